What follows belongs to an exercise in optimizing a design on an open flow for small area and few clock cycles; a production flow would make more cautious choices.
At most, simulation tests tie the RTL to the original design; equivalence was not proved.
Order is by start time. A run may have started before the one above it ended, and the first run may already hold edits.
Some runs may be left out. An edit can pass the tests and still lose a function that they never use.
Only the layout flow was run in run 2; the RTL was not checked for function there.

[flow/config.mk]
export PLATFORM = sky130hd
export DESIGN_NAME = cpu
export DESIGN_NICKNAME = cpu
export VERILOG_FILES = /design/flow/design.v
export SDC_FILE = /design/flow/constraint.sdc
export NUM_CORES = 4
export LEC_CHECK = 0
export CAP_MARGIN = 20
export CORE_MARGIN = 2
export CORE_UTILIZATION = 30
export SETUP_SLACK_MARGIN = 1.0
export SLEW_MARGIN = 20
[flow/constraint.sdc]
create_clock -name core_clock -period 14.0 [get_ports {clk}]
set_input_delay 2.8000 -clock core_clock [delete_from_list [all_inputs] [get_ports {clk}]]
set_output_delay 2.8000 -clock core_clock [all_outputs]
set_load 0.01 [all_outputs]
[flow/design.v]
module alu32 ( input [5:0] op,       
               input [31:0] rv1,     
               input [31:0] rv2,     
               output [31:0] rvout   
             );
    localparam ADD   = 6'd0;
    localparam SLL   = 6'd1;
    localparam SLT   = 6'd2;
    localparam SLTU  = 6'd3;
    localparam XOR   = 6'd4;
    localparam SRL   = 6'd5;
    localparam OR    = 6'd6;
    localparam AND   = 6'd7;
    localparam SRA   = 6'd8;
    localparam SUB   = 6'd9;
    reg [31:0] rvout_r;
    always @(op, rv1, rv2) begin
        case(op)
            ADD:
                rvout_r = rv1 + rv2;
            SUB:
                rvout_r = rv1 - rv2;
            SLL:
                rvout_r = rv1 << rv2[4:0];
            SLT:
                rvout_r = $signed(rv1) < $signed(rv2);
            SLTU:
                rvout_r = rv1 < rv2;
            XOR:
                rvout_r = rv1 ^ rv2;
            SRL:
                rvout_r = rv1 >> rv2[4:0];
            SRA:
                rvout_r = $signed(rv1) >>> rv2[4:0];
            OR:
                rvout_r = rv1 | rv2;
            AND:
                rvout_r = rv1 & rv2;
            default:
                rvout_r = 32'b0;
        endcase
    end
    assign rvout = rvout_r;
endmodule
module regfile ( input reset,
                 input [4:0] rs1,      
                 input [4:0] rs2,      
                 input [4:0] rd,       
                 input we,             
                 input [31:0] wdata,   
                 output [31:0] rv1,    
                 output [31:0] rv2,    
                 input clk             
               );
    reg [31:0] internalRegisters [0:31];
    reg [31:0] rv1_r, rv2_r;
    always @(posedge clk) begin
            if (we == 1'b1) begin
                if(rd == 5'd0)
                    internalRegisters[rd] <= 32'd0;
                else
                    internalRegisters[rd] <= wdata;
            end
    end
    assign rv1 = (rs1 == 5'd0) ? 32'd0 : internalRegisters[rs1];
    assign rv2 = (rs2 == 5'd0) ? 32'd0 : internalRegisters[rs2];
endmodule
module control ( input [31:0] idata,     
                 input reset,            
                 output branch,          
                 output jump,            
                 output dMEMToReg,       
                 output [5:0] aluOp,     
                 output [4:0] rs1,       
                 output [4:0] rs2,       
                 output [4:0] rd,        
                 output regOrImm,        
                 output regWrite         
               );
    reg dMEMToReg_r, regOrImm_r, regWrite_r, branch_r, jump_r;
    reg [5:0] aluOp_r;
    reg [4:0] rs1_r, rs2_r, rd_r;
    localparam LUI = 7'b0110111;
    localparam AUIPC = 7'b0010111;
    localparam JAL = 7'b1101111;
    localparam JALR = 7'b1100111;
    localparam BXX = 7'b1100011;
    localparam LXX = 7'b0000011;
    localparam SXX = 7'b0100011;
    localparam IXX = 7'b0010011;
    localparam RXX = 7'b0110011;
    always @(idata) begin
        case(idata[6:0])
            LUI,
            AUIPC: begin
                branch_r = 1'b0;
                jump_r = 1'b0;
                dMEMToReg_r = 1'b0;
                aluOp_r = 6'd0;
                rs1_r = 5'd0;
                rs2_r = 5'd0;
                rd_r = idata[11:7];
                regOrImm_r = 1'b1;
                regWrite_r = 1'b1;
            end
            JAL: begin
                branch_r = 1'b0;
                jump_r = 1'b1;
                dMEMToReg_r = 1'b0;
                aluOp_r = 6'd0;
                rs1_r = 5'd0;
                rs2_r = 5'd0;
                rd_r = idata[11:7];
                regOrImm_r = 1'b0;
                regWrite_r = 1'b1;
            end
            JALR: begin
                branch_r = 1'b0;
                jump_r = 1'b1;
                dMEMToReg_r = 1'b0;
                aluOp_r = 6'd0;
                rs1_r = idata[19:15];
                rs2_r = 5'd0;
                rd_r = idata[11:7];
                regOrImm_r = 1'b0;
                regWrite_r = 1'b1;
            end
            BXX: begin
                branch_r = 1'b1;
                jump_r = 1'b0;
                dMEMToReg_r = 1'b0;
                case(idata[14:12])
                    3'd0:    
                        aluOp_r = 6'd9;
                    3'd1:    
                        aluOp_r = 6'd9;
                    3'd4:    
                        aluOp_r = 6'd2;
                    3'd5:    
                        aluOp_r = 6'd2;
                    3'd6:    
                        aluOp_r = 6'd3;
                    3'd7:    
                        aluOp_r = 6'd3;
                    default:
                        aluOp_r = 6'd15;
                endcase
                rs1_r = idata[19:15];
                rs2_r = idata[24:20];
                rd_r = 5'd0;
                regOrImm_r = 1'b0;
                regWrite_r = 1'b0;
            end
            LXX: begin
                branch_r = 1'b0;
                jump_r = 1'b0;
                dMEMToReg_r = 1'b1;
                aluOp_r = 6'd0;
                rs1_r = idata[19:15];
                rs2_r = 5'd0;
                rd_r = idata[11:7];
                regOrImm_r = 1'b1;
                regWrite_r = 1'b1;
            end
            SXX: begin
                branch_r = 1'b0;
                jump_r = 1'b0;
                dMEMToReg_r = 1'b0;
                aluOp_r = 6'd0;
                rs1_r = idata[19:15];
                rs2_r = idata[24:20];
                rd_r = 5'd0;
                regOrImm_r = 1'b1;
                regWrite_r = 1'b0;
            end
            IXX: begin
                branch_r = 1'b0;
                jump_r = 1'b0;
                dMEMToReg_r = 1'b0;
                case (idata[14:12])
                    3'd0,    
                    3'd2,    
                    3'd3,    
                    3'd4,    
                    3'd6,    
                    3'd7:    
                        aluOp_r = {3'd0, idata[14:12]};
                    3'd1:    
                        aluOp_r = {3'd0, idata[14:12]};
                    3'd5:    
                        aluOp_r = (idata[30]) ? 6'd8:6'd5;
                    default:
                        aluOp_r = {3'd0, idata[14:12]};
                endcase
                rs1_r = idata[19:15];
                rs2_r = 5'd0;
                rd_r = idata[11:7];
                regOrImm_r = 1'b1;
                regWrite_r = 1'b1;
            end
            RXX: begin
                branch_r = 1'b0;
                jump_r = 1'b0;
                dMEMToReg_r = 1'b0;
                case(idata[14:12])
                    3'd1,    
                    3'd2,    
                    3'd3,    
                    3'd4,    
                    3'd6,    
                    3'd7:    
                        aluOp_r = {3'd0, idata[14:12]};
                    3'd0:    
                        aluOp_r = (idata[30]) ? 6'd9:6'd0;
                    3'd5:    
                        aluOp_r = (idata[30]) ? 6'd8:6'd5;
                    default:
                        aluOp_r = {3'd0, idata[14:12]};
                endcase
                rs1_r = idata[19:15];
                rs2_r = idata[24:20];
                rd_r = idata[11:7];
                regOrImm_r = 1'b0;
                regWrite_r = 1'b1;
            end
            default: begin  
                branch_r = 1'b0;
                jump_r = 1'b0;
                dMEMToReg_r = 1'b0;
                aluOp_r = 6'd0;
                rs1_r = 5'd0;
                rs2_r = 5'd0;
                rd_r = 5'd0;
                regOrImm_r = 1'b0;
                regWrite_r = 1'b0;
            end
        endcase
    end
    assign branch = ~reset & branch_r;
    assign jump = ~reset & jump_r;
    assign dMEMToReg = ~reset & dMEMToReg_r;
    assign aluOp = ~reset & aluOp_r;
    assign rs1 = ~reset & rs1_r;
    assign rs2 = ~reset & rs2_r;
    assign rd = ~reset & rd_r;
    assign regOrImm = ~reset & regOrImm_r;
    assign regWrite = ~reset & regWrite_r;
endmodule
module immGen ( input [31:0] idata,      
                output [31:0] imm        
              );
    localparam LUI = 7'b0110111;
    localparam AUIPC = 7'b0010111;
    localparam JAL = 7'b1101111;
    localparam JALR = 7'b1100111;
    localparam BXX = 7'b1100011;
    localparam LXX = 7'b0000011;
    localparam SXX = 7'b0100011;
    localparam IXX = 7'b0010011;
    localparam RXX = 7'b0110011;
    reg [31:0] imm_r;
    always @(idata) begin
        case(idata[6:0])
            LUI,
            AUIPC:
                imm_r = idata[31:12] << 12;
            JAL:
                imm_r = $signed({idata[31], idata[19:12], idata[20], idata[30:21], 1'b0});
            BXX:
                imm_r = $signed({idata[31], idata[7], idata[30:25], idata[11:8], 1'b0});
            SXX:
                imm_r = $signed({idata[31:25], idata[11:7]});
            LXX,
            JALR:
                imm_r = $signed(idata[31:20]);
            IXX:
                case(idata[14:12])
                    3'd0,        
                    3'd2,        
                    3'd3,        
                    3'd4,        
                    3'd6,        
                    3'd7:        
                        imm_r = $signed(idata[31:20]);
                    3'd1,        
                    3'd5:        
                        imm_r = {27'b0, idata[24:20]};
                endcase
            RXX:
                imm_r = 32'b0;
            default:
                imm_r = 32'b0;
        endcase
    end
    assign imm = imm_r;
endmodule
module cpu ( input clk,              
             input reset,            
             output reg [31:0] iaddr,  
             input [31:0] idata,     
             output [31:0] daddr,    
             input [31:0] drdata,    
             output [31:0] dwdata,   
             output [3:0] dwe        
           );
    wire branch, jump;
    reg start;
    wire dMEMMuxSel, immMuxSel;
    wire we_RF;
    wire [4:0] rs1_RF, rs2_RF, rd_RF;
    wire [31:0] wdata_RF, rv1_RF, rv2_RF;
    reg [31:0] drdata_RF;
    wire [5:0] op_ALU;
    wire [31:0] rv1_ALU, rv2_ALU, out_ALU;
    wire [31:0] immediate;
    reg [3:0] dwe_r;
    reg [31:0] maskedDWData_r;
    localparam LUI = 7'b0110111;
    localparam AUIPC = 7'b0010111;
    localparam JAL = 7'b1101111;
    localparam JALR = 7'b1100111;
    localparam BXX = 7'b1100011;
    localparam LXX = 7'b0000011;
    localparam SXX = 7'b0100011;
    localparam IXX = 7'b0010011;
    localparam RXX = 7'b0110011;
    always @(posedge clk) begin
        if (reset) begin
            iaddr <= 0;
            start <= 0;
        end
        else begin
            if (start == 0) begin
                start <= 1'b1;
                iaddr <= 0;
            end
            else begin
                start <= 1'b1;
                if (jump) begin
                    if (idata[6:0]==JALR)
                        iaddr <= ((immediate+rv1_RF) >> 1) << 1;
                    else if (idata[6:0]==JAL)
                        iaddr <= immediate + iaddr;
                end
                else if (branch) begin
                    iaddr <= iaddr + 32'd4;
                    case(idata[14:12])
                        3'd0: begin    
                            if (out_ALU == 32'b0)
                                iaddr <= immediate + iaddr;
                        end
                        3'd1: begin    
                            if (out_ALU != 32'b0)
                                iaddr <= immediate + iaddr;
                        end
                        3'd4: begin    
                            if (out_ALU == 32'b1)
                                iaddr <= immediate + iaddr;
                        end
                        3'd5: begin    
                            if (out_ALU == 32'b0)
                                iaddr <= immediate + iaddr;
                        end
                        3'd6: begin    
                            if (out_ALU == 32'b1)
                                iaddr <= immediate + iaddr;
                        end
                        3'd7: begin    
                            if (out_ALU == 32'b0)
                                iaddr <= immediate + iaddr;
                        end
                        default:
                            iaddr <= iaddr + 32'd4;
                    endcase
                end
                else
                    iaddr <= iaddr + 32'd4;
            end
        end
    end
    control cntrl(
        .idata(idata),
        .reset(reset),
        .branch(branch),
        .jump(jump),
        .dMEMToReg(dMEMMuxSel),
        .aluOp(op_ALU),
        .rs1(rs1_RF),
        .rs2(rs2_RF),
        .rd(rd_RF),
        .regOrImm(immMuxSel),
        .regWrite(we_RF)
    );
    immGen ig(
        .idata(idata),
        .imm(immediate)
    );
    regfile rf(
        .clk(clk),
        .rs1(rs1_RF),
        .rs2(rs2_RF),
        .rd(rd_RF),
        .we(we_RF),
        .wdata(wdata_RF),
        .rv1(rv1_RF),
        .rv2(rv2_RF),
        .reset(reset)
    );
    alu32 alu(
        .op(op_ALU),
        .rv1(rv1_ALU),
        .rv2(rv2_ALU),
        .rvout(out_ALU)
    );
    assign rv1_ALU = (idata[6:0] == JAL | idata[6:0] == JALR) ? iaddr+32'd4 : (idata[6:0] == AUIPC) ? iaddr : rv1_RF;
    assign rv2_ALU = (immMuxSel) ? immediate : rv2_RF;
    assign wdata_RF = (dMEMMuxSel) ? drdata_RF : out_ALU;
    assign dwe = {4{~reset}} & dwe_r;
    assign daddr = out_ALU;
    assign dwdata = {32{~reset}} & maskedDWData_r;
    always @(*) begin
        if (idata[6:0] == SXX) begin
            case(idata[14:12])
                3'b000: begin
                    maskedDWData_r = {4{rv2_RF[7:0]}};      
                    case(daddr[1:0])
                        2'b00:
                            dwe_r = 4'b0001;
                        2'b01:
                            dwe_r = 4'b0010;
                        2'b10:
                            dwe_r = 4'b0100;
                        2'b11:
                            dwe_r = 4'b1000;
                    endcase
                end
                3'b001: begin
                    maskedDWData_r = {2{rv2_RF[15:0]}};      
                    case(daddr[1:0])
                        2'b00:
                            dwe_r = 4'b0011;
                        2'b10:
                            dwe_r = 4'b1100;
                        default:
                            dwe_r = 4'b0000;
                    endcase
                end
                3'b010: begin
                    maskedDWData_r = rv2_RF;
                    case(daddr[1:0])
                        2'b00:
                            dwe_r = 4'b1111;
                        default:
                            dwe_r = 4'b0000;
                    endcase
                end
                default: begin
                    maskedDWData_r = 32'b0;
                    dwe_r = 4'b0000;
                end
            endcase
        end
        else begin
            dwe_r = 4'b0000;
            maskedDWData_r = 32'b0;
        end
    end
    always @(*) begin
        if (idata[6:0] == LXX) begin
            case(idata[14:12])
                3'b000: begin
                    case(daddr[1:0])
                        2'b00:
                            drdata_RF = $signed(drdata[7:0]);
                        2'b01:
                            drdata_RF = $signed(drdata[15:8]);
                        2'b10:
                            drdata_RF = $signed(drdata[23:16]);
                        2'b11:
                            drdata_RF = $signed(drdata[31:24]);
                    endcase
                end
                3'b001: begin
                    case(daddr[1:0])
                        2'b00:
                            drdata_RF = $signed(drdata[15:0]);
                        2'b10:
                            drdata_RF = $signed(drdata[31:16]);
                        default:
                            drdata_RF = 32'b0;
                    endcase
                end
                3'b010: begin
                    drdata_RF = drdata;
                end
                3'b100: begin
                    case(daddr[1:0])
                        2'b00:
                            drdata_RF = drdata[7:0];
                        2'b01:
                            drdata_RF = drdata[15:8];
                        2'b10:
                            drdata_RF = drdata[23:16];
                        2'b11:
                            drdata_RF = drdata[31:24];
                    endcase
                end
                3'b101: begin
                    case(daddr[1:0])
                        2'b00:
                            drdata_RF = drdata[15:0];
                        2'b10:
                            drdata_RF = drdata[31:16];
                        default:
                            drdata_RF = 32'b0;
                    endcase
                end
                default: begin
                    drdata_RF = 32'b0;
                end
            endcase
        end
        else
            drdata_RF = 32'b0;
    end
endmodule
[flow/run.sh]
#!/bin/bash
# synth_recipe.tcl (not shown) runs the flow's synth.tcl, then flattens the netlist and writes it again
# the make line also repeats each setting of config.mk as NAME=value (left out here)
make -C /OpenROAD-flow-scripts/flow DESIGN_CONFIG=/design/flow/config.mk WORK_HOME=/design/flow/orfs CLKGATE_MAP_FILE= SYNTH_SCRIPT=/design/flow/synth_recipe.tcl finish
==> reports/metrics.yaml, run 1 <==
finish:
  postLayoutCoreUtil_pct: 36.2
  regArea_mm2: 0.0314
  instances_no_fill: 10791
  syn2layout_area_growth_pct: 19.8
  layout.nets: 7925
  drive_gt1_share_pct: 14.3
  multi_input_area_mm2: 0.0348
  fillers: 22369
clocking:
  clk_pin_slew_ps: 60
  cts_tree: "built"
  ctsRootBufferMaster: "clkbuf_16"
  ctsHoldBuffers: 0
  htree_levels: 3
  insertion_delay_ps: 820
  max-clock-path-buffers: 3
  clock-sinks: 1057
  cts_made_buffers: 112
worst_setup_path:
  crit_path_end_kind: "output port"
  critPathLaunchType: "input port"
  crit_fanout: 14
  r2r_slack_ps: 5150
  worstPathArrival_ps: 10340
  crit_path_frequent_cell: "buf_4"
  crit_type: "in2out"
  critPathMaxStageDelay_ps: 660
  slowest_stage: "or4b_4"
  r2r_start: "iaddr[2]"
  crit_required_ps: 11200
  reg2reg_to: "iaddr[2]"
  rr_worst_depth: 27
global_routing:
  grt_use_met2_pct: 44.4
  overflow: 0
  grt_pass1_wl_um: 502000
  track_usage_pct: 30.3
  antenna_found_initial: 17
  grt_busiest_layer: "met2"
  grt_max_degree: 90
  first_global_vias: 64144
  gr-usage-met1_pct: 37.7
  gr-usage-met3_pct: 10.1
timing:
  hold_violations: 0
  slew_headroom_pct: 20.7
  worst_pin_slew_ps: 1190
  rsz0062_at_grt: "true"
  finalCriticalPeriod_ps: 13140
  slew_viol_final: 0
  worst_slack_ps: 858
  fin_crit_sh_pct: 93.9
  clock_skew_ps: 73.4
  fmax_mhz: 76.1
  finalSetupViolCount: 0
yosys:
  yosysTopAreaCell: "edfxtp_1"
  synth-xor-area-share_pct: 1.06
  avgSynthCellArea_um2: 9.10
  synthSimpleGateAreaFrac_pct: 19.7
  ys_warn_count: 5
  synth_compound_area_share_pct: 21.6
  async_flop_share_pct: 0
  synth_fa_ha_area_share_pct: 3.05
  syn_area_mm2: 0.0679
  ys_types: 120
  synth_top_family_by_area: "compound AO/OA/AOI/OAI gates"
  synth.area.top_cells: "edfxtp_1 (45%), nand2_1 (8.9%), a21oi_1 (3.2%)"
  ys.flop_type: "edfxtp_1"
  syn-instance-count: 7465
  synth_edf_count: 1024
  synthMuxAreaShare_pct: 3.60
  seq_area_frac_synth_pct: 46.2
  yosys.area.top_type_share_pct: 45.3
  ys_ff_latch: 1057
worst_hold_path:
  min_from: "iaddr[0]"
  hold_path.class: "reg2reg"
  whs_endpoint: "iaddr[0]"
  hold_depth: 2
floorplanning:
  die_w_um: 480
  io-pin-count: 166
  dieArea_mm2: 0.230
  row_count: 174
  die_h_um: 480
  core-area_mm2: 0.225
  start_util_pct: 30.2
drt:
  drt-initial-drc-count: 11702
  vias: 69825
  routed_wl_um: 367000
  final_antenna_net_count: 0
  avgRoutedWirePerCell_um: 34.0
  first_pass_iters: 7
  vias_per_cell: 6.47
  drc: 0
placement:
  hpwl_um: 239000
  dp_slack_ps: -386
  dp.cells: 10505
  gp_congestion: 1.06
  port_buffers: 165
status:
  status: "timing/DRC/antenna clean"
flow_run:
  cap_violations: 0
cell usage in the layout, fill, tap and decap left out, types with 36 or more instances in the layout:
| master | synthesis | layout |
|---|---|---|
| xnor2_1 | 52 | 52 |
| nor3_1 | 134 | 129 |
| o211ai_1 | 76 | 76 |
| nand3_1 | 404 | 403 |
| inv_1 | 167 | 167 |
| o22ai_1 | 83 | 80 |
| mux2i_1 | 202 | 191 |
| a221oi_1 | 147 | 143 |
| o221ai_1 | 49 | 49 |
| nor2_1 | 516 | 450 |
| nor2_4 | 2 | 42 |
| a311oi_1 | 81 | 80 |
| nand2_1 | 1603 | 1599 |
| buf_12 | 0 | 36 |
| nor4_1 | 58 | 44 |
| clkbuf_16 | 0 | 117 |
| buf_4 | 32 | 469 |
| ha_1 | 159 | 155 |
| a21oi_1 | 439 | 406 |
| o31ai_1 | 43 | 40 |
| a211oi_1 | 128 | 122 |
| edfxtp_1 | 1024 | 1024 |
| a21o_1 | 43 | 42 |
| a31oi_1 | 177 | 172 |
| and2_1 | 54 | 53 |
| o21ai_0 | 322 | 311 |
| and3_1 | 111 | 110 |
| clkdlybuf4s50_1 | 0 | 151 |
cells in the mapped netlist (20+ instances only):
library cell and instances:
inv_1 167, a311oi_1 81, o211ai_1 76, nand2b_1 31
a221oi_1 147, a221o_1 26, or3_1 32, buf_1 79
a22oi_1 28, a21oi_1 439, xnor2_1 52, edfxtp_1 1024
a2bb2oi_1 20, a21o_1 43, a31o_2 22, nand2_1 1603
nor3_1 134, a2111oi_0 43, buf_2 145, dfxtp_1 33
o221a_2 34, nand4_1 23, a211oi_1 128, o21bai_1 21
o21a_1 31, o22ai_1 83, o21ai_0 322, ha_1 159
mux2i_1 202, and3_1 111, nand3_1 404, a31oi_1 177
o31ai_1 43, and2_1 54, nor4_1 58, clkbuf_1 330
a311o_1 23, o21ai_1 25, buf_4 32, o32ai_1 20
xor2_1 30, nor2_1 516, mux2_2 20, o221ai_1 49
critical path, delay by kind of cell:
family | cells | cell delay (ps)
compound gates | 13 | 3270
simple gates | 4 | 1240
buf+inv | 7 | 2450
fa+ha+maj | 1 | 540
per-stage QoR:
stage          hold slack, ps  instance area (µm²)  TNS (ps)
6_report                  664                81400         0
5_1_grt                   691                81300         0
4_1_cts                   624                80500         0
3_5_place_dp              618                75400     -1510
3_3_place_gp              614                75400     -1480
2_1_floorplan             520                67900         0
worst max path at each step:
stage | startpoint | end | depth (start not counted)
floorplan | idata[3] | dwe[1] | 34
global placement | idata[6] | dwe[1] | 29
detailed placement | idata[6] | dwe[1] | 29
CTS | idata[3] | daddr[31] | 30
global route | idata[3] | daddr[31] | 33
finish | idata[15] | daddr[31] | 25
timing repair:
| item | CTS | global route |
|---|---|---|
| cloned | 11 | 7 |
| resized for setup | 145 | 111 |
| pin swaps | 23 | 35 |
| endpoints found under the setup margin | 29 | 15 |
| setup buffers | 27 | 24 |
metal layers:
| metal | up-vias | wire, µm |
|---|---|---|
| li1 | 28534 | - |
| met1 | 33956 | 133000 |
| met2 | 5919 | 152000 |
| met3 | 1404 | 51700 |
| met4 | 12 | 30200 |
| met5 | - | 81 |
cells by family after synthesis:
family                   after synthesis
flip-flops                          1057
AO/OA/AOI/OAI                       2095
multiplexers                         232
adder cells (fa/ha/maj)              163
XOR/XNOR                              82
AND/OR/NAND/NOR                     3064
buffers and inverters                772
final cells by class:
class                      count  share of cell area [%]
multi-input combinational   5637                    42.7
sequential                  1057                    38.6
timing repair buffer         715                    8.40
tap                         2992                    4.60
clock buffer                 121                    3.49
clock inverter                85                    1.35
inverter                     173                   0.798
antenna                       11                  0.0338
state kept, by name (all words and copies together), names as in the netlist:
name / count
rf.internalRegisters: 1024
iaddr: 32
start: 1
Testbench counts, summed over its fixed seeds: cycles 20,808.
Power of run 1 is not shown: the default activity estimate is doubtful for this run.
==> inputs of run 2 (changes only) <==
==> flow/design.v (replaced) <==
module alu32 ( input [31:0] idata,
               input [31:0] rv1,
               input [31:0] op2,
               input is_load,
               input is_link,
               input [31:0] drdata,
               input [31:2] pc4,
               output [31:0] out,
               output [31:0] sum,
               output lt,
               output ltu,
               output eq
             );
    wire [2:0] f3 = idata[14:12];
    wire b30 = idata[30];
    wire alu_class = ~idata[6] & idata[4] & ~idata[2];    
    wire is_op = alu_class & idata[5];
    wire is_branch = idata[6] & ~idata[2];
    wire sub = is_branch | (alu_class & ~f3[2] & f3[1]) | (is_op & b30 & (f3 == 3'd0));
    wire [31:0] b = op2 ^ {32{sub}};
    wire [31:0] p = rv1 ^ b;
    wire [31:0] g = rv1 & b;
    wire cout;
    bkadd #(32) add (.p(p), .g(g), .cin(sub), .s(sum), .cout(cout));
    assign ltu = ~cout;
    assign lt = ltu ^ rv1[31] ^ op2[31];
    assign eq = &p;                      
    wire shl = ~f3[2];
    wire [31:0] sr;
    shifter sh (.a(rv1), .left(shl), .arith(b30), .n(op2[4:0]), .y(sr));
    wire [31:0] lg = f3[0] ? g : (p | (g & {32{f3[1]}}));
    wire [1:0] a = sum[1:0];
    wire [7:0] ld_b = a[1] ? (a[0] ? drdata[31:24] : drdata[23:16])
                           : (a[0] ? drdata[15:8] : drdata[7:0]);
    wire [7:0] ld_h = a[1] ? drdata[31:24] : drdata[15:8];
    wire ld_sign = ~f3[2] & (f3[0] ? ld_h[7] : ld_b[7]);
    wire ld_zero = ~f3[1] & f3[0] & a[0];
    wire [31:0] ld;
    assign ld[7:0]   = f3[1] ? drdata[7:0] : ld_b;
    assign ld[15:8]  = f3[1] ? drdata[15:8] : f3[0] ? ld_h : {8{ld_sign}};
    assign ld[31:16] = f3[1] ? drdata[31:16] : {16{ld_sign}};
    wire other = is_load | is_link;
    wire r_sum = ~other & (~alu_class | (f3 == 3'd0));
    wire r_slt = ~other & alu_class & (f3[2:1] == 2'b01);
    wire r_lg  = ~other & alu_class & f3[2] & (f3[1] | ~f3[0]);
    wire r_sll = ~other & alu_class & (f3 == 3'd1);
    wire r_srx = ~other & alu_class & (f3 == 3'd5);
    wire r_ld  = is_load & ~ld_zero;
    wire [31:0] srev;
    genvar i;
    for (i = 0; i < 32; i = i + 1) begin : g_rev
        assign srev[i] = sr[31 - i];
    end
    assign out = ({32{r_sum}} & sum)
               | {31'd0, r_slt & (f3[0] ? ltu : lt)}
               | ({32{r_lg}}  & lg)
               | ({32{r_sll}} & srev)
               | ({32{r_srx}} & sr)
               | ({32{r_ld}}  & ld)
               | ({32{is_link}} & {pc4, 2'b00});
endmodule
module bkadd #(parameter W = 32) ( input [W-1:0] p, input [W-1:0] g, input cin,
                                   output [W-1:0] s, output cout );
    reg [W-1:0] G, P;
    integer d, i;
    always @(*) begin
        G = g; P = p;
        G[0] = g[0] | (p[0] & cin);
        for (d = 1; d < W; d = d * 2)
            for (i = 0; i < W; i = i + 1)
                if ((i + 1) % (2 * d) == 0 && i >= d) begin
                    G[i] = G[i] | (P[i] & G[i - d]);
                    P[i] = P[i] & P[i - d];
                end
        for (d = 1 << ($clog2(W) - 1); d >= 1; d = d / 2)
            for (i = 0; i < W; i = i + 1)
                if ((i + 1) % (2 * d) == d && i > d) begin
                    G[i] = G[i] | (P[i] & G[i - d]);
                    P[i] = P[i] & P[i - d];
                end
    end
    assign s = p ^ {G[W-2:0], cin};
    assign cout = G[W-1];
endmodule
module shifter ( input [31:0] a, input left, input arith, input [4:0] n,
                 output [31:0] y );
    wire [31:0] rrev;
    genvar i;
    for (i = 0; i < 32; i = i + 1) begin : g_rev
        assign rrev[i] = a[31 - i];
    end
    wire [31:0] sin = left ? rrev : a;
    wire fill = arith & a[31];
    assign y = $signed({fill, sin}) >>> n;
endmodule
module rdport ( input [31:0] sel, input [1023:0] d, output [31:0] y );
    genvar b, i;
    for (b = 0; b < 32; b = b + 1) begin : bit_
        wire [31:0] col;
        for (i = 0; i < 32; i = i + 1) begin : c
            assign col[i] = d[32*i + b];
        end
        rdbit u (.s(sel), .d(col), .y(y[b]));
    end
endmodule
module rdbit ( input [31:0] s, input [31:0] d, output y );
    wire [10:0] t;
    genvar k;
    for (k = 0; k < 10; k = k + 1) begin : g
        aoi222 u (.a1(s[3*k]), .b1(d[3*k]), .a2(s[3*k+1]), .b2(d[3*k+1]),
                  .a3(s[3*k+2]), .b3(d[3*k+2]), .y(t[k]));
    end
    aoi22 u10 (.a1(s[30]), .b1(d[30]), .a2(s[31]), .b2(d[31]), .y(t[10]));
    nand11 n (.a(t), .y(y));
endmodule
module aoi222 ( input a1, b1, a2, b2, a3, b3, output y );
    assign y = ~((a1 & b1) | (a2 & b2) | (a3 & b3));
endmodule
module aoi22 ( input a1, b1, a2, b2, output y );
    assign y = ~((a1 & b1) | (a2 & b2));
endmodule
module nand11 ( input [10:0] a, output y );
    assign y = ~&a;
endmodule
module control ( input [31:0] idata,
                 output is_load,
                 output is_store,
                 output is_branch,
                 output is_jal,
                 output is_jalr,
                 output is_link,
                 output is_auipc,
                 output u_type,
                 output use_imm,
                 output reg_we
               );
    wire b6 = idata[6], b5 = idata[5], b4 = idata[4], b3 = idata[3], b2 = idata[2];
    assign is_load   = ~b6 & ~b5 & ~b4;
    assign is_store  = ~b6 & b5 & ~b4;
    assign is_branch = b6 & ~b2;
    assign is_jal    = b3;
    assign is_jalr   = b6 & ~b3 & b2;
    assign is_link   = b6 & b2;
    assign u_type    = ~b6 & b4 & b2;
    assign is_auipc  = u_type & ~b5;
    assign use_imm   = ~(b5 & b4 & ~b2) & ~is_branch;    
    assign reg_we    = ~is_store & ~is_branch;
endmodule
module regdec ( input [4:0] a, input en, input x0, output [31:0] sel );
    genvar i;
    assign sel[0] = x0;
    for (i = 1; i < 32; i = i + 1) begin : d
        assign sel[i] = en & (a == i);
    end
endmodule
module immGen ( input [31:0] idata,
                output [31:0] imm,
                output [20:2] imm_pc
              );
    wire b6 = idata[6], b5 = idata[5], b4 = idata[4], b2 = idata[2];
    wire s_type = ~b4 & b5 & ~b6;
    wire u_type = b4 & b2;
    assign imm[31:12] = u_type ? idata[31:12] : {20{idata[31]}};
    assign imm[11:5]  = u_type ? 7'd0 : idata[31:25];
    assign imm[4:0]   = u_type ? 5'd0 : s_type ? idata[11:7] : idata[24:20];
    wire j = idata[3];
    assign imm_pc[20]    = idata[31];
    assign imm_pc[19:12] = j ? idata[19:12] : {8{idata[31]}};
    assign imm_pc[11]    = j ? idata[20] : idata[7];
    assign imm_pc[10:5]  = idata[30:25];
    assign imm_pc[4:2]   = j ? idata[24:22] : idata[11:9];
endmodule
module cpu ( input clk,
             input reset,
             output [31:0] iaddr,
             input [31:0] idata,
             output [31:0] daddr,
             input [31:0] drdata,
             output [31:0] dwdata,
             output [3:0] dwe
           );
    reg [31:2] pc;
    assign iaddr = {pc, 2'b00};
    wire is_load, is_store, is_branch, is_jal, is_jalr, is_link, is_auipc;
    wire u_type, use_imm, reg_we;
    wire [2:0] f3 = idata[14:12];
    wire [31:0] imm;
    wire [20:2] imm_pc;
    control ctl (
        .idata(idata), .is_load(is_load), .is_store(is_store),
        .is_branch(is_branch), .is_jal(is_jal), .is_jalr(is_jalr),
        .is_link(is_link), .is_auipc(is_auipc), .u_type(u_type),
        .use_imm(use_imm), .reg_we(reg_we)
    );
    immGen ig (.idata(idata), .imm(imm), .imm_pc(imm_pc));
    wire [31:0] wdata;
    wire [1023:0] xr;                  
    assign xr[31:0] = 32'd0;
    genvar k;
    for (k = 1; k < 32; k = k + 1) begin : x
        reg [31:0] q;
        always @(posedge clk)
            if (reg_we && idata[11:7] == k)
                q <= wdata;
        assign xr[32*k +: 32] = q;
    end
    wire [31:0] sel1, sel2;
    regdec d1 (.a(idata[19:15]), .en(~u_type), .x0(is_auipc), .sel(sel1));
    regdec d2 (.a(idata[24:20]), .en(1'b1), .x0(1'b0), .sel(sel2));
    wire [1023:0] xr1 = {xr[1023:32], pc, 2'b00};
    wire [31:0] rv1, rv2;
    rdport p1 (.sel(sel1), .d(xr1), .y(rv1));
    rdport p2 (.sel(sel2), .d(xr), .y(rv2));
    wire [31:0] op2 = use_imm ? imm : rv2;
    wire [31:0] alu_out, sum;
    wire lt, ltu, eq;
    wire [31:2] pc4 = pc + 30'd1;
    alu32 alu (
        .idata(idata), .rv1(rv1), .op2(op2),
        .is_load(is_load), .is_link(is_link), .drdata(drdata), .pc4(pc4),
        .out(wdata), .sum(sum), .lt(lt), .ltu(ltu), .eq(eq)
    );
    assign daddr = sum;
    wire cond = (f3[2] ? (f3[1] ? ltu : lt) : eq) ^ f3[0];
    wire taken = is_jal | (is_branch & cond);
    wire [31:2] pctgt;
    pcadd pa (.pc(pc), .imm(imm_pc), .s(pctgt));
    always @(posedge clk) begin
        if (reset)
            pc <= 30'd0;
        else if (is_jalr)
            pc <= sum[31:2];
        else if (taken)
            pc <= pctgt;
        else
            pc <= pc4;
    end
    assign dwdata[7:0]   = rv2[7:0];
    assign dwdata[15:8]  = (f3[1] | f3[0]) ? rv2[15:8] : rv2[7:0];
    assign dwdata[23:16] = f3[1] ? rv2[23:16] : rv2[7:0];
    assign dwdata[31:24] = f3[1] ? rv2[31:24] : f3[0] ? rv2[15:8] : rv2[7:0];
    wire [1:0] a = sum[1:0];
    wire st = is_store & ~reset;
    wire a00 = ~a[1] & ~a[0];
    wire sb = ~f3[1] & ~f3[0];
    wire sh = f3[0];
    wire sw = f3[1];
    assign dwe[0] = st & a00;
    assign dwe[1] = st & ((sb & ~a[1] & a[0]) | (~sb & a00));
    assign dwe[2] = st & ((sb & a[1] & ~a[0]) | (sh & a[1] & ~a[0]) | (sw & a00));
    assign dwe[3] = st & ((sb & a[1] & a[0]) | (sh & a[1] & ~a[0]) | (sw & a00));
endmodule
module pcadd ( input [31:2] pc, input [20:2] imm, output [31:2] s );
    wire [21:2] c;
    assign c[2] = 1'b0;
    genvar i;
    for (i = 2; i <= 20; i = i + 1) begin : lo
        assign s[i] = pc[i] ^ imm[i] ^ c[i];
        if (i < 20) begin : cy
            assign c[i+1] = (pc[i] & imm[i]) | (c[i] & (pc[i] ^ imm[i]));
        end
    end
    wire c21 = (pc[20] & imm[20]) | (c[20] & (pc[20] ^ imm[20]));
    wire sg = imm[20];
    wire [31:21] x;
    wire [32:21] cx, ci;
    assign cx[21] = 1'b0;
    assign ci[21] = c21;
    for (i = 21; i <= 31; i = i + 1) begin : hi
        assign x[i] = pc[i] ^ sg ^ cx[i];
        assign cx[i+1] = (pc[i] & sg) | (cx[i] & (pc[i] ^ sg));
        assign s[i] = x[i] ^ ci[i];
        assign ci[i+1] = x[i] & ci[i];
    end
endmodule
--- a/flow/config.mk
+++ b/flow/config.mk
@@ -10,3 +10,4 @@
 export CORE_UTILIZATION = 30
 export SETUP_SLACK_MARGIN = 1.0
 export SLEW_MARGIN = 20
+export SYNTH_HIERARCHICAL = 1
==> run 2 against run 1 <==
Die area fell by 26%. Maximum frequency increased by 1.7%. Non-clock buffer count shrank 348. Worst hold slack gained 230 ps. Register-to-register slack got worse by 1600 ps.
==> reports/metrics.yaml, run 2 <==
status:
  status: "timing/DRC/antenna clean"  # unchanged
global_routing:
  grt_max_degree: 69  # was 90
  first_global_vias: 38119  # was 64144
  track_usage_pct: 25.8  # was 30.3%
  gr-usage-met1_pct: 34.1  # was 37.7%
  gr-usage-met3_pct: 6.21  # was 10.1%
  grt_busiest_layer: "met2"  # unchanged
  grt_pass1_wl_um: 310000  # was 502000 µm
  antenna_found_initial: 19  # was 17
  grt_use_met2_pct: 38.6  # was 44.4%
  overflow: 0  # unchanged
clocking:
  clock-sinks: 1022  # was 1057
  htree_levels: 3  # unchanged
  clk_pin_slew_ps: 60  # about the same
  cts_made_buffers: 103  # was 112
  ctsRootBufferMaster: "clkbuf_16"  # unchanged
  insertion_delay_ps: 730  # was 820 ps
  cts_tree: "built"  # unchanged
  max-clock-path-buffers: 3  # unchanged
floorplanning:
  die_h_um: 412  # was 480 µm
  io-pin-count: 166  # unchanged
  start_util_pct: 30.3  # was 30.2%
  die_w_um: 412  # was 480 µm
  core-area_mm2: 0.165  # was 0.225 mm²
  row_count: 149  # was 174
  dieArea_mm2: 0.170  # was 0.230 mm²
yosys:
  yosysTopAreaCell: "edfxtp_1"  # unchanged
  syn_area_mm2: 0.0500  # was 0.0679 mm²
  ys.flop_type: "edfxtp_1"  # unchanged
  synth.area.top_cells: "edfxtp_1 (60%), a222oi_1 (13%), nand4_1 (1.9%)"  # was edfxtp_1 (45%), nand2_1 (8.9%), a21oi_1 (3.2%)
  synth.most_common_cell: "edfxtp_1"  # was nand2_1
  synth_edf_count: 992  # was 1024
  seq_area_frac_synth_pct: 60.7  # was 46.2%
  ys_warn_count: 8  # was 5
  syn-instance-count: 3405  # was 7465
  ys_types: 100  # was 120
  yosys.area.top_type_share_pct: 59.5  # was 45.3%
  ys_ff_latch: 1022  # was 1057
  async_flop_share_pct: 0  # unchanged
  ys_top_cells_by_count: "edfxtp_1 (992), a222oi_1 (640), nor2_1 (199)"  # was nand2_1 (1603), edfxtp_1 (1024), nor2_1 (516)
  avgSynthCellArea_um2: 14.7  # was 9.10 µm²
drt:
  vias: 41542  # was 69825
  avgRoutedWirePerCell_um: 37.7  # was 34.0 µm
  final_antenna_net_count: 0  # unchanged
  first_pass_iters: 13  # was 7
  drt-initial-drc-count: 10293  # was 11702
  routed_wl_um: 229000  # was 367000 µm
  vias_per_cell: 6.84  # was 6.47
  drc: 0  # unchanged
placement:
  port_buffers: 161  # was 165
  dp.cells: 5870  # was 10505
  hpwl_um: 152000  # was 239000 µm
  gp_congestion: 1.02  # was 1.06
finish:
  mostFrequentLayoutCells: "edfxtp_1 (992), a222oi_1 (640), buf_4 (203)"  # was nand2_1 (1599), edfxtp_1 (1024), buf_4 (469)
  layout.nets: 3950  # was 7925
  final_common_cell: "edfxtp_1"  # was nand2_1
  drive_gt1_share_pct: 17.7  # was 14.3%
  syn2layout_area_growth_pct: 19.1  # was 19.8%
  largest_reg_flops: 992  # was 1024
  regMostFlops: "x.q"  # was rf.internalRegisters
  instances_no_fill: 6071  # was 10791
  top_regs: "x.q: 992 flops, pc: 30 flops"  # was rf.internalRegisters: 1024 flops, iaddr: 32 flops, start: 1 flops
worst_hold_path:
  hold_path.class: "reg2reg"  # unchanged
worst_setup_path:
  crit_path_end_kind: "output port"  # unchanged
  crit_fanout: 14  # unchanged
  critPathLaunchType: "input port"  # unchanged
  crit_required_ps: 11200  # about the same
  critPathBufInv: 4  # was 7
  worstPathArrival_ps: 10120  # was 10340 ps
  crit_path_frequent_cell: "ha_1"  # was buf_4
  slowest_stage: "nor2_4"  # was or4b_4
  crit_chain: "clkdlybuf4s50_1 > buf_4 > and3b_1 > inv_1 > nand4bb_2 > nor2_4 > a222oi_1 > nand4_1 > or3_1 > ha_1 > ha_1 > or2_2 > ha_1 > o211ai_1 > a211oi_2 > nor3_2 > o31ai_4 > a31o_2 > a21o_1 > a21o_1 > ha_1 > nor2_1 > xnor2_1 > clkdlybuf4s50_1"
  crit_family: "simple AND/OR/NAND/NOR gates"  # was compound AO/OA/AOI/OAI gates
  critPathMaxStageDelay_ps: 690  # was 660 ps
  crit_type: "in2out"  # unchanged
timing:
  clock_skew_ps: 31.0  # was 73.4 ps
  worst_pin_slew_ps: 1030  # was 1190 ps
  finalSetupViolCount: 0  # unchanged
  rsz0062_at_grt: "false"  # was true
  fmax_mhz: 77.4  # was 76.1 MHz
  fin_crit_sh_pct: 92.3  # was 93.9%
  slew_headroom_pct: 30.6  # was 20.7%
  hold_slack_ps: 894  # was 664 ps
  finalCriticalPeriod_ps: 12920  # was 13140 ps
  slew_viol_final: 0  # unchanged
  hold_violations: 0  # unchanged
  fin_setup_tns_ps: 0  # unchanged
flow_run:
  cap_violations: 0  # unchanged
==> run 2: cell types whose count changed in the layout (fill, tap and decap cells not counted), sizes merged, moves of 124 or more <==
cell and change:
a211oi -128, a21oi -396, a222oi +636, a31oi -167, buf -330, inv -133, mux2i -144, nand2 -1502
nand3 -311, nand4 +129, nor2 -316, nor3 -124, o21ai -319
==> run 2: kinds of logic (layout without fill, tap and decap cells) <==
family / count (synthesis) / in the layout / synth area share (%)
flops: 1022 / 1022 / 60.7
simple gates: 767 / 770 / 8.22
compound gates: 1090 / 1090 / 20.4
buf+inv: 173 / 595 / 1.69
xor+xnor: 84 / 84 / 1.47
mux: 178 / 178 / 4.83
fa+ha+maj: 89 / 89 / 2.63
other cells: 2 / 54 / 0.0150
==> run 2: what timing repair did <==
item	CTS	global route
hold buffers	0	0
endpoints found under the setup margin	2	7
pin swaps	1	7
gates cloned	0	3
resized for setup	5	11
setup buffers	0	6
==> run 2: metal layers <==
layer | routed length [µm] | share of wire [%]
met5 | 38 | 0.017
met4 | 14900 | 6.5
met3 | 33000 | 14
met2 | 98900 | 43
met1 | 82300 | 36
==> run 2: area by class of cell <==
| type | instances | area, µm² |
|---|---|---|
| clock inverter | 56 | 622 |
| fill | 15667 | 106000 |
| multi-input combinational | 2256 | 19800 |
| clock buffer | 127 | 2710 |
| tap | 2189 | 2740 |
| sequential | 1022 | 30400 |
| inverter | 45 | 169 |
| timing repair buffer | 367 | 3180 |
| antenna | 9 | 22.5 |
==> run 2: path summary, 6_finish.rpt <==
check | start | endpoint | slack [ps] | cells after the start
max | idata[6] | daddr[21] | 1080 | 24
min | pc[15] | pc[15] | 890 | 3
max reg2reg | pc[2] | pc[31] | 3570 | 33
min reg2reg | pc[15] | pc[15] | 890 | 3
==> run 2: Yosys stat by module, one instance, submodules excluded, a selection <==
module / copies in the design / flip-flops and latches / area, µm²
cpu: 1 / 1022 / 32800
alu32: 1 / 0 / 3060
shifter: 1 / 0 / 2650
pcadd: 1 / 0 / 781
immGen: 1 / 0 / 601
regdec: 2 / 0 / 238
control: 1 / 0 / 82.6
nand11: 64 / 0 / 23.8
aoi22: 64 / 0 / 12.5
aoi222: 640 / 0 / 10.0
==> run 2: metrics by stage <==
step                worst slack [ps]  area (µm²)  util [%]
floorplan                       1300       50200         -
CTS                             1010       59400      36.0
detailed placement              56.0       56100      33.9
finish                          1080       59600      36.0
global placement                46.3       56100      33.9
global route                    1000       59600      36.0
==> run 2: tightest hold or removal path, delay by kind of cell, from the launching register on <==
| kind | cells | cell delay, ps |
|---|---|---|
| buffers and inverters | 1 | 200 |
| DFF | 1 | 300 |
| xor gates and xnor gates | 1 | 170 |
| AOI/OAI and AO/OA | 1 | 180 |
Power of run 2 is not shown: the default activity estimate is doubtful for this run.
==> inputs of run 3 (changes only) <==
==> flow/design.v (replaced) <==
module alu32 ( input [31:0] idata,
               input [31:0] rv1,
               input [31:0] op2,
               input is_load,
               input is_link,
               input [31:0] drdata,
               input [31:2] pc4,
               output [31:0] out,
               output [31:0] sum,
               output lt,
               output ltu,
               output eq
             );
    wire [2:0] f3 = idata[14:12];
    wire b30 = idata[30];
    wire alu_class = ~idata[6] & idata[4] & ~idata[2];    
    wire is_op = alu_class & idata[5];
    wire is_branch = idata[6] & ~idata[2];
    wire sub = is_branch | (alu_class & ~f3[2] & f3[1]) | (is_op & b30 & (f3 == 3'd0));
    wire [31:0] b = op2 ^ {32{sub}};
    wire [31:0] p = rv1 ^ b;
    wire [31:0] g = rv1 & b;
    wire cout;
    bkadd #(32) add (.p(p), .g(g), .cin(sub), .s(sum), .cout(cout));
    assign ltu = ~cout;
    assign lt = ltu ^ rv1[31] ^ op2[31];
    assign eq = &p;                      
    wire [31:0] sr;
    shifter sh (.a(rv1), .left(~f3[2]), .arith(b30), .n(op2[4:0]), .y(sr));
    wire other = is_load | is_link;
    wire r_sum = ~other & (~alu_class | (f3 == 3'd0));
    wire r_slt = ~other & alu_class & (f3[2:1] == 2'b01);
    wire s_p   = ~other & alu_class & f3[2] & ~f3[0];           
    wire s_g   = ~other & alu_class & f3[2] & f3[1];            
    wire r_sll = ~other & alu_class & (f3 == 3'd1);
    wire r_srx = ~other & alu_class & (f3 == 3'd5);
    wire [1:0] a = sum[1:0];
    wire lw  = is_load & f3[1];
    wire lbh = is_load & ~f3[1] & ~(f3[0] & a[0]);            
    wire lh  = lbh & f3[0];
    wire [3:0] lane;                                           
    assign lane[0] = lw | (lbh & ~a[1] & ~a[0]);
    assign lane[1] = lbh & ~a[1] & a[0];
    assign lane[2] = lbh & a[1] & ~a[0];
    assign lane[3] = lbh & a[1] & a[0];
    wire h0 = lw | (lh & ~a[1]);                               
    wire h1 = lh & a[1];                                       
    wire byte7 = a[1] ? (a[0] ? drdata[31] : drdata[23]) : (a[0] ? drdata[15] : drdata[7]);
    wire half15 = a[1] ? drdata[31] : drdata[15];
    wire sign = ~f3[2] & (f3[0] ? half15 : byte7);
    wire e8  = lbh & ~f3[0] & sign;                            
    wire e16 = lbh & sign;                                     
    wire slt = r_slt & (f3[0] ? ltu : lt);
    genvar i;
    for (i = 0; i < 32; i = i + 1) begin : o
        wire t0, t1, t2;
        aoi222 u0 (.a1(r_sum), .b1(sum[i]), .a2(s_p), .b2(p[i]), .a3(s_g), .b3(g[i]), .y(t0));
        aoi222 u1 (.a1(r_sll), .b1(sr[31 - i]), .a2(r_srx), .b2(sr[i]),
                   .a3(is_link), .b3(i >= 2 ? pc4[i < 2 ? 2 : i] : 1'b0), .y(t1));
        if (i < 8) begin : lo
            aoi222 u2 (.a1(lane[0]), .b1(drdata[i]), .a2(lane[1]), .b2(drdata[i + 8]),
                       .a3(lane[2]), .b3(drdata[i + 16]), .y(t2));
            if (i == 0) begin : b0
                or3n_a21 u3 (.t0(t0), .t1(t1), .t2(t2), .a1(lane[3]), .a2(drdata[i + 24]), .b(slt), .y(out[i]));
            end else begin : bn
                or3n_a2 u3 (.t0(t0), .t1(t1), .t2(t2), .a1(lane[3]), .a2(drdata[i + 24]), .y(out[i]));
            end
        end else if (i < 16) begin : mid
            or2n_a221 u3 (.t0(t0), .t1(t1), .a1(h0), .b1(drdata[i]), .a2(h1), .b2(drdata[i + 16]),
                          .c(e8), .y(out[i]));
        end else begin : hi
            or2n_a21 u3 (.t0(t0), .t1(t1), .a1(lw), .a2(drdata[i]), .b(e16), .y(out[i]));
        end
    end
endmodule
module or3n_a21 ( input t0, t1, t2, a1, a2, b, output y );
    assign y = ~(t0 & t1 & t2 & ~((a1 & a2) | b));
endmodule
module or3n_a2 ( input t0, t1, t2, a1, a2, output y );
    assign y = ~(t0 & t1 & t2 & ~(a1 & a2));
endmodule
module or2n_a221 ( input t0, t1, a1, b1, a2, b2, c, output y );
    assign y = ~(t0 & t1 & ~((a1 & b1) | (a2 & b2) | c));
endmodule
module or2n_a21 ( input t0, t1, a1, a2, b, output y );
    assign y = ~(t0 & t1 & ~((a1 & a2) | b));
endmodule
module bkadd #(parameter W = 32, parameter TOP = 16) (   
    input [W-1:0] p, input [W-1:0] g, input cin,
                                   output [W-1:0] s, output cout );
    reg [W-1:0] G, P;
    integer d, i;
    always @(*) begin
        G = g; P = p;
        G[0] = g[0] | (p[0] & cin);
        for (d = 1; d < W; d = d * 2)
            for (i = 0; i < W; i = i + 1)
                if ((i + 1) % (2 * d) == 0 && i >= d) begin
                    G[i] = G[i] | (P[i] & G[i - d]);
                    P[i] = P[i] & P[i - d];
                end
        for (d = TOP; d >= 1; d = d / 2)
            for (i = 0; i < W; i = i + 1)
                if ((i + 1) % (2 * d) == d && i > d) begin
                    G[i] = G[i] | (P[i] & G[i - d]);
                    P[i] = P[i] & P[i - d];
                end
    end
    assign s = p ^ {G[W-2:0], cin};
    assign cout = G[W-1];
endmodule
module mx2i ( input a0, input a1, input s, output y );
    assign y = ~(s ? a1 : a0);
endmodule
module shifter ( input [31:0] a, input left, input arith, input [4:0] n,
                 output [31:0] y );
    wire [31:0] t [0:5];
    wire fill = arith & a[31];
    wire [5:0] f;                        
    assign f[0] = fill;
    genvar i, k;
    for (i = 0; i < 32; i = i + 1) begin : rev
        mx2i m (.a0(a[i]), .a1(a[31 - i]), .s(left), .y(t[0][i]));
    end
    for (k = 1; k <= 5; k = k + 1) begin : lv
        assign f[k] = (k % 2) ? ~fill : fill;
        for (i = 0; i < 32; i = i + 1) begin : b
            if (i + (1 << (k - 1)) < 32) begin : m
                mx2i m (.a0(t[k-1][i]), .a1(t[k-1][i + (1 << (k - 1))]), .s(n[k-1]), .y(t[k][i]));
            end else begin : f_
                mx2i m (.a0(t[k-1][i]), .a1(f[k]), .s(n[k-1]), .y(t[k][i]));
            end
        end
    end
    assign y = t[5];
endmodule
module rdport32 ( input [31:0] sel, input [1023:0] d, output [31:0] y );
    genvar b, i;
    for (b = 0; b < 32; b = b + 1) begin : bit_
        wire [31:0] col;
        for (i = 0; i < 32; i = i + 1) begin : c
            assign col[i] = d[32*i + b];
        end
        rdbit32 u (.s(sel), .d(col), .y(y[b]));
    end
endmodule
module rdport31 ( input [30:0] sel, input [991:0] d, output [31:0] y );
    genvar b, i;
    for (b = 0; b < 32; b = b + 1) begin : bit_
        wire [30:0] col;
        for (i = 0; i < 31; i = i + 1) begin : c
            assign col[i] = d[32*i + b];
        end
        rdbit31 u (.s(sel), .d(col), .y(y[b]));
    end
endmodule
module rdbit32 ( input [31:0] s, input [31:0] d, output y );
    wire [9:0] t;
    genvar k;
    for (k = 0; k < 10; k = k + 1) begin : g
        aoi222 u (.a1(s[3*k]), .b1(d[3*k]), .a2(s[3*k+1]), .b2(d[3*k+1]),
                  .a3(s[3*k+2]), .b3(d[3*k+2]), .y(t[k]));
    end
    tail2 n (.t(t), .a1(s[30]), .b1(d[30]), .a2(s[31]), .b2(d[31]), .y(y));
endmodule
module rdbit31 ( input [30:0] s, input [30:0] d, output y );
    wire [9:0] t;
    genvar k;
    for (k = 0; k < 10; k = k + 1) begin : g
        aoi222 u (.a1(s[3*k]), .b1(d[3*k]), .a2(s[3*k+1]), .b2(d[3*k+1]),
                  .a3(s[3*k+2]), .b3(d[3*k+2]), .y(t[k]));
    end
    tail1 n (.t(t), .a(s[30]), .b(d[30]), .y(y));
endmodule
module aoi222 ( input a1, b1, a2, b2, a3, b3, output y );
    assign y = ~((a1 & b1) | (a2 & b2) | (a3 & b3));
endmodule
module tail2 ( input [9:0] t, input a1, b1, a2, b2, output y );
    assign y = ~(&t & ~((a1 & b1) | (a2 & b2)));
endmodule
module tail1 ( input [9:0] t, input a, b, output y );
    assign y = ~(&t & ~(a & b));
endmodule
module hold ( input we, input wn, input d, input q, output y );
    assign y = (we & d) | (wn & q);
endmodule
module wrdec ( input [4:0] a, input we, output [31:1] wen, output [31:1] wn );
    genvar i;
    for (i = 1; i < 32; i = i + 1) begin : d
        assign wen[i] = we & (a == i);
        assign wn[i] = ~wen[i];
    end
endmodule
module control ( input [31:0] idata,
                 output is_load,
                 output is_store,
                 output is_branch,
                 output is_jal,
                 output is_jalr,
                 output is_link,
                 output is_auipc,
                 output u_type,
                 output use_imm,
                 output reg_we
               );
    wire b6 = idata[6], b5 = idata[5], b4 = idata[4], b3 = idata[3], b2 = idata[2];
    assign is_load   = ~b6 & ~b5 & ~b4;
    assign is_store  = ~b6 & b5 & ~b4;
    assign is_branch = b6 & ~b2;
    assign is_jal    = b3;
    assign is_jalr   = b6 & ~b3 & b2;
    assign is_link   = b6 & b2;
    assign u_type    = ~b6 & b4 & b2;
    assign is_auipc  = u_type & ~b5;
    assign use_imm   = ~(b5 & b4 & ~b2) & ~is_branch;    
    assign reg_we    = ~is_store & ~is_branch;
endmodule
module regdec1 ( input [4:0] a, input en, input x0, output [31:0] sel );
    genvar i;
    assign sel[0] = x0;
    for (i = 1; i < 32; i = i + 1) begin : d
        assign sel[i] = en & (a == i);
    end
endmodule
module regdec2 ( input [4:0] a, output [31:1] sel );
    genvar i;
    for (i = 1; i < 32; i = i + 1) begin : d
        assign sel[i] = (a == i);
    end
endmodule
module immGen ( input [31:0] idata,
                input [31:0] rv2,
                output [31:0] op2,
                output [20:2] imm_pc
              );
    wire b6 = idata[6], b5 = idata[5], b4 = idata[4], b2 = idata[2];
    wire use_rv2 = (b5 & b4 & ~b2) | (b6 & ~b2);            
    wire u = ~use_rv2 & b4 & b2;                             
    wire s = ~b6 & ~b4 & b5;                                  
    wire i = ~use_rv2 & ~u & ~s;                             
    wire sgn = idata[31] & ~use_rv2 & ~u;                    
    assign op2[31]    = use_rv2 ? rv2[31] : idata[31];
    assign op2[30:12] = ({19{use_rv2}} & rv2[30:12]) | ({19{u}} & idata[30:12]) | {19{sgn}};
    assign op2[11:5]  = ({7{use_rv2}} & rv2[11:5]) | ({7{~use_rv2 & ~u}} & idata[31:25]);
    assign op2[4:0]   = ({5{use_rv2}} & rv2[4:0]) | ({5{i}} & idata[24:20]) | ({5{s}} & idata[11:7]);
    wire j = idata[3];
    assign imm_pc[20]    = idata[31];
    assign imm_pc[19:12] = j ? idata[19:12] : {8{idata[31]}};
    assign imm_pc[11]    = j ? idata[20] : idata[7];
    assign imm_pc[10:5]  = idata[30:25];
    assign imm_pc[4:2]   = j ? idata[24:22] : idata[11:9];
endmodule
module cpu ( input clk,
             input reset,
             output [31:0] iaddr,
             input [31:0] idata,
             output [31:0] daddr,
             input [31:0] drdata,
             output [31:0] dwdata,
             output [3:0] dwe
           );
    reg [31:2] pc;
    assign iaddr = {pc, 2'b00};
    wire is_load, is_store, is_branch, is_jal, is_jalr, is_link, is_auipc;
    wire u_type, use_imm, reg_we;
    wire [2:0] f3 = idata[14:12];
    wire [20:2] imm_pc;
    control ctl (
        .idata(idata), .is_load(is_load), .is_store(is_store),
        .is_branch(is_branch), .is_jal(is_jal), .is_jalr(is_jalr),
        .is_link(is_link), .is_auipc(is_auipc), .u_type(u_type),
        .use_imm(use_imm), .reg_we(reg_we)
    );
    wire [31:0] wdata;
    wire [1023:32] xr;                 
    wire [31:1] wen, wn;
    wrdec wd (.a(idata[11:7]), .we(reg_we), .wen(wen), .wn(wn));
    genvar k, j;
    for (k = 1; k < 32; k = k + 1) begin : x
        reg [31:0] q;
        wire [31:0] nq;
        for (j = 0; j < 32; j = j + 1) begin : b
            hold h (.we(wen[k]), .wn(wn[k]), .d(wdata[j]), .q(q[j]), .y(nq[j]));
        end
        always @(posedge clk)
            q <= nq;
        assign xr[32*k +: 32] = q;
    end
    wire [31:0] sel1;
    wire [31:1] sel2;
    regdec1 d1 (.a(idata[19:15]), .en(~u_type), .x0(is_auipc), .sel(sel1));
    regdec2 d2 (.a(idata[24:20]), .sel(sel2));
    wire [31:0] rv1, rv2;
    rdport32 p1 (.sel(sel1), .d({xr, pc, 2'b00}), .y(rv1));
    rdport31 p2 (.sel(sel2), .d(xr), .y(rv2));
    wire [31:0] op2;
    immGen ig (.idata(idata), .rv2(rv2), .op2(op2), .imm_pc(imm_pc));
    wire [31:0] alu_out, sum;
    wire lt, ltu, eq;
    wire [31:2] pc4, npc;
    alu32 alu (
        .idata(idata), .rv1(rv1), .op2(op2),
        .is_load(is_load), .is_link(is_link), .drdata(drdata), .pc4(pc4),
        .out(wdata), .sum(sum), .lt(lt), .ltu(ltu), .eq(eq)
    );
    assign daddr = sum;
    wire cond = (f3[2] ? (f3[1] ? ltu : lt) : eq) ^ f3[0];
    wire taken = is_jal | (is_branch & cond);
    pcnext pn (.pc(pc), .imm(imm_pc), .sum(sum[31:2]), .reset(reset),
               .is_jalr(is_jalr), .taken(taken), .pc4(pc4), .npc(npc));
    always @(posedge clk)
        pc <= npc;
    assign dwdata[7:0]   = rv2[7:0];
    assign dwdata[15:8]  = (f3[1] | f3[0]) ? rv2[15:8] : rv2[7:0];
    assign dwdata[23:16] = f3[1] ? rv2[23:16] : rv2[7:0];
    assign dwdata[31:24] = f3[1] ? rv2[31:24] : f3[0] ? rv2[15:8] : rv2[7:0];
    wire [1:0] a = sum[1:0];
    wire st = is_store & ~reset;
    wire a00 = ~a[1] & ~a[0];
    wire sb = ~f3[1] & ~f3[0];
    wire sh = f3[0];
    wire sw = f3[1];
    assign dwe[0] = st & a00;
    assign dwe[1] = st & ((sb & ~a[1] & a[0]) | (~sb & a00));
    assign dwe[2] = st & ((sb & a[1] & ~a[0]) | (sh & a[1] & ~a[0]) | (sw & a00));
    assign dwe[3] = st & ((sb & a[1] & a[0]) | (sh & a[1] & ~a[0]) | (sw & a00));
endmodule
module pcnext ( input [31:2] pc, input [20:2] imm, input [31:2] sum,
                input reset, input is_jalr, input taken,
                output [31:2] pc4, output [31:2] npc );
    wire [32:2] ci;
    assign ci[2] = 1'b1;
    genvar i;
    for (i = 2; i <= 31; i = i + 1) begin : inc
        assign pc4[i] = pc[i] ^ ci[i];
        assign ci[i+1] = pc[i] & ci[i];
    end
    wire [31:2] s;
    wire [21:2] c;
    assign c[2] = 1'b0;
    for (i = 2; i <= 20; i = i + 1) begin : lo
        assign s[i] = pc[i] ^ imm[i] ^ c[i];
        assign c[i+1] = (pc[i] & imm[i]) | (c[i] & (pc[i] ^ imm[i]));
    end
    wire sg = imm[20];
    wire [31:21] x;
    wire [32:21] cx, cc;
    assign cx[21] = 1'b0;
    assign cc[21] = c[21];
    for (i = 21; i <= 31; i = i + 1) begin : hi
        assign x[i] = pc[i] ^ sg ^ cx[i];
        assign cx[i+1] = (pc[i] & sg) | (cx[i] & (pc[i] ^ sg));
        assign s[i] = x[i] ^ cc[i];
        assign cc[i+1] = x[i] & cc[i];
    end
    wire s_j = ~reset & is_jalr;
    wire s_t = ~reset & ~is_jalr & taken;
    wire s_n = ~reset & ~is_jalr & ~taken;
    for (i = 2; i <= 31; i = i + 1) begin : sel
        ao222 m (.a1(s_j), .b1(sum[i]), .a2(s_t), .b2(s[i]), .a3(s_n), .b3(pc4[i]), .y(npc[i]));
    end
endmodule
module ao222 ( input a1, b1, a2, b2, a3, b3, output y );
    assign y = (a1 & b1) | (a2 & b2) | (a3 & b3);
endmodule
--- a/flow/config.mk
+++ b/flow/config.mk
@@ -7,7 +7,10 @@
 export LEC_CHECK = 0
 export CAP_MARGIN = 20
 export CORE_MARGIN = 2
-export CORE_UTILIZATION = 30
-export SETUP_SLACK_MARGIN = 1.0
+export CORE_UTILIZATION = 40
+export CTS_CLUSTER_DIAMETER = 100
+export CTS_CLUSTER_SIZE = 20
+export PLACE_DENSITY = 0.6
+export SETUP_SLACK_MARGIN = 0.3
 export SLEW_MARGIN = 20
 export SYNTH_HIERARCHICAL = 1
==> run 3 against run 2 <==
Still clean. Worst hold slack lost 390 ps. Synthesized cell count up 18%. First-iteration DRC count increased by 25%. Maximum frequency down 4.2%. Worst setup slack worse by 570 ps. Non-clock buffer count rose by 16. Via count rose by 14%. Critical path depth down 2. Core utilization increased by 10 points. Routed wire length is 4.8% higher. Cell count is 1.8% lower.
==> reports/metrics.yaml, run 3 <==
status:
  status: "timing/DRC/antenna clean"  # unchanged
timing:
  slew_viol_final: 0  # unchanged
  fin_crit_sh_pct: 96.4  # was 92.3%
  fin_setup_tns_ps: 0  # unchanged
  slew_headroom_pct: 6.85  # was 30.6%
  clock_skew_ps: 50.5  # was 31.0 ps
  hold_violations: 0  # unchanged
  finalSetupViolCount: 0  # unchanged
  rsz0062_at_grt: "false"  # unchanged
  worst_pin_slew_ps: 1400  # was 1030 ps
  finalCriticalPeriod_ps: 13490  # was 12920 ps
  fmax_mhz: 74.1  # was 77.4 MHz
worst_setup_path:
  critPathMaxStageDelay_ps: 890  # was 690 ps
  crit_path_end_kind: "output port"  # unchanged
  critPathBufInv: 3  # was 4
  crit_type: "in2out"  # unchanged
  critPathLaunchType: "input port"  # unchanged
  r2r_slack_ps: 3010  # was 3570 ps
  crit_fanout: 31  # was 14
  worstPathArrival_ps: 10690  # was 10120 ps
  crit_required_ps: 11200  # about the same
  reg2reg_to: "pc[31]"  # unchanged
  crit_path_frequent_cell: "ha_1"  # unchanged
  crit_family: "compound AO/OA/AOI/OAI gates"  # was simple AND/OR/NAND/NOR gates
  slowest_stage: "a222oi_1"  # was nor2_4
  crit_chain: "clkdlybuf4s50_1 > nand3b_1 > nor2_2 > buf_4 > a222oi_1 > nand4_1 > a2111o_1 > a221o_2 > xor2_1 > ha_1 > ha_1 > o211ai_1 > a211oi_2 > nor3_2 > o31ai_4 > a41oi_2 > o211a_1 > nor2_1 > ha_1 > nor2_1 > xnor2_1 > clkdlybuf4s50_1"  # was clkdlybuf4s50_1 > buf_4 > and3b_1 > inv_1 > nand4bb_2 > nor2_4 > a222oi_1 > nand4_1 > or3_1 > ha_1 > ha_1 > or2_2 > ha_1 > o211ai_1 > a211oi_2 > nor3_2 > o31ai_4 > a31o_2 > a21o_1 > a21o_1 > ha_1 > nor2_1 > xnor2_1 > clkdlybuf4s50_1
  r2r_start: "pc[2]"  # unchanged
  rr_worst_depth: 33  # unchanged
clocking:
  max-clock-path-buffers: 3  # unchanged
  cts_tree: "built"  # unchanged
  clock-sinks: 1022  # unchanged
  htree_levels: 2  # was 3
  post-cts-setup-buffers: 0  # unchanged
  cts_made_buffers: 59  # was 103
  insertion_delay_ps: 710  # was 730 ps
  ctsHoldBuffers: 0  # unchanged
  cts_resized: 0  # was 5
  ctsRootBufferMaster: "clkbuf_16"  # unchanged
  clk_pin_slew_ps: 90  # was 60 ps
floorplanning:
  core-area_mm2: 0.116  # was 0.165 mm²
  die_w_um: 345  # was 412 µm
  io-pin-count: 166  # unchanged
  start_util_pct: 40.2  # was 30.3%
  die_h_um: 345  # was 412 µm
  dieArea_mm2: 0.119  # was 0.170 mm²
  row_count: 125  # was 149
worst_hold_path:
  min_from: "x[1].q[24]"  # was pc[15]
  whs_endpoint: "x[1].q[24]"  # was pc[15]
  hold_depth: 1  # was 3
  hold_path.class: "reg2reg"  # unchanged
drt:
  drc: 0  # unchanged
  final_antenna_net_count: 0  # unchanged
  vias_per_cell: 7.94  # was 6.84
  avgRoutedWirePerCell_um: 40.3  # was 37.7 µm
  routed_wl_um: 240000  # was 229000 µm
  first_pass_iters: 13  # unchanged
  drt-initial-drc-count: 12832  # was 10293
  vias: 47321  # was 41542
yosys:
  avgSynthCellArea_um2: 11.6  # was 14.7 µm²
  syn-instance-count: 4020  # was 3405
  ys_warn_count: 9  # was 8
  syn_area_mm2: 0.0465  # was 0.0500 mm²
global_routing:
  antenna_found_initial: 16  # was 19
  first_global_vias: 41949  # was 38119
  grt_max_degree: 40  # was 69
  overflow: 0  # unchanged
  grt_pass1_wl_um: 332000  # was 310000 µm
  track_usage_pct: 38.4  # was 25.8%
placement:
  port_buffers: 161  # unchanged
  gp_congestion: 1.05  # was 1.02
  hpwl_um: 165000  # was 152000 µm
finish:
  mostFrequentLayoutCells: "a22o_1 (1024), dfxtp_1 (1022), a222oi_1 (742)"  # was edfxtp_1 (992), a222oi_1 (640), buf_4 (203)
  regMostFlops: "x.q"  # unchanged
  drive_gt1_share_pct: 11.3  # was 17.7%
  fillers: 10677  # was 15667
  syn2layout_area_growth_pct: 15.2  # was 19.1%
  layout.nets: 4605  # was 3950
  top_regs: "x.q: 992 flops, pc: 30 flops"  # unchanged
  largest_reg_flops: 992  # unchanged
  final_common_cell: "a22o_1"  # was edfxtp_1
flow_run:
  cap_violations: 0  # unchanged
==> run 3: worst max path at each step <==
stage / slack (ps) / to / cells past startpoint / from
floorplan: 1460 / pc[31] / 34 / idata[3]
global placement: 200 / pc[31] / 35 / idata[3]
detailed placement: 200 / pc[31] / 35 / idata[3]
CTS: 890 / daddr[27] / 22 / idata[20]
global route: 480 / pc[31] / 35 / idata[3]
finish: 510 / daddr[31] / 22 / idata[20]
==> run 3: layout make-up <==
cell class              instances  area (µm²)  share of cell area [%]
diodes                          5        12.5                  0.0234
clock buffers                  60        1490                    2.78
clock inverters                 8         150                   0.280
inverters                      66         248                   0.462
multi-input cells            2891       26000                    48.6
flip-flops and latches       1022       20500                    38.2
well taps                    1524        1910                    3.56
repair buffers                383        3270                    6.10
==> run 3: worst register-to-register path: cells and delay by family (launching register included) <==
family / cells / cell delay (ps)
buf+inv: 1 / 60
fa+ha+maj: 29 / 9710
xor+xnor: 2 / 290
compound gates: 1 / 230
flops: 1 / 580
==> run 3: metrics by stage <==
stage	setup WS (ps)	cells	util [%]	instance area (µm²)	hold slack [ps]
final	510	5959	46.3	53600	501
after floorplan	1460	4024	-	46500	461
after detailed placement	199	5874	44.8	51800	477
after global placement	201	5874	44.8	51800	475
after CTS	889	5942	46.2	53500	501
after global routing	482	5954	46.3	53600	512
==> run 3: routing by layer <==
layer | wire length [µm] | up-vias | GRT usage (%)
met3 | 35900 | 571 | 13.5
li1 | - | 19025 | -
met1 | 93300 | 23623 | 52.2
met4 | 11600 | 16 | 14.3
met5 | 109 | - | 0
met2 | 99100 | 4086 | 55.6
Testbench counts for the RTL of run 3, summed over its fixed seeds: cycles 20,776.
Power of run 3 is not shown: the default activity estimate is doubtful for this run.
==> inputs of run 4 (changes only) <==
--- a/flow/design.v
+++ b/flow/design.v
@@ -185,12 +185,23 @@
     assign y = (we & d) | (wn & q);
 endmodule
 module wrdec ( input [4:0] a, input we, output [31:1] wen, output [31:1] wn );
+    wire [3:0] hi;
+    wire [7:0] lo;
     genvar i;
+    for (i = 0; i < 4; i = i + 1) begin : h
+        assign hi[i] = we & (a[4:3] == i);
+    end
+    for (i = 0; i < 8; i = i + 1) begin : l
+        assign lo[i] = (a[2:0] == i);
+    end
     for (i = 1; i < 32; i = i + 1) begin : d
-        assign wen[i] = we & (a == i);
-        assign wn[i] = ~wen[i];
+        en2 e (.a(hi[i / 8]), .b(lo[i % 8]), .y(wen[i]), .yn(wn[i]));
     end
 endmodule
+module en2 ( input a, input b, output y, output yn );
+    assign yn = ~(a & b);
+    assign y = ~yn;
+endmodule
 module control ( input [31:0] idata,
                  output is_load,
                  output is_store,
==> flow/flow/run.sh (new file) <==
#!/bin/bash
# The standard layout (standard.sh, unchanged synthesis and steps),
# with the port buffers made from buf_1 cells instead of the default cell.
set -euo pipefail
export BUFFER_PORTS_ARGS="-buffer_cell sky130_fd_sc_hd__buf_1"
bash standard.sh > flow.log 2>&1
==> flow/standard.sh (new file) <==
#!/bin/bash
# synth_recipe.tcl (not shown) runs the flow's synth.tcl, then flattens the netlist and writes it again
# the make line also repeats each setting of config.mk as NAME=value (left out here)
make -C /OpenROAD-flow-scripts/flow DESIGN_CONFIG=/design/flow/config.mk WORK_HOME=/design/flow/orfs CLKGATE_MAP_FILE= SYNTH_SCRIPT=/design/flow/synth_recipe.tcl "${@:-finish}"
--- a/flow/config.mk
+++ b/flow/config.mk
@@ -7,10 +7,10 @@
 export LEC_CHECK = 0
 export CAP_MARGIN = 20
 export CORE_MARGIN = 2
-export CORE_UTILIZATION = 40
+export CORE_UTILIZATION = 30
 export CTS_CLUSTER_DIAMETER = 100
 export CTS_CLUSTER_SIZE = 20
 export PLACE_DENSITY = 0.6
 export SETUP_SLACK_MARGIN = 0.3
-export SLEW_MARGIN = 20
+export SLEW_MARGIN = 30
 export SYNTH_HIERARCHICAL = 1
removed: flow/run.sh
==> run 4 against run 3 <==
Still clean. Worst setup slack better by 70 ps. Design area is 1.3% lower. Register-to-register slack hardly changed. Critical endpoint unchanged.
==> reports/metrics.yaml, run 4 <==
status:
  status: "timing/DRC/antenna clean"  # unchanged
worst_setup_path:
  crit_required_ps: 11200  # about the same
  critPathMaxStageDelay_ps: 830  # was 890 ps
  slowest_stage: "nand2b_1"  # was a222oi_1
  critPathLaunchType: "input port"  # unchanged
  crit_path_end_kind: "output port"  # unchanged
  rr_worst_depth: 33  # unchanged
  crit_fanout: 33  # was 31
  crit_chain: "buf_1 > nand2b_1 > nor2_4 > a222oi_1 > nand4_1 > a2111o_1 > a221o_2 > buf_4 > xor2_1 > ha_1 > ha_1 > or2_2 > ha_1 > o211ai_1 > a211oi_2 > nor3_2 > o31ai_4 > a41oi_2 > o211a_1 > nor2_1 > ha_1 > nor2_1 > xnor2_1 > buf_1"  # was clkdlybuf4s50_1 > nand3b_1 > nor2_2 > buf_4 > a222oi_1 > nand4_1 > a2111o_1 > a221o_2 > xor2_1 > ha_1 > ha_1 > o211ai_1 > a211oi_2 > nor3_2 > o31ai_4 > a41oi_2 > o211a_1 > nor2_1 > ha_1 > nor2_1 > xnor2_1 > clkdlybuf4s50_1
  r2r_start: "pc[2]"  # unchanged
  crit_type: "in2out"  # unchanged
  r2r_slack_ps: 3000  # was 3010 ps
  reg2reg_to: "pc[31]"  # unchanged
  worstPathArrival_ps: 10620  # was 10690 ps
  crit_path_frequent_cell: "ha_1"  # unchanged
drt:
  routed_wl_um: 239000  # was 240000 µm
  final_antenna_net_count: 0  # unchanged
  vias: 46578  # was 47321
  avgRoutedWirePerCell_um: 37.1  # was 40.3 µm
  drt-initial-drc-count: 11875  # was 12832
  vias_per_cell: 7.22  # was 7.94
  first_pass_iters: 14  # was 13
  drc: 0  # unchanged
timing:
  clock_skew_ps: 35.4  # was 50.5 ps
  hold_violations: 0  # unchanged
  slew_headroom_pct: 25.3  # was 6.85%
  rsz0062_at_grt: "false"  # unchanged
  worst_pin_slew_ps: 1120  # was 1400 ps
  fin_crit_sh_pct: 95.9  # was 96.4%
  finalSetupViolCount: 0  # unchanged
  slew_viol_final: 0  # unchanged
  fin_setup_tns_ps: 0  # unchanged
  finalCriticalPeriod_ps: 13420  # was 13490 ps
  fmax_mhz: 74.5  # was 74.1 MHz
yosys:
  ys_warn_count: 9  # unchanged
  syn_area_mm2: 0.0464  # was 0.0465 mm²
  syn-instance-count: 3998  # was 4020
  avgSynthCellArea_um2: 11.6  # about the same
finish:
  top_regs: "x.q: 992 flops, pc: 30 flops"  # unchanged
  largest_reg_flops: 992  # unchanged
  final_common_cell: "a22o_1"  # unchanged
  layout.nets: 4582  # was 4605
  regMostFlops: "x.q"  # unchanged
  drive_gt1_share_pct: 10.4  # was 11.3%
  syn2layout_area_growth_pct: 13.9  # was 15.2%
  postLayoutCoreUtil_pct: 34.4  # was 46.3%
  fillers: 15511  # was 10677
  mostFrequentLayoutCells: "a22o_1 (1024), dfxtp_1 (1022), a222oi_1 (742)"  # unchanged
  design_area_mm2: 0.0529  # was 0.0536 mm²
placement:
  port_buffers: 161  # unchanged
  dpl_cell_area_mm2: 0.0512  # was 0.0518 mm²
  hpwl_um: 169000  # was 165000 µm
  gp_congestion: 1.00  # was 1.05
global_routing:
  grt_pass1_wl_um: 333000  # was 332000 µm
  overflow: 0  # unchanged
  first_global_vias: 41993  # was 41949
  track_usage_pct: 28.5  # was 38.4%
  grt_max_degree: 40  # unchanged
  antenna_found_initial: 11  # was 16
clocking:
  clock-sinks: 1022  # unchanged
  insertion_delay_ps: 720  # was 710 ps
  cts_tree: "built"  # unchanged
  ctsHoldBuffers: 0  # unchanged
  clk_pin_slew_ps: 80  # was 90 ps
  cts_resized: 0  # unchanged
  cts_made_buffers: 58  # was 59
  post-cts-setup-buffers: 0  # unchanged
  ctsRootBufferMaster: "clkbuf_16"  # unchanged
  htree_levels: 2  # unchanged
  max-clock-path-buffers: 3  # unchanged
worst_hold_path:
  min_from: "x[10].q[21]"  # was x[1].q[24]
  whs_endpoint: "x[10].q[21]"  # was x[1].q[24]
  hold_path.class: "reg2reg"  # unchanged
  hold_depth: 1  # unchanged
floorplanning:
  die_h_um: 397  # was 345 µm
  start_util_pct: 30.2  # was 40.2%
  dieArea_mm2: 0.158  # was 0.119 mm²
  core-area_mm2: 0.154  # was 0.116 mm²
  row_count: 144  # was 125
  die_w_um: 397  # was 345 µm
  io-pin-count: 166  # unchanged
flow_run:
  cap_violations: 0  # unchanged
[run 4: how the worst max path moves through the flow]
stage | start | end | slack [ps] | depth (start not counted)
finish | idata[24] | daddr[31] | 580 | 24
global route | idata[3] | pc[31] | 600 | 35
CTS | idata[24] | daddr[31] | 930 | 24
detailed placement | idata[3] | pc[31] | 230 | 35
global placement | idata[3] | pc[31] | 150 | 35
floorplan | idata[3] | pc[31] | 1210 | 34
[run 4: worst max-delay path: cells and delay by family]
family	cells	cell delay (ps)
XOR/XNOR	2	540
buffers and inverters	3	820
AO/OA/AOI/OAI	8	3270
AND/OR/NAND/NOR	7	2210
adder cells (fa/ha/maj)	4	940
[run 4: final cells by class]
cell class	count	area, µm²	area share [%]
clock inverters	6	106	0.201
inverters	66	248	0.469
multi-input cells	2879	25900	48.9
clock buffers	59	1460	2.75
repair buffers	373	2150	4.07
well taps	2044	2560	4.84
diodes	5	12.5	0.0237
flip-flops and latches	1022	20500	38.7
[run 4: per-stage QoR]
step	hold WS, ps	setup slack [ps]	cells
floorplan	461	1210	4002
global placement	474	153	6363
detailed placement	476	234	6376
CTS	504	931	6441
global route	513	604	6450
finish	500	580	6454
[run 4: layer usage]
layer | global-route usage (%) | wire (µm) | share of wire (%) | up-vias
met5 | 0 | 51 | 0.021 | -
met4 | 10.4 | 10800 | 4.5 | 10
met3 | 9.92 | 34400 | 14 | 520
met2 | 42.7 | 102000 | 42 | 3812
met1 | 37.6 | 92700 | 39 | 23285
li1 | - | - | - | 18951
Testbench counts for the RTL of run 4, summed over its fixed seeds: cycles 20,776.
Power of run 4 is not shown: the default activity estimate is doubtful for this run.
==> inputs of run 5 (changes only) <==
==> flow/run.sh (new file) <==
#!/bin/bash
# synth_recipe.tcl (not shown) runs the flow's synth.tcl, then flattens the netlist and writes it again
# the make line also repeats each setting of config.mk as NAME=value (left out here)
make -C /OpenROAD-flow-scripts/flow DESIGN_CONFIG=/design/flow/config.mk WORK_HOME=/design/flow/orfs CLKGATE_MAP_FILE= SYNTH_SCRIPT=/design/flow/synth_recipe.tcl finish
removed: flow/flow/run.sh
removed: flow/standard.sh
==> run 5 against run 4 <==
Via count barely moved. Still clean on timing, DRC and antenna. Clock-buffer cell count is 1 higher. Critical path depth down 2. Area after synthesis unchanged. Worst hold slack gained 5.5 ps. Clock skew grew 28 ps. Sequential share of layout area fell by 0.89 points. Global-route usage fell by 0.077 points. Cell count is 0.34% higher. Non-clock buffer count rose by 24. Core utilization grew 0.81 points. Flip-flop and latch count did not move.
==> reports/metrics.yaml, run 5 <==
finish:
  fillers: 15359  # was 15511
  regArea_mm2: 0.0205  # unchanged
  mostFrequentLayoutCells: "a22o_1 (1024), dfxtp_1 (1022), a222oi_1 (742)"  # unchanged
  drive_gt1_share_pct: 10.9  # was 10.4%
  final_common_cell: "a22o_1"  # unchanged
  multi_input_area_mm2: 0.0259  # about the same
  layout.nets: 4606  # was 4582
  top_regs: "x.q: 992 flops, pc: 30 flops"  # unchanged
  largest_reg_flops: 992  # unchanged
  regMostFlops: "x.q"  # unchanged
  syn2layout_area_growth_pct: 16.6  # was 13.9%
worst_hold_path:
  hold_depth: 1  # unchanged
  hold_path.class: "reg2reg"  # unchanged
global_routing:
  overflow: 0  # unchanged
  first_global_vias: 42020  # was 41993
  grt_pass1_wl_um: 332000  # was 333000 µm
  track_usage_pct: 28.4  # was 28.5%
  grt_max_degree: 39  # was 40
  antenna_found_initial: 8  # was 11
timing:
  fmax_mhz: 74.9  # was 74.5 MHz
  worst_pin_slew_ps: 1140  # was 1120 ps
  slew_headroom_pct: 24.1  # was 25.3%
  hold_violations: 0  # unchanged
  clock_skew_ps: 63.0  # was 35.4 ps
  rsz0062_at_grt: "false"  # unchanged
  fin_crit_sh_pct: 95.3  # was 95.9%
  fin_setup_tns_ps: 0  # unchanged
  slew_viol_final: 0  # unchanged
  finalSetupViolCount: 0  # unchanged
  worst_slack_ps: 651  # was 580 ps
  finalCriticalPeriod_ps: 13350  # was 13420 ps
worst_setup_path:
  critPathLaunchType: "input port"  # unchanged
  crit_path_end_kind: "output port"  # unchanged
  crit_required_ps: 11200  # about the same
  rr_worst_depth: 33  # unchanged
  worstPathArrival_ps: 10550  # was 10620 ps
  r2r_slack_ps: 3150  # was 3000 ps
  crit_chain: "clkdlybuf4s50_1 > nand3b_1 > nor2_4 > buf_4 > a222oi_1 > nand4_1 > a2111o_1 > a221o_2 > xor2_1 > ha_1 > o211ai_1 > a211oi_2 > nor3_2 > o31ai_4 > a41oi_2 > o211a_1 > nor2_1 > ha_1 > nor2_1 > xnor2_1 > buf_4 > clkdlybuf4s50_1"  # was buf_1 > nand2b_1 > nor2_4 > a222oi_1 > nand4_1 > a2111o_1 > a221o_2 > buf_4 > xor2_1 > ha_1 > ha_1 > or2_2 > ha_1 > o211ai_1 > a211oi_2 > nor3_2 > o31ai_4 > a41oi_2 > o211a_1 > nor2_1 > ha_1 > nor2_1 > xnor2_1 > buf_1
  slowest_stage: "a222oi_1"  # was nand2b_1
  critPathMaxStageDelay_ps: 910  # was 830 ps
  crit_fanout: 31  # was 33
  crit_type: "in2out"  # unchanged
drt:
  final_antenna_net_count: 0  # unchanged
  drc: 0  # unchanged
  first_pass_iters: 15  # was 14
  routed_wl_um: 238000  # was 239000 µm
  vias: 46546  # was 46578
  avgRoutedWirePerCell_um: 36.8  # was 37.1 µm
  vias_per_cell: 7.19  # was 7.22
  drt-initial-drc-count: 12121  # was 11875
floorplanning:
  die_w_um: 397  # unchanged
  core-area_mm2: 0.154  # unchanged
  start_util_pct: 30.2  # unchanged
  die_h_um: 397  # unchanged
  io-pin-count: 166  # unchanged
  dieArea_mm2: 0.158  # unchanged
  row_count: 144  # unchanged
yosys:
  syn-instance-count: 3998  # unchanged
  avgSynthCellArea_um2: 11.6  # unchanged
  syn_area_mm2: 0.0464  # unchanged
  ys_warn_count: 9  # unchanged
clocking:
  htree_levels: 2  # unchanged
  max-clock-path-buffers: 3  # unchanged
  clock-sinks: 1022  # unchanged
  insertion_delay_ps: 740  # was 720 ps
  clk_pin_slew_ps: 80  # about the same
  cts_made_buffers: 58  # unchanged
  ctsRootBufferMaster: "clkbuf_16"  # unchanged
  cts_tree: "built"  # unchanged
placement:
  dp_slack_ps: -204  # was 234 ps
  gp_congestion: 0.990  # was 1.00
  port_buffers: 161  # unchanged
  hpwl_um: 168000  # was 169000 µm
flow_run:
  cap_violations: 0  # unchanged
status:
  status: "timing/DRC/antenna clean"  # unchanged
## run 5: path summary, 6_finish.rpt
check	to	startpoint
setup reg to reg	pc[31]	pc[2]
setup / recovery	daddr[31]	idata[20]
hold reg to reg	x[4].q[23]	x[4].q[23]
hold / removal	x[4].q[23]	x[4].q[23]
## run 5: final cells by class
type                       instances  area share (%)
tap                             2044            4.73
multi-input combinational       2879            47.8
antenna                            2         0.00925
clock inverter                     6           0.247
inverter                          66           0.458
sequential                      1022            37.8
timing repair buffer             397            6.20
clock buffer                      60            2.74
## run 5: metrics by stage
stage	cells	cell area (µm²)	hold slack (ps)	util, %
6_report	6476	54100	505	35.2
5_1_grt	6474	54100	514	35.2
4_1_cts	6469	54100	502	35.1
3_5_place_dp	6403	52400	479	34.1
3_3_place_gp	6399	52400	474	34.1
2_1_floorplan	4002	46400	461	-
## run 5: metal layers
metal  share of wire (%)  up-vias  track usage, %
met2                  42     3663            42.0
met5               0.034        -               0
met3                  15      502            10.3
li1                    -    18985               -
met1                  39    23384            37.7
met4                 4.5       12            10.5
## run 5: what timing repair did
action	4_1_cts	5_1_grt
hold buffers	0	0
setup endpoints to repair	0	1
hold endpoints to repair	0	0
setup buffers	0	0
resized for setup	0	2
## run 5: critical path, delay by kind of cell
kind | cells | cell delay, ps
xor gates and xnor gates | 2 | 370
adders and majority gates | 2 | 590
AOI/OAI and AO/OA | 8 | 3600
and+or+nand+nor | 6 | 1340
buffers and inverters | 4 | 1810
Power of run 5 is not shown: the default activity estimate is doubtful for this run.
==> inputs of run 6 (changes only) <==
--- a/flow/design.v
+++ b/flow/design.v
@@ -176,10 +176,33 @@
     assign y = ~((a1 & b1) | (a2 & b2) | (a3 & b3));
 endmodule
 module tail2 ( input [9:0] t, input a1, b1, a2, b2, output y );
-    assign y = ~(&t & ~((a1 & b1) | (a2 & b2)));
+    wire n1, n2, u0, u1, u2;
+    g_nand2 m1 (.a(a1), .b(b1), .y(n1));
+    g_nand2 m2 (.a(a2), .b(b2), .y(n2));
+    g_nand4 k0 (.a(t[0]), .b(t[1]), .c(t[2]), .d(t[3]), .y(u0));
+    g_nand4 k1 (.a(t[4]), .b(t[5]), .c(t[6]), .d(t[7]), .y(u1));
+    g_nand4 k2 (.a(t[8]), .b(t[9]), .c(n1), .d(n2), .y(u2));
+    g_or3 o (.a(u0), .b(u1), .c(u2), .y(y));
 endmodule
 module tail1 ( input [9:0] t, input a, b, output y );
-    assign y = ~(&t & ~(a & b));
+    wire n1, u0, u1, u2;
+    g_nand2 m1 (.a(a), .b(b), .y(n1));
+    g_nand4 k0 (.a(t[0]), .b(t[1]), .c(t[2]), .d(t[3]), .y(u0));
+    g_nand4 k1 (.a(t[4]), .b(t[5]), .c(t[6]), .d(t[7]), .y(u1));
+    g_nand3 k2 (.a(t[8]), .b(t[9]), .c(n1), .y(u2));
+    g_or3 o (.a(u0), .b(u1), .c(u2), .y(y));
+endmodule
+module g_nand2 ( input a, b, output y );
+    assign y = ~(a & b);
+endmodule
+module g_nand3 ( input a, b, c, output y );
+    assign y = ~(a & b & c);
+endmodule
+module g_nand4 ( input a, b, c, d, output y );
+    assign y = ~(a & b & c & d);
+endmodule
+module g_or3 ( input a, b, c, output y );
+    assign y = a | b | c;
 endmodule
 module hold ( input we, input wn, input d, input q, output y );
     assign y = (we & d) | (wn & q);
==> flow/flow/run.sh (new file) <==
#!/bin/bash
# The standard layout (standard.sh, unchanged synthesis and steps),
# with the port buffers made from buf_1 cells instead of the default cell
# and clock tree synthesis without dummy loads.
set -euo pipefail
export BUFFER_PORTS_ARGS="-buffer_cell sky130_fd_sc_hd__buf_1"
export CTS_ARGS="-sink_clustering_enable -repair_clock_nets -dont_use_dummy_load -sink_clustering_size 22 -sink_clustering_max_diameter 100"
bash standard.sh > flow.log 2>&1
==> flow/standard.sh (new file) <==
#!/bin/bash
# synth_recipe.tcl (not shown) runs the flow's synth.tcl, then flattens the netlist and writes it again
# the make line also repeats each setting of config.mk as NAME=value (left out here)
make -C /OpenROAD-flow-scripts/flow DESIGN_CONFIG=/design/flow/config.mk WORK_HOME=/design/flow/orfs CLKGATE_MAP_FILE= SYNTH_SCRIPT=/design/flow/synth_recipe.tcl "${@:-finish}"
removed: flow/run.sh
==> run 6 against run 5 <==
Still clean. Global-route usage grew 2.5 points. Worst setup slack gained 160 ps. Sequential share of layout area grew 1.3 points. Register-to-register slack lost 290 ps. Non-clock buffer count shrank 47. Die area shrank 0.26%. Worst hold slack lost 5.6 ps. Flip-flop and latch count is the same. Area after synthesis shrank 0.26%. Clock-buffer cell count shrank 7. Via count grew 4.2%. Critical path type is now in2reg. Largest cell class unchanged.
==> reports/metrics.yaml, run 6 <==
clocking:
  htree_levels: 2  # unchanged
  clock-sinks: 1022  # unchanged
  ctsHoldBuffers: 0  # unchanged
  cts_tree: "built"  # unchanged
  insertion_delay_ps: 730  # was 740 ps
  cts_resized: 0  # unchanged
  clk_pin_slew_ps: 60  # was 80 ps
  max-clock-path-buffers: 3  # unchanged
  post-cts-setup-buffers: 0  # unchanged
  cts_made_buffers: 53  # was 58
  ctsRootBufferMaster: "clkbuf_16"  # unchanged
global_routing:
  antenna_found_initial: 42  # was 8
  grt_pass1_wl_um: 351000  # was 332000 µm
  track_usage_pct: 30.9  # was 28.4%
  overflow: 0  # unchanged
  first_global_vias: 43309  # was 42020
  grt_max_degree: 36  # was 39
finish:
  postLayoutCoreUtil_pct: 34.1  # was 35.2%
  top_regs: "x.q: 992 flops, pc: 30 flops"  # unchanged
  drive_gt1_share_pct: 9.25  # was 10.9%
  layout.nets: 4618  # was 4606
  regMostFlops: "x.q"  # unchanged
  largest_reg_flops: 992  # unchanged
  fillers: 15558  # was 15359
  syn2layout_area_growth_pct: 13.1  # was 16.6%
  mostFrequentLayoutCells: "dfxtp_1 (1022), a22o_1 (992), a222oi_1 (742)"  # was a22o_1 (1024), dfxtp_1 (1022), a222oi_1 (742)
  final_common_cell: "dfxtp_1"  # was a22o_1
worst_setup_path:
  r2r_start: "pc[2]"  # unchanged
  slowest_stage: "fa_1"  # was a222oi_1
  rr_worst_depth: 33  # unchanged
  critPathMaxStageDelay_ps: 470  # was 910 ps
  crit_path_end_kind: "flop"  # was output port
  critPathLaunchType: "input port"  # unchanged
  reg2reg_to: "pc[31]"  # unchanged
  crit_type: "in2reg"  # was in2out
  r2r_slack_ps: 2860  # was 3150 ps
  crit_fanout: 2  # was 31
  worstPathArrival_ps: 13720  # was 10550 ps
  crit_path_frequent_cell: "fa_1"
  crit_required_ps: 14540  # was 11200 ps
worst_hold_path:
  min_from: "x[20].q[9]"  # was x[4].q[23]
  whs_endpoint: "x[20].q[9]"  # was x[4].q[23]
  hold_depth: 1  # unchanged
  hold_path.class: "reg2reg"  # unchanged
timing:
  clock_skew_ps: 77.3  # was 63.0 ps
  fin_crit_sh_pct: 94.2  # was 95.3%
  finalCriticalPeriod_ps: 13190  # was 13350 ps
  hold_violations: 0  # unchanged
  finalSetupViolCount: 0  # unchanged
  fmax_mhz: 75.8  # was 74.9 MHz
  rsz0062_at_grt: "false"  # unchanged
  fin_setup_tns_ps: 0  # unchanged
  slew_viol_final: 0  # unchanged
  slew_headroom_pct: 23.4  # was 24.1%
  worst_pin_slew_ps: 1140  # about the same
yosys:
  syn_area_mm2: 0.0463  # was 0.0464 mm²
  syn-instance-count: 4062  # was 3998
  ys_warn_count: 9  # unchanged
  avgSynthCellArea_um2: 11.4  # was 11.6 µm²
floorplanning:
  core-area_mm2: 0.154  # about the same
  io-pin-count: 166  # unchanged
  start_util_pct: 30.1  # was 30.2%
  die_h_um: 397  # about the same
  die_w_um: 397  # about the same
  row_count: 144  # unchanged
  dieArea_mm2: 0.157  # was 0.158 mm²
drt:
  drt-initial-drc-count: 12502  # was 12121
  avgRoutedWirePerCell_um: 39.8  # was 36.8 µm
  drc: 0  # unchanged
  vias_per_cell: 7.45  # was 7.19
  first_pass_iters: 14  # was 15
  final_antenna_net_count: 0  # unchanged
  vias: 48484  # was 46546
  routed_wl_um: 259000  # was 238000 µm
placement:
  port_buffers: 161  # unchanged
  gp_congestion: 1.04  # was 0.990
  hpwl_um: 167000  # was 168000 µm
status:
  status: "timing/DRC/antenna clean"  # unchanged
flow_run:
  cap_violations: 0  # unchanged
==> run 6: final cells by class <==
type	count	area, µm²	share of cell area (%)
Multi-Input combinational cell	2943	25700	49.0
Sequential cell	1022	20500	39.1
Tap cell	2044	2560	4.88
Timing Repair Buffer	350	2060	3.93
Clock buffer	53	1330	2.53
Inverter	66	248	0.473
Antenna cell	28	70.1	0.134
==> run 6: critical path, delay by kind of cell <==
family,cells,cell delay (ps)
adders and majority gates,29,9650
buffers and inverters,2,330
AOI/OAI and AO/OA,1,240
xor gates and xnor gates,2,310
muxes,1,370
==> run 6: stage by stage <==
step                      std cells  area (µm²)  setup slack (ps)  hold WS, ps
after global routing           6490       52300               553          516
after detailed placement       6425       50900               279          479
after global placement         6423       50800               245          474
final                          6506       52400               813          500
after floorplan                4066       46300              1030          461
after CTS                      6478       52200               897          503
==> run 6: worst max path at each step <==
stage	start	endpoint	depth (start not counted)
after global placement	idata[22]	pc[31]	35
after detailed placement	idata[22]	pc[31]	35
final	idata[22]	pc[31]	35
after floorplan	idata[3]	pc[31]	34
after CTS	idata[22]	pc[31]	35
after global routing	idata[22]	pc[31]	35
==> run 6: routing by layer <==
| metal | vias up | wire [µm] | GRT usage (%) |
|---|---|---|---|
| met5 | - | 261 | 0.708 |
| met1 | 24093 | 92000 | 37.9 |
| met4 | 40 | 19700 | 19.3 |
| li1 | 19031 | - | - |
| met3 | 855 | 44800 | 15.4 |
| met2 | 4465 | 102000 | 42.6 |
Testbench counts for the RTL of run 6, summed over its fixed seeds: cycles 20,776.
Power of run 6 is not shown: the default activity estimate is doubtful for this run.
==> inputs of run 7 (changes only) <==
==> flow/flow/run.sh (replaced) <==
#!/bin/bash
# The standard layout (standard.sh, unchanged synthesis and steps),
# with the port buffers made from buf_1 cells instead of the default cell
# and clock tree synthesis with clkbuf_8 buffers and no dummy loads.
set -euo pipefail
export BUFFER_PORTS_ARGS="-buffer_cell sky130_fd_sc_hd__buf_1"
export CTS_ARGS="-sink_clustering_enable -repair_clock_nets -dont_use_dummy_load -sink_clustering_size 14 -sink_clustering_max_diameter 80 -buf_list sky130_fd_sc_hd__clkbuf_8"
bash standard.sh > flow.log 2>&1
==> run 7 against run 6 <==
Critical path type unchanged. Clock skew down 6.9 ps. Clock-buffer cell count up 31. Die area unchanged. Critical path depth unchanged. Non-clock buffer count unchanged. Via count up 0.56%.
==> reports/metrics.yaml, run 7 <==
placement:
  gp_congestion: 1.04  # unchanged
  hpwl_um: 167000  # unchanged
  port_buffers: 161  # unchanged
floorplanning:
  io-pin-count: 166  # unchanged
  dieArea_mm2: 0.157  # unchanged
  start_util_pct: 30.1  # unchanged
  die_h_um: 397  # unchanged
  core-area_mm2: 0.154  # unchanged
  die_w_um: 397  # unchanged
  row_count: 144  # unchanged
clocking:
  ctsHoldBuffers: 0  # unchanged
  htree_levels: 3  # was 2
  cts_resized: 0  # unchanged
  ctsRootBufferMaster: "clkbuf_8"  # was clkbuf_16
  post-cts-setup-buffers: 0  # unchanged
  clock-sinks: 1022  # unchanged
  insertion_delay_ps: 810  # was 730 ps
  cts_made_buffers: 84  # was 53
  cts_tree: "built"  # unchanged
  clk_pin_slew_ps: 50  # was 60 ps
  max-clock-path-buffers: 3  # unchanged
global_routing:
  grt_max_degree: 36  # unchanged
  antenna_found_initial: 49  # was 42
  track_usage_pct: 31.0  # was 30.9%
  overflow: 0  # unchanged
  grt_pass1_wl_um: 353000  # was 351000 µm
  first_global_vias: 43454  # was 43309
flow_run:
  cap_violations: 0  # unchanged
timing:
  finalCriticalPeriod_ps: 13100  # was 13190 ps
  worst_pin_slew_ps: 1180  # was 1140 ps
  fin_crit_sh_pct: 93.6  # was 94.2%
  hold_violations: 0  # unchanged
  rsz0062_at_grt: "false"  # unchanged
  fin_setup_tns_ps: 0  # unchanged
  clock_skew_ps: 70.4  # was 77.3 ps
  slew_viol_final: 0  # unchanged
  finalSetupViolCount: 0  # unchanged
  slew_headroom_pct: 20.5  # was 23.4%
  fmax_mhz: 76.3  # was 75.8 MHz
finish:
  mostFrequentLayoutCells: "dfxtp_1 (1022), a22o_1 (992), a222oi_1 (742)"  # unchanged
  final_common_cell: "dfxtp_1"  # unchanged
  top_regs: "x.q: 992 flops, pc: 30 flops"  # unchanged
  regMostFlops: "x.q"  # unchanged
  layout.nets: 4649  # was 4618
  largest_reg_flops: 992  # unchanged
  syn2layout_area_growth_pct: 12.8  # was 13.1%
  drive_gt1_share_pct: 9.88  # was 9.25%
drt:
  drt-initial-drc-count: 12717  # was 12502
  drc: 0  # unchanged
  vias_per_cell: 7.45  # about the same
  vias: 48754  # was 48484
  avgRoutedWirePerCell_um: 39.6  # was 39.8 µm
  routed_wl_um: 260000  # was 259000 µm
  first_pass_iters: 13  # was 14
  final_antenna_net_count: 0  # unchanged
yosys:
  avgSynthCellArea_um2: 11.4  # unchanged
  ys_warn_count: 9  # unchanged
  syn-instance-count: 4062  # unchanged
  syn_area_mm2: 0.0463  # unchanged
worst_hold_path:
  hold_path.class: "reg2reg"  # unchanged
worst_setup_path:
  crit_fanout: 2  # unchanged
  crit_required_ps: 14650  # was 14540 ps
  slowest_stage: "fa_1"  # unchanged
  crit_path_frequent_cell: "fa_1"  # unchanged
  critPathMaxStageDelay_ps: 470  # about the same
  worstPathArrival_ps: 13750  # was 13720 ps
  crit_path_end_kind: "flop"  # unchanged
  crit_type: "in2reg"  # unchanged
  critPathLaunchType: "input port"  # unchanged
status:
  status: "timing/DRC/antenna clean"  # unchanged
==> run 7: layout make-up <==
| type | count | area (µm²) |
|---|---|---|
| Fill cell | 15586 | 101000 |
| Multi-Input combinational cell | 2943 | 25600 |
| Sequential cell | 1022 | 20500 |
| Tap cell | 2044 | 2560 |
| Timing Repair Buffer | 350 | 2060 |
| Clock buffer | 84 | 1160 |
| Inverter | 66 | 248 |
| Antenna cell | 39 | 97.6 |
==> run 7: through the flow <==
stage	worst slack, ps	hold WS, ps	cell area [µm²]	instances	util [%]
5_1_grt	687	516	52200	6524	33.9
3_3_place_gp	245	474	50800	6423	33.1
4_1_cts	1030	500	52100	6509	33.9
2_1_floorplan	1030	461	46300	4066	-
6_report	895	503	52200	6548	34.0
3_5_place_dp	279	479	50900	6425	33.1
==> run 7: worst max-delay path: cells and delay by family <==
family / cells / cell delay (ps)
buf+inv: 2 / 330
mux: 1 / 370
fa+ha+maj: 29 / 9650
xor+xnor: 2 / 320
compound gates: 1 / 240
==> run 7: per-layer routing <==
metal  share of wire (%)  vias to the layer above  global-route usage (%)  routed length, µm
li1                    -                    19076                       -                  -
met1                  36                    24174                    38.3              93200
met2                  39                     4561                    42.8             102000
met3                  17                      899                    15.0              43800
met4                 7.6                       44                    19.4              19800
met5                0.15                        -                       0                390
==> run 7: final timing paths <==
check             slack [ps]  startpoint          to  depth (start not counted)
setup / recovery         900   idata[22]      pc[31]                         35
hold / removal           500  x[13].q[4]  x[13].q[4]                          1
setup reg to reg        2850       pc[2]      pc[31]                         33
hold reg to reg          500  x[13].q[4]  x[13].q[4]                          1
Power of run 7 is not shown: the default activity estimate is doubtful for this run.
==> inputs of run 8 (changes only) <==
==> flow/flow/run.sh (replaced) <==
#!/bin/bash
# The standard layout (standard.sh, unchanged synthesis and steps),
# with the port buffers made from buf_1 cells instead of the default cell
# and clock tree synthesis with clkbuf_8 buffers and no dummy loads.
set -euo pipefail
export BUFFER_PORTS_ARGS="-buffer_cell sky130_fd_sc_hd__buf_1"
export CTS_ARGS="-sink_clustering_enable -repair_clock_nets -dont_use_dummy_load -sink_clustering_size 16 -sink_clustering_max_diameter 80 -buf_list sky130_fd_sc_hd__clkbuf_8"
bash standard.sh > flow.log 2>&1
--- a/flow/config.mk
+++ b/flow/config.mk
@@ -12,5 +12,5 @@
 export CTS_CLUSTER_SIZE = 20
 export PLACE_DENSITY = 0.6
 export SETUP_SLACK_MARGIN = 0.3
-export SLEW_MARGIN = 30
+export SLEW_MARGIN = 20
 export SYNTH_HIERARCHICAL = 1
==> run 8 against run 7 <==
Critical endpoint is now daddr[23]. Non-clock buffer count fell by 2. Register-to-register slack better by 60 ps. Clock skew is 13 ps higher. Still clean on timing, DRC and antenna. Cell count down 0.43%.
==> reports/metrics.yaml, run 8 <==
status:
  status: "timing/DRC/antenna clean"  # unchanged
clocking:
  cts_made_buffers: 75  # was 84
  insertion_delay_ps: 820  # was 810 ps
  cts_tree: "built"  # unchanged
  clk_pin_slew_ps: 100  # was 50 ps
  ctsHoldBuffers: 0  # unchanged
  post-cts-setup-buffers: 0  # unchanged
  max-clock-path-buffers: 3  # unchanged
  cts_resized: 0  # unchanged
  clock-sinks: 1022  # unchanged
  htree_levels: 3  # unchanged
  ctsRootBufferMaster: "clkbuf_8"  # unchanged
worst_setup_path:
  crit_family: "simple AND/OR/NAND/NOR gates"  # was adder cells
  crit_path_frequent_cell: "ha_1"  # was fa_1
  crit_required_ps: 11200  # was 14650 ps
  crit_path_end_kind: "output port"  # was flop
  critPathMaxStageDelay_ps: 940  # was 470 ps
  crit_chain: "buf_1 > nand3b_1 > nor2_2 > a222oi_1 > nand4_1 > or3_1 > a221o_2 > xor2_1 > ha_1 > ha_1 > or2_2 > ha_1 > o211ai_1 > a211oi_2 > nor3_2 > o31ai_4 > a31o_2 > a211oi_1 > o21bai_1 > ha_1 > nor2_1 > xnor2_1 > buf_1"
  crit_type: "in2out"  # was in2reg
  critPathLaunchType: "input port"  # unchanged
  crit_fanout: 33  # was 2
  slowest_stage: "nor2_2"  # was fa_1
  worstPathArrival_ps: 10250  # was 13750 ps
  critPathBufInv: 2  # unchanged
floorplanning:
  io-pin-count: 166  # unchanged
  die_w_um: 397  # unchanged
  row_count: 144  # unchanged
  start_util_pct: 30.1  # unchanged
  core-area_mm2: 0.154  # unchanged
  die_h_um: 397  # unchanged
  dieArea_mm2: 0.157  # unchanged
timing:
  rsz0062_at_grt: "false"  # unchanged
  fin_setup_tns_ps: 0  # unchanged
  slew_headroom_pct: 22.4  # was 20.5%
  finalSetupViolCount: 0  # unchanged
  fmax_mhz: 76.6  # was 76.3 MHz
  hold_violations: 0  # unchanged
  clock_skew_ps: 83.3  # was 70.4 ps
  fin_crit_sh_pct: 93.2  # was 93.6%
  worst_pin_slew_ps: 1160  # was 1180 ps
  finalCriticalPeriod_ps: 13050  # was 13100 ps
  slew_viol_final: 0  # unchanged
finish:
  final_common_cell: "dfxtp_1"  # unchanged
  drive_gt1_share_pct: 9.54  # was 9.88%
  layout.nets: 4638  # was 4649
  largest_reg_flops: 992  # unchanged
  top_regs: "x.q: 992 flops, pc: 30 flops"  # unchanged
  syn2layout_area_growth_pct: 12.2  # was 12.8%
  mostFrequentLayoutCells: "dfxtp_1 (1022), a22o_1 (992), a222oi_1 (742)"  # unchanged
  regMostFlops: "x.q"  # unchanged
global_routing:
  antenna_found_initial: 48  # was 49
  track_usage_pct: 31.1  # was 31.0%
  first_global_vias: 43522  # was 43454
  grt_pass1_wl_um: 353000  # about the same
  overflow: 0  # unchanged
  grt_max_degree: 36  # unchanged
placement:
  gp_congestion: 1.04  # unchanged
  port_buffers: 161  # unchanged
  hpwl_um: 167000  # about the same
drt:
  vias: 48563  # was 48754
  avgRoutedWirePerCell_um: 39.8  # was 39.6 µm
  final_antenna_net_count: 0  # unchanged
  drt-initial-drc-count: 12821  # was 12717
  routed_wl_um: 259000  # was 260000 µm
  first_pass_iters: 17  # was 13
  drc: 0  # unchanged
  vias_per_cell: 7.45  # about the same
flow_run:
  cap_violations: 0  # unchanged
yosys:
  syn_area_mm2: 0.0463  # unchanged
  ys_warn_count: 9  # unchanged
  avgSynthCellArea_um2: 11.4  # unchanged
  syn-instance-count: 4062  # unchanged
worst_hold_path:
  hold_path.class: "reg2reg"  # unchanged
-- run 8: path summary, 6_finish.rpt --
kind	slack (ps)	cells after the start	startpoint	endpoint
max	950	23	idata[20]	daddr[23]
min	510	1	x[31].q[30]	x[31].q[30]
max reg2reg	2910	33	pc[2]	pc[31]
min reg2reg	510	1	x[31].q[30]	x[31].q[30]
-- run 8: final cells by class --
type / count / area [µm²]
fillers: 15613 / 102000
multi-input cells: 2943 / 25600
flip-flops and latches: 1022 / 20500
well taps: 2044 / 2560
repair buffers: 348 / 2010
clock buffers: 75 / 1030
inverters: 66 / 248
diodes: 22 / 55.1
-- run 8: layer usage --
layer,wire length (µm),GRT usage (%),vias up
met3,43800,14.9,825
li1,-,-,19026
met4,19500,18.9,48
met1,93200,38.6,24237
met2,102000,42.8,4427
met5,577,1.39,-
-- run 8: metrics by stage --
stage | cells | util (%) | hold WS (ps) | instance area (µm²) | setup WS, ps
final | 6520 | 33.8 | 507 | 51900 | 946
after global routing | 6507 | 33.8 | 518 | 51900 | 682
after CTS | 6498 | 33.8 | 504 | 51900 | 1010
after detailed placement | 6423 | 33.1 | 476 | 50900 | 260
after global placement | 6423 | 33.1 | 474 | 50800 | 245
after floorplan | 4066 | - | 461 | 46300 | 1030
Power of run 8 is not shown: the default activity estimate is doubtful for this run.
==> inputs of run 9 (changes only) <==
--- a/flow/config.mk
+++ b/flow/config.mk
@@ -12,5 +12,5 @@
 export CTS_CLUSTER_SIZE = 20
 export PLACE_DENSITY = 0.6
 export SETUP_SLACK_MARGIN = 0.3
-export SLEW_MARGIN = 20
+export SLEW_MARGIN = 25
 export SYNTH_HIERARCHICAL = 1
==> run 9 against run 8 <==
Still clean on timing, DRC and antenna. Area after synthesis did not move. Routed wire length hardly changed. Global-route usage is essentially flat. First-iteration DRC count down 2.7%. Die area unchanged. Core utilization up 0.055 points. Maximum frequency about the same. Cell count up 0.21%. Non-clock buffer count grew 2. Critical path type is now in2reg.
==> reports/metrics.yaml, run 9 <==
timing:
  finalCriticalPeriod_ps: 13050  # about the same
  finalSetupViolCount: 0  # unchanged
  slew_viol_final: 0  # unchanged
  slew_headroom_pct: 23.9  # was 22.4%
  worst_slack_ps: 945  # was 946 ps
  hold_slack_ps: 508  # was 507 ps
  clock_skew_ps: 87.3  # was 83.3 ps
  fin_setup_tns_ps: 0  # unchanged
  fin_crit_sh_pct: 93.2  # about the same
  worst_pin_slew_ps: 1130  # was 1160 ps
  fmax_mhz: 76.6  # about the same
  hold_violations: 0  # unchanged
  rsz0062_at_grt: "false"  # unchanged
flow_run:
  cap_violations: 0  # unchanged
placement:
  port_buffers: 161  # unchanged
  hpwl_um: 167000  # about the same
  dp_slack_ps: 249  # was 260 ps
  gp_congestion: 1.04  # unchanged
drt:
  routed_wl_um: 259000  # about the same
  drc: 0  # unchanged
  avgRoutedWirePerCell_um: 39.7  # was 39.8 µm
  vias: 48468  # was 48563
  first_pass_iters: 17  # unchanged
  drt-initial-drc-count: 12473  # was 12821
  final_antenna_net_count: 0  # unchanged
  vias_per_cell: 7.42  # was 7.45
clocking:
  cts_made_buffers: 75  # unchanged
  clock-sinks: 1022  # unchanged
  insertion_delay_ps: 800  # was 820 ps
  ctsRootBufferMaster: "clkbuf_8"  # unchanged
  ctsHoldBuffers: 0  # unchanged
  htree_levels: 3  # unchanged
  post-cts-setup-buffers: 0  # unchanged
  cts_tree: "built"  # unchanged
  clk_pin_slew_ps: 100  # about the same
  max-clock-path-buffers: 3  # unchanged
  cts_resized: 0  # unchanged
floorplanning:
  die_h_um: 397  # unchanged
  start_util_pct: 30.1  # unchanged
  core-area_mm2: 0.154  # unchanged
  row_count: 144  # unchanged
  io-pin-count: 166  # unchanged
  die_w_um: 397  # unchanged
  dieArea_mm2: 0.157  # unchanged
worst_hold_path:
  hold_depth: 1  # unchanged
  min_from: "x[26].q[23]"  # was x[31].q[30]
  whs_endpoint: "x[26].q[23]"  # was x[31].q[30]
  hold_path.class: "reg2reg"  # unchanged
worst_setup_path:
  worstPathArrival_ps: 13680  # was 10250 ps
  slowest_stage: "fa_1"  # was nor2_2
  critPathLaunchType: "input port"  # unchanged
  rr_worst_depth: 33  # unchanged
  r2r_start: "pc[2]"  # unchanged
  crit_type: "in2reg"  # was in2out
  crit_fanout: 2  # was 33
  crit_path_end_kind: "flop"  # was output port
  crit_required_ps: 14630  # was 11200 ps
  critPathMaxStageDelay_ps: 460  # was 940 ps
  crit_path_frequent_cell: "fa_1"  # was ha_1
  r2r_slack_ps: 2930  # was 2910 ps
  reg2reg_to: "pc[31]"  # unchanged
global_routing:
  grt_pass1_wl_um: 353000  # about the same
  track_usage_pct: 31.1  # about the same
  first_global_vias: 43507  # was 43522
  grt_max_degree: 36  # unchanged
  overflow: 0  # unchanged
  antenna_found_initial: 50  # was 48
status:
  status: "timing/DRC/antenna clean"  # unchanged
yosys:
  ys_warn_count: 9  # unchanged
  syn-instance-count: 4062  # unchanged
  syn_area_mm2: 0.0463  # unchanged
  avgSynthCellArea_um2: 11.4  # unchanged
finish:
  largest_reg_flops: 992  # unchanged
  top_regs: "x.q: 992 flops, pc: 30 flops"  # unchanged
  final_common_cell: "dfxtp_1"  # unchanged
  mostFrequentLayoutCells: "dfxtp_1 (1022), a22o_1 (992), a222oi_1 (742)"  # unchanged
  postLayoutCoreUtil_pct: 33.9  # was 33.8%
  drive_gt1_share_pct: 9.67  # was 9.54%
  regMostFlops: "x.q"  # unchanged
  fillers: 15682  # was 15613
  layout.nets: 4640  # was 4638
  syn2layout_area_growth_pct: 12.4  # was 12.2%
## run 9: final cells by class
type | instances | area, µm² | area share, %
Antenna cell | 34 | 85.1 | 0.164
Clock buffer | 75 | 1030 | 1.98
Multi-Input combinational cell | 2943 | 25600 | 49.2
Timing Repair Buffer | 350 | 2040 | 3.93
Tap cell | 2044 | 2560 | 4.92
Inverter | 66 | 248 | 0.476
Sequential cell | 1022 | 20500 | 39.3
## run 9: worst max-delay path by stage
stage / slack, ps / start / endpoint / cells past startpoint
2_1_floorplan: 1030 / idata[3] / pc[31] / 34
3_3_place_gp: 240 / idata[22] / pc[31] / 35
3_5_place_dp: 250 / idata[22] / pc[31] / 35
4_1_cts: 1010 / idata[22] / pc[31] / 35
5_1_grt: 640 / idata[3] / pc[31] / 35
6_report: 950 / idata[22] / pc[31] / 35
## run 9: per-stage QoR
step / cell area, µm² / cells
after floorplan: 46300 / 4066
after global placement: 50800 / 6423
after detailed placement: 50900 / 6424
after CTS: 51900 / 6499
after global routing: 52000 / 6507
final: 52000 / 6534
## run 9: critical path: cells and delay by family
family | cells | cell delay (ps)
multiplexers | 1 | 350
buffers and inverters | 2 | 300
XOR/XNOR | 2 | 300
adder cells (fa/ha/maj) | 29 | 9680
AO/OA/AOI/OAI | 1 | 240
## run 9: metal layers
metal | GRT usage, % | wire length [µm]
met5 | 0.523 | 346
met4 | 20.6 | 21400
met3 | 15.2 | 43500
met2 | 42.5 | 101000
met1 | 38.0 | 92700
Power of run 9 is not shown: the default activity estimate is doubtful for this run.

afterwards: timing with drivers on the ports:
In the flow no input, the clock included, has a driving cell. The finished layouts below were timed again as built, in two steps.
Step 1: set_driving_cell puts a clkbuf_16 on clk and a buf_2 on each other input, an assumption about the parent block.
Step 2 also shifts input and output timing later by t, the mid clock arrival at the registers, as if the neighbouring blocks saw the same clock.
a / b / c = ideal / step 1 / step 2; a / b = the first two.
run	t, ns	setup WS [ns]	cell pins on the clock port's net
run 1	0.874	0.858 / 0.831 / 0.831	1
run 2	0.794	1.078 / 1.050 / 0.508	1
run 3	0.769	0.510 / 0.477 / 0.076	1
run 4	0.788	0.580 / 0.557 / 0.160	1
run 5	0.786	0.651 / 0.621 / -0.023	1
run 6	0.768	0.813 / 0.831 / 0.098	1
run 7	0.858	0.895 / 0.886 / 0.093	1
run 8	0.865	0.946 / 0.835 / 0.150	1
run 9	0.826	0.945 / 0.922 / 0.167	1
Met with ideal ports but missed after step 2: setup timing in run 5. The setup slack of run 7, which loses most, moves by -0.009 ns with the drivers and by -0.802 ns with both steps.
